What follows belongs to an exercise in optimizing a design on an open flow for small area and few clock cycles; a production flow would make more cautious choices.
Function was checked by simulation only, so behaviour that the tests miss may differ from the original.
The runs stand in the order in which they began. Some may have run side by side, so a run need not build on the results above it, and the first need not be the original design.
Some runs may be left out. An edit can pass the tests and still lose a function that they never use.
No driver is modelled on the clock port, so clock power and skew are understated where the tree is cut down; a real chip needs a root buffer or a tree.

==> flow/design.v <==
module BRIDGE #(
    parameter ADDR_WIDTH = 32,
    parameter DATA_WIDTH = 32,
    parameter IDLE        = 3'b000,
    parameter READ        = 3'b001,
    parameter RENABLE     = 3'b010,
    parameter WWAIT       = 3'b011,
    parameter WRITE       = 3'b100,
    parameter WRITE_P     = 3'b101,
    parameter WENABLE     = 3'b110,
    parameter WENABLE_P   = 3'b111
)(
    input                        hclk,
    input                        hresetn,
    input                        hselapb,
    input                        hwrite,
    input       [1:0]            htrans,
    input       [ADDR_WIDTH-1:0] haddr,
    input       [DATA_WIDTH-1:0] hwdata,
    input       [DATA_WIDTH-1:0] prdata,
    output reg  [ADDR_WIDTH-1:0] paddr,
    output reg  [DATA_WIDTH-1:0] pwdata,
    output reg                   psel,
    output reg                   penable,
    output reg                   pwrite,
    output reg                   hresp,
    output reg                   hready,
    output reg  [DATA_WIDTH-1:0] hrdata
);
    reg [2:0] present_state, next_state;
    reg [ADDR_WIDTH-1:0] haddr_temp;
    reg [DATA_WIDTH-1:0] hwdata_temp;
    reg [ADDR_WIDTH-1:0] haddr_pend;
    reg hwrite_temp;
    reg valid;
    reg load_addr, load_pend, load_data, pend_to_addr;
    always @(*) begin
        valid = (hselapb == 1'b1) && (htrans == 2'b10 || htrans == 2'b11);
    end
    always @(posedge hclk or negedge hresetn) begin
        if (!hresetn)
            present_state <= IDLE;
        else
            present_state <= next_state;
    end
    always @(posedge hclk) begin
        if (load_addr)
            haddr_temp <= haddr;
        else if (pend_to_addr)
            haddr_temp <= haddr_pend;
        if (load_pend) begin
            haddr_pend  <= haddr;
            hwrite_temp <= hwrite;
        end
        if (load_data)
            hwdata_temp <= hwdata;
    end
    always @(*) begin
        next_state   = present_state;
        psel         = 1'b0;
        penable      = 1'b0;
        pwrite       = 1'b0;
        hready       = 1'b1;
        hresp        = 1'b0;
        paddr        = {ADDR_WIDTH{1'b0}};
        pwdata       = {DATA_WIDTH{1'b0}};
        hrdata       = {DATA_WIDTH{1'b0}};
        load_addr    = 1'b0;
        load_pend    = 1'b0;
        load_data    = 1'b0;
        pend_to_addr = 1'b0;
        case (present_state)
            IDLE: begin
                hready = 1'b1;
                if (valid) begin
                    load_addr = 1'b1;
                    if (!hwrite)
                        next_state = READ;
                    else
                        next_state = WWAIT;
                end
            end
            READ: begin
                psel   = 1'b1;
                paddr  = haddr_temp;
                pwrite = 1'b0;
                hready = 1'b0;
                next_state = RENABLE;
            end
            RENABLE: begin
                psel    = 1'b1;
                penable = 1'b1;
                paddr   = haddr_temp;
                hrdata  = prdata;
                hready  = 1'b1;
                if (valid) begin
                    load_addr = 1'b1;
                    if (!hwrite)
                        next_state = READ;
                    else
                        next_state = WWAIT;
                end else begin
                    next_state = IDLE;
                end
            end
            WWAIT: begin
                load_data = 1'b1;
                if (valid) begin
                    load_pend  = 1'b1;
                    next_state = WRITE_P;
                end else
                    next_state = WRITE;
            end
            WRITE: begin
                psel   = 1'b1;
                paddr  = haddr_temp;
                pwdata = hwdata_temp;
                pwrite = 1'b1;
                hready = 1'b0;
                next_state = WENABLE;
            end
            WRITE_P: begin
                psel   = 1'b1;
                paddr  = haddr_temp;
                pwdata = hwdata_temp;
                pwrite = 1'b1;
                hready = 1'b0;
                next_state = WENABLE_P;
            end
            WENABLE: begin
                psel    = 1'b1;
                penable = 1'b1;
                paddr   = haddr_temp;
                pwdata  = hwdata_temp;
                pwrite  = 1'b1;
                hready  = 1'b1;
                if (valid) begin
                    load_addr = 1'b1;
                    if (!hwrite)
                        next_state = READ;
                    else
                        next_state = WWAIT;
                end else begin
                    next_state = IDLE;
                end
            end
            WENABLE_P: begin
                psel         = 1'b1;
                penable      = 1'b1;
                paddr        = haddr_temp;
                pwdata       = hwdata_temp;
                pwrite       = 1'b1;
                pend_to_addr = 1'b1;
                if (hwrite_temp) begin
                    hready    = 1'b1;
                    load_data = 1'b1;
                    if (valid) begin
                        load_pend  = 1'b1;
                        next_state = WRITE_P;
                    end else
                        next_state = WRITE;
                end else begin
                    hready     = 1'b0;
                    next_state = READ;
                end
            end
            default: next_state = IDLE;
        endcase
    end
endmodule
==> flow/run.sh <==
#!/bin/bash
# synth_recipe.tcl (not shown) runs the flow's synth.tcl, then flattens the netlist and writes it again
# the make line also repeats each setting of config.mk as NAME=value (left out here)
make -C /OpenROAD-flow-scripts/flow DESIGN_CONFIG=/design/flow/config.mk WORK_HOME=/design/flow/orfs CLKGATE_MAP_FILE= SYNTH_SCRIPT=/design/flow/synth_recipe.tcl finish
==> flow/config.mk <==
export PLATFORM = sky130hd
export DESIGN_NAME = BRIDGE
export DESIGN_NICKNAME = BRIDGE
export VERILOG_FILES = /design/flow/design.v
export SDC_FILE = /design/flow/constraint.sdc
export NUM_CORES = 8
export LEC_CHECK = 0
export CAP_MARGIN = 20
export CORE_MARGIN = 2
export CORE_UTILIZATION = 40
export SLEW_MARGIN = 20
==> flow/constraint.sdc <==
create_clock -name core_clock -period 5.0 [get_ports {hclk}]
set_input_delay 1.0000 -clock core_clock [delete_from_list [all_inputs] [get_ports {hclk}]]
set_output_delay 1.0000 -clock core_clock [all_outputs]
set_load 0.01 [all_outputs]
==> impl_results.md, run 1 <==
* Status: finished clean
* Via count at 2840
* Worst hold path type: flip-flop to flip-flop
* Seq cells post-synth at 100
* Tcrit/Tclk final at 78.0%
* Hold Path End: haddr_temp[4]$_DFFE_PP_
* Area delta synth->final at 54.8%
* FFs w/ async S/R, synth at 3.00%
* M3 GR Usage at 5.70%
* First-pass GRT wire length at 14700 um
* Crit path time final at 3.90 ns
* Max-slew headroom at 34.5%
* GR Layer Usage met2 at 26.2%
* Worst skew pair latency at 0.36 ns
* Post-cts resize count at 0
* Sequential fraction of the synthesis area at 71.3%
* CP Capture Type: output pin
* Area leader, netlist: edfxtp_1
* Routed length per instance at 16.0 um
* Critical path arrival at 2.90 ns
* Row count at 37
* Clock Tree Root: clkbuf_8
* Gate Count Post-Synth at 272
* DR pass1 iterations at 4
* Reg-to-reg slack, setup at 2.30 ns
* FMAX at 0.256 GHz
* Worst Path Required at 4.00 ns
* Antenna Nets Post-Route at 0
* GRT Resource Usage Total at 16.9%
* HP Start: haddr_pend[4]$_DFFE_PP_
* Worst r2r dst: haddr_temp[24]$_DFFE_PP_
* Synth top area cells: edfxtp_1 69%, mux2_2 8.1%, and2_1 4.8%, and3_1 4.8%, nor2b_1 4.8%
* Ant. Diodes at 0
* CP Max Fanout at 41
* TNS Setup at 0 ns
* Die H at 106 um
* Routed WL at 9730 um
* Core area at 10200 um2
* Post-DP HPWL at 7070 um
* Most common cell in the netlist: edfxtp_1
* EDFF count, synth at 97
* Crit path from: present_state[1]$_DFFE_PN0P_
* Prevailing post-synth register cell: edfxtp_1
* DIE AREA at 11300 um2
* Reg2reg path depth at 4
* Worst hold stages at 1
* Setup violations, final at 0
* Top post-synthesis cells by count: 97 x edfxtp_1, 32 x and2_1, 32 x and3_1, 32 x nor2b_1, 30 x mux2_2
* Max Cap Viol at 0
* Nets at 569
* Routed vias/inst at 4.67
* Clk pin slew, worst setup/hold paths at 0.10 ns
* H-tree depth at 3
* M1 GR Usage at 22.1%
* Endpoints failing hold at 0
* Initial antenna violation count at 0
* Pins Over Slew Limit at 0
* Busiest layer in global routing: met2
* Synth warnings at 1
* Top-area cell type share of the netlist area at 69.5%
* Sink Count at 100
* Number of global-route vias before repair at 2750
* Startpoint Class: flip-flop
* Hold_buf cts at 0
* CTS tree: done
* PortBufs at 200
* Placer Congestion at 0.720
* Post-CTS Setup Inserts at 0
* Total grt overflow at 0
* Syn nets at 374
* RSZ-0062 raised after global routing: false
* Die X at 106 um
* Fraction of layout cells with a size suffix above 1 at 11.4%
* Iter 0 DRT Violations at 152
* Multi-input logic area at 1110 um2
* FF+latch area at 2990 um2
* Netlist cell types at 25
* Number of top-level pins at 203
* Largest net degree at the start of global routing at 42
* Mean Syn Cell Area at 15.4 um2
* Worst-margin pin slew at 0.980 ns
* Filler instances at 843
* Clock tree buffer depth at 2
* Kind of critical path: flip-flop to output pin
* DRC at 0
* Synthesized cell area at 4190 um2
* R2r startpoint: present_state[1]$_DFFE_PN0P_
* Initial Utilization at 41.0%
* Total CTS buffers at 9
* Worst clock skew at 0.00959 ns
[metal layers]
layer,routed length (um),up-vias
li1,-,1366
met1,4150,1352
met2,4560,110
met3,881,12
met4,145,0
met5,0,-
[worst max path at each step]
stage	endpoint	slack [ns]	cells past startpoint
3_5_place_dp	paddr[8]	1.47	4
2_1_floorplan	haddr_temp[0]$_DFFE_PP_	1.06	2
6_report	paddr[14]	1.10	4
3_3_place_gp	paddr[8]	1.44	4
4_1_cts	paddr[22]	1.06	4
5_1_grt	paddr[22]	0.82	4
[placed cells by master, fill, tap and decap left out, drive strengths merged]
master / count
clkbuf: 9
nor2b: 33
and3: 32
nor2: 4
nor3: 1
buf: 4
and2: 32
dfrtp: 3
o211ai: 1
conb: 1
clkinv: 5
nand2: 2
o32ai: 1
inv: 6
clkdlybuf4s50: 200
edfxtp: 97
a21oi: 2
a21boi: 1
o21ai: 3
nand3: 1
a211oi: 1
mux2: 32
xor2: 1
[per-stage QoR]
| step | setup WS (ns) | hold WS (ns) | std cells | cell area, um2 | utilization [%] |
|---|---|---|---|---|---|
| after floorplan | 1.06 | 0.501 | 272 | 4190 | - |
| after global placement | 1.44 | 0.509 | 592 | 6310 | 61.7 |
| after detailed placement | 1.47 | 0.517 | 592 | 6310 | 61.7 |
| after CTS | 1.06 | 0.541 | 608 | 6490 | 63.4 |
| after global routing | 0.818 | 0.562 | 608 | 6490 | 63.4 |
| final | 1.10 | 0.537 | 608 | 6490 | 63.4 |
[kinds of logic after synthesis]
| kind of cell | synth area share, % |
|---|---|
| flops | 71.3 |
| mux | 8.60 |
| simple gates | 15.6 |
| buf+inv | 2.90 |
| compound gates | 1.34 |
| xor+xnor | 0.209 |
| other cells | 0.0895 |
[sequential cells by signal, indices dropped and copies added, names as in the netlist]
| register | flops |
|---|---|
| hwdata_temp | 32 |
| hwrite_temp | 1 |
| haddr_pend | 32 |
| present_state | 3 |
| haddr_temp | 32 |
[final cells by class]
class | count | area share (%)
Timing Repair Buffer | 204 | 31.3
Sequential cell | 100 | 46.0
Multi-Input combinational cell | 148 | 17.1
Tap cell | 136 | 2.62
Inverter | 4 | 0.231
Clock inverter | 7 | 0.790
Clock buffer | 9 | 1.91
[worst max-delay path, cell delays in order, from the launching register on]
cell and delay [ns]:
dfrtp_1 0.98, xor2_1 0.22, nor2_4 0.67, nor2b_1 0.12, clkdlybuf4s50_1 0.54
Testbench counts, summed over its fixed seeds: cycles 10,769.
Power of run 1 is not shown: the default activity estimate is doubtful for this run.
==> run 2, diff against run 1 <==
==> flow/design.v (replaced) <==
module BRIDGE #(
    parameter ADDR_WIDTH = 32,
    parameter DATA_WIDTH = 32
)(
    input                        hclk,
    input                        hresetn,
    input                        hselapb,
    input                        hwrite,
    input       [1:0]            htrans,
    input       [ADDR_WIDTH-1:0] haddr,
    input       [DATA_WIDTH-1:0] hwdata,
    input       [DATA_WIDTH-1:0] prdata,
    output reg  [ADDR_WIDTH-1:0] paddr,
    output      [DATA_WIDTH-1:0] pwdata,
    output reg                   psel,
    output reg                   penable,
    output reg                   pwrite,
    output                       hresp,
    output                       hready,
    output      [DATA_WIDTH-1:0] hrdata
);
    wire valid = hselapb & htrans[1];
    assign hready = ~psel | penable;
    assign hresp  = 1'b0;
    assign pwdata = hwdata;
    assign hrdata = prdata;
    always @(posedge hclk or negedge hresetn) begin
        if (!hresetn) begin
            psel    <= 1'b0;
            penable <= 1'b0;
        end else begin
            psel    <= (hready & valid) | (psel & ~penable);
            penable <= psel & ~penable;
        end
    end
    always @(posedge hclk) begin
        if (hready) begin
            paddr  <= haddr;
            pwrite <= hwrite;
        end
    end
endmodule
==> run 2 against run 1 <==
Still clean on timing, DRC and antenna. Register-to-register slack better by 1.5 ns. Cell area shrank 70%. Critical path type unchanged. Global-route usage is 1.3 points higher. Maximum frequency grew 44%. Via count fell by 73%. Worst setup slack improved by 1.2 ns. Sequential cell count is 65 lower. Wire length decreased by 58%. Largest cell class unchanged. Critical path depth is 2 lower. First-iteration DRC count down 55%. Critical endpoint is now hready. Count of clock-buffer cells in the layout decreased by 3. Core utilization shrank 11 points.
==> impl_results.md, run 2 <==
* Initial antenna violation count at 0
* Synth top area cells: edfxtp_1 64%, buf_4 31%, dfrtp_1 3.2%, nand2b_4 0.88%, nand2_2 0.40%
* Sequential fraction of the synthesis area at 66.7%
* HP Start: psel$_DFF_PN0_
* Via count at 754
* DRC at 0
* Clock tree buffer depth at 2
* Worst hold stages at 2
* Largest net degree at the start of global routing at 37
* DIE AREA at 4420 um2
* R2r startpoint: psel$_DFF_PN0_
* Row count at 22
* EDFF count, synth at 33
* Reg-to-reg slack, setup at 3.84 ns
* Pins Over Slew Limit at 0
* Multi-input logic area at 27.5 um2
* Synthesized cell area at 1560 um2
* Top post-synthesis cells by count: 65 x buf_4, 33 x edfxtp_1, 2 x dfrtp_1
* Worst hold path type: flip-flop to flip-flop
* Worst skew pair latency at 0.28 ns
* FMAX at 0.369 GHz
* CTS tree: done
* Final Core Density at 52.2%
* Fraction of layout cells with a size suffix above 1 at 8.33%
* GRT Resource Usage Total at 18.3%
* Kind of critical path: flip-flop to output pin
* DR pass1 iterations at 4
* First-pass GRT wire length at 5110 um
* CP Max Fanout at 36
* Mean Syn Cell Area at 14.9 um2
* Placer Congestion at 0.814
* Worst clock skew at 0.00622 ns
* TNS Setup at 0 ns
* Post-cts resize count at 0
* RSZ-0062 raised after global routing: false
* Most common cell after layout, fill and taps aside: clkdlybuf4s50_1
* Critical path arrival at 1.71 ns
* Nets at 221
* Worst r2r dst: paddr[27]$_DFFE_PP_
* Area leader, netlist: edfxtp_1
* Sink Count at 35
* Total CTS buffers at 5
* Hold_buf cts at 0
* Synth warnings at 1
* Syn nets at 207
* Die H at 66.5 um
* Crit path time final at 2.71 ns
* Initial Utilization at 42.0%
* Max Cap Viol at 0
* Clock Tree Root: clkbuf_8
* Crit path from: psel$_DFF_PN0_
* Routed WL at 4080 um
* Status: finished clean
* Number of top-level pins at 203
* Filler instances at 314
* Biggest register: paddr
* Prevailing post-synth register cell: edfxtp_1
* Clk pin slew, worst setup/hold paths at 0.06 ns
* H-tree depth at 2
* Seq cells post-synth at 35
* Routed vias/inst at 4.49
* PortBufs at 72
* Max reg flops at 32
* Hold_ws at 0.817 ns
* Endpoints failing hold at 0
* Iter 0 DRT Violations at 69
* Antenna Nets Post-Route at 0
* Hold Path End: penable$_DFF_PN0_
* Ant. Diodes at 0
* Number of global-route vias before repair at 787
* Gate Count Post-Synth at 105
* Reg2reg path depth at 1
* Startpoint Class: flip-flop
* Worst Path Required at 4.00 ns
* FFs w/ async S/R, synth at 5.71%
* Routed length per instance at 24.3 um
* Most frequent cells in the layout: 72 x clkdlybuf4s50_1, 33 x edfxtp_1, 5 x clkbuf_8
* FF+latch area at 1040 um2
* Core area at 3720 um2
* Top-area cell type share of the netlist area at 63.5%
* Die X at 66.5 um
* Setup violations, final at 0
* Most common cell in the netlist: buf_4
* Post-CTS Setup Inserts at 0
* Total grt overflow at 0
* Netlist cell types at 8
* CP Capture Type: output pin
* Tcrit/Tclk final at 54.2%
* Area delta synth->final at 24.2%
==> run 2: per-stage QoR <==
step / std cells / area [um2] / worst slack (ns)
floorplan: 105 / 1560 / 2.88
global placement: 160 / 1850 / 2.60
detailed placement: 160 / 1850 / 2.58
CTS: 168 / 1940 / 2.27
global route: 168 / 1940 / 2.23
finish: 168 / 1940 / 2.29
==> run 2: kinds of logic (layout without fill, tap and decap cells) <==
group	Yosys count	after routing	share of synthesized area, %
buffers and inverters	66	81	31.5
DFF	35	35	66.7
other	1	1	0.240
and+or+nand+nor	3	3	1.52
==> run 2: per-layer routing <==
| layer | vias up | GRT usage [%] | part of all wire [%] |
|---|---|---|---|
| li1 | 308 | - | - |
| met1 | 325 | 9.23 | 19 |
| met2 | 96 | 36.0 | 59 |
| met3 | 25 | 12.0 | 16 |
| met4 | 0 | 15.8 | 6.6 |
| met5 | - | 0 | 0 |
==> run 2: worst max-delay path by stage <==
| stage | endpoint | slack [ns] | cells after the start |
|---|---|---|---|
| 3_3_place_gp | hready | 2.60 | 2 |
| 4_1_cts | hready | 2.27 | 2 |
| 3_5_place_dp | hready | 2.58 | 2 |
| 6_report | hready | 2.29 | 2 |
| 2_1_floorplan | hrdata[0] | 2.88 | 1 |
| 5_1_grt | hready | 2.23 | 2 |
==> run 2: final cells by class <==
class	count	share of cell area [%]
Clock buffer	6	3.74
Clock inverter	2	0.646
Inverter	1	0.194
Multi-Input combinational cell	4	1.42
Sequential cell	35	53.7
Tap cell	48	3.10
Timing Repair Buffer	72	37.2
==> run 2: critical path, cell delays in order, from the launching register on <==
cell,delay [ns]
dfrtp_1,0.41
nand2b_4,0.38
clkdlybuf4s50_1,0.63
Testbench counts for the RTL of run 2, summed over its fixed seeds: cycles 9,608.
Power of run 2 is not shown: the default activity estimate is doubtful for this run.
==> run 3, diff against run 2 <==
==> flow/flow/run.sh (new file) <==
#!/bin/bash
# Standard ORFS layout with the smallest buffer (buf_1) on the ports and a
# clock tree built from small clock buffers without dummy loads.
set -euo pipefail
bash standard.sh finish \
  BUFFER_PORTS_ARGS="-buffer_cell sky130_fd_sc_hd__buf_1" \
  CTS_ARGS="-sink_clustering_enable -repair_clock_nets -dont_use_dummy_load -buf_list sky130_fd_sc_hd__clkbuf_4 -root_buf sky130_fd_sc_hd__clkbuf_4" \
  > standard.log 2>&1
==> flow/standard.sh (new file) <==
#!/bin/bash
# synth_recipe.tcl (not shown) runs the flow's synth.tcl, then flattens the netlist and writes it again
# the make line also repeats each setting of config.mk as NAME=value (left out here)
make -C /OpenROAD-flow-scripts/flow DESIGN_CONFIG=/design/flow/config.mk WORK_HOME=/design/flow/orfs CLKGATE_MAP_FILE= SYNTH_SCRIPT=/design/flow/synth_recipe.tcl "${@:-finish}"
removed: flow/run.sh
==> run 3 against run 2 <==
Still clean. Area after synthesis unchanged. Synthesized cell count unchanged. Cell area decreased by 26%. Non-clock buffer count unchanged. Die area unchanged. Count of clock-buffer cells in the layout decreased by 1. Critical path type unchanged.
==> impl_results.md, run 3 <==
* Worst r2r dst: paddr[18]$_DFFE_PP_
* Max reg flops at 32
* Placer Congestion at 0.721
* Synth top area cells: edfxtp_1 64%, buf_4 31%, dfrtp_1 3.2%, nand2b_4 0.88%, nand2_2 0.40%
* Gate Count Post-Synth at 105
* Kind of critical path: flip-flop to output pin
* Status: finished clean
* Endpoints failing hold at 0
* Post-cts resize count at 0
* Total grt overflow at 0
* Seq cells post-synth at 35
* WP buf/inv at 1
* Top-area cell type share of the netlist area at 63.5%
* Core area at 3720 um2
* Largest net degree at the start of global routing at 37
* Routed WL at 3880 um
* Clock Tree Root: clkbuf_4
* Die X at 66.5 um
* Reg2reg path depth at 1
* Critical Path, Cell by Cell: nand2b_4, buf_1
* Worst clock skew at 0.0237 ns
* Pins Over Slew Limit at 0
* Critical path arrival at 1.32 ns
* Worst skew pair latency at 0.33 ns
* FMAX at 0.432 GHz
* Hold_buf cts at 0
* Slowest cell on the critical path: dfrtp_1
* PortBufs at 72
* Iter 0 DRT Violations at 47
* Row count at 22
* Post-CTS Setup Inserts at 0
* DRC at 0
* Netlist cell types at 8
* RSZ-0062 raised after global routing: false
* Ant. Diodes at 0
* Slowest cell delay on critical path at 0.41 ns
* Most common cell after layout, fill and taps aside: buf_1
* Nets at 221
* TNS Setup at 0 ns
* Sequential fraction of the synthesis area at 66.7%
* Crit-path leading delay family: flip-flops
* Reg-to-reg slack, setup at 3.84 ns
* Routed length per instance at 23.5 um
* Synth warnings at 1
* Area delta synth->final at -7.70%
* Initial Utilization at 42.0%
* Number of top-level pins at 203
* FFs w/ async S/R, synth at 5.71%
* Fraction of layout cells with a size suffix above 1 at 6.84%
* Top post-synthesis cells by count: 65 x buf_4, 33 x edfxtp_1, 2 x dfrtp_1
* Antenna Nets Post-Route at 0
* DR pass1 iterations at 4
* Area leader, netlist: edfxtp_1
* GRT Resource Usage Total at 17.4%
* Routed vias/inst at 4.52
* Synthesized cell area at 1560 um2
* R2r startpoint: psel$_DFF_PN0_
* Clk pin slew, worst setup/hold paths at 0.07 ns
* Sink Count at 35
* Die H at 66.5 um
* Filler instances at 375
* CP Capture Type: output pin
* Max Cap Viol at 0
* H-tree depth at 2
* Worst Path Required at 4.00 ns
* Mean Syn Cell Area at 14.9 um2
* Setup violations, final at 0
* Crit path time final at 2.32 ns
* EDFF count, synth at 33
* CTS tree: done
* CP Max Fanout at 36
* Initial antenna violation count at 0
* Tcrit/Tclk final at 46.3%
* Startpoint Class: flip-flop
* Most common cell in the netlist: buf_4
* Worst hold path type: primary input to asynchronous set/reset pin
* Via count at 746
* Biggest register: paddr
* DIE AREA at 4420 um2
* Total CTS buffers at 5
* Syn nets at 207
* Number of global-route vias before repair at 763
* Most frequent cells in the layout: 72 x buf_1, 33 x edfxtp_1, 5 x clkbuf_4
* Prevailing post-synth register cell: edfxtp_1
* Clock tree buffer depth at 2
* First-pass GRT wire length at 4880 um
[run 3: cell type report]
class / count / area (um2) / area share [%]
Sequential cell: 35 / 1040 / 72.3
Timing Repair Buffer: 72 / 270 / 18.8
Tap cell: 48 / 60.1 / 4.17
Clock buffer: 5 / 37.5 / 2.61
Multi-Input combinational cell: 4 / 27.5 / 1.91
Inverter: 1 / 3.75 / 0.261
[run 3: logic make-up after synthesis]
| group | after synthesis | share of synthesized area [%] |
|---|---|---|
| buffers and inverters | 66 | 31.5 |
| flip-flops | 35 | 66.7 |
| other | 1 | 0.240 |
| AND/OR/NAND/NOR | 3 | 1.52 |
[run 3: per-layer routing]
layer / GRT usage, % / wire length, um / vias to the layer above
met1: 9.59 / 747 / 323
met2: 33.9 / 2330 / 95
met3: 13.7 / 634 / 22
met5: 0 / 0 / -
met4: 11.0 / 174 / 0
li1: - / - / 306
[run 3: how the worst max path moves through the flow]
stage / endpoint / start / cells after the start / slack (ns)
2_1_floorplan: hrdata[0] / prdata[0] / 1 / 2.88
3_3_place_gp: pwdata[20] / hwdata[20] / 0 / 3.00
3_5_place_dp: pwdata[20] / hwdata[20] / 0 / 3.00
4_1_cts: hready / psel$_DFF_PN0_ / 2 / 2.66
5_1_grt: hready / psel$_DFF_PN0_ / 2 / 2.59
6_report: hready / psel$_DFF_PN0_ / 2 / 2.68
[run 3: per-stage QoR]
step	worst slack [ns]	std cells	utilization [%]	cell area [um2]	hold slack, ns
after floorplan	2.88	105	-	1560	0.704
after global placement	3.00	160	37.7	1400	0.785
after detailed placement	3.00	160	37.7	1400	0.790
after CTS	2.66	165	38.8	1440	0.446
after global routing	2.59	165	38.8	1440	0.443
final	2.68	165	38.8	1440	0.461
Power of run 3 is not shown: the default activity estimate is doubtful for this run.
==> run 4, diff against run 3 <==
==> flow/flow/run.sh (replaced) <==
#!/bin/bash
# Standard ORFS layout with the smallest buffer (buf_1) on the ports and a
# small clock tree without dummy loads.
set -euo pipefail
bash standard.sh finish \
  BUFFER_PORTS_ARGS="-buffer_cell sky130_fd_sc_hd__buf_1" \
  CTS_ARGS="-sink_clustering_enable -sink_clustering_size 50 -sink_clustering_max_diameter 500 -repair_clock_nets -dont_use_dummy_load -buf_list sky130_fd_sc_hd__clkbuf_8 -root_buf sky130_fd_sc_hd__clkbuf_8" \
  > standard.log 2>&1
==> run 4 against run 3 <==
Still clean on timing, DRC and antenna. Core utilization grew 0.84 points. Sequential share of layout area shrank 1.5 points. Via count shrank 0.13%. Die area is the same. Clock skew shrank 0.0094 ns. Hold slack gained 0.048 ns. Maximum frequency grew 2.2%. First-iteration DRC count grew 47%. Critical endpoint unchanged. Highest routed layer unchanged.
==> impl_results.md, run 4 <==
* Status: finished clean
* Number of global-route vias before repair at 775
* Iter 0 DRT Violations at 69
* Clk pin slew, worst setup/hold paths at 0.05 ns
* Crit-path leading delay family: flip-flops
* Biggest register: paddr
* Placer Congestion at 0.721
* H-tree depth at 2
* Die X at 66.5 um
* Sequential fraction of the synthesis area at 66.7%
* Tcrit/Tclk final at 45.4%
* Post-CTS Setup Inserts at 0
* DR pass1 iterations at 4
* Top-area cell type share of the netlist area at 63.5%
* Slowest cell on the critical path: dfrtp_1
* Critical path arrival at 1.27 ns
* EDFF count, synth at 33
* Netlist cell types at 8
* Sink Count at 35
* Worst Path Required at 4.00 ns
* Ant. Diodes at 0
* Row count at 22
* GRT Resource Usage Total at 17.3%
* CP Max Fanout at 36
* Most frequent cells in the layout: 72 x buf_1, 33 x edfxtp_1, 5 x clkbuf_8
* Pins Over Slew Limit at 0
* Core area at 3720 um2
* RSZ-0062 raised after global routing: false
* Critical Path, Cell by Cell: nand2b_4, buf_1
* Mean Syn Cell Area at 14.9 um2
* Syn nets at 207
* Max Cap Viol at 0
* Worst hold path type: primary input to asynchronous set/reset pin
* Worst skew pair latency at 0.28 ns
* Startpoint Class: flip-flop
* Most common cell after layout, fill and taps aside: buf_1
* Prevailing post-synth register cell: edfxtp_1
* Synth top area cells: edfxtp_1 64%, buf_4 31%, dfrtp_1 3.2%, nand2b_4 0.88%, nand2_2 0.40%
* Crit path time final at 2.27 ns
* Routed length per instance at 23.6 um
* Area leader, netlist: edfxtp_1
* Gate Count Post-Synth at 105
* Total grt overflow at 0
* Slowest cell delay on critical path at 0.40 ns
* FMAX at 0.441 GHz
* Via count at 745
* Endpoints failing hold at 0
* Synthesized cell area at 1560 um2
* DIE AREA at 4420 um2
* Worst clock skew at 0.0144 ns
* Initial Utilization at 42.0%
* Finished Layout Cells at 165
* Nets at 221
* Most common cell in the netlist: buf_4
* Die H at 66.5 um
* CP Capture Type: output pin
* PortBufs at 72
* First-pass GRT wire length at 4860 um
* Seq cells post-synth at 35
* Max reg flops at 32
* Number of top-level pins at 203
* Synth warnings at 1
* Routed vias/inst at 4.52
* Antenna Nets Post-Route at 0
* Total CTS buffers at 5
* Initial antenna violation count at 0
* Filler instances at 369
* TNS Setup at 0 ns
* Post-cts resize count at 0
* Kind of critical path: flip-flop to output pin
* Fraction of layout cells with a size suffix above 1 at 6.84%
* Placed Cells at 160
* Area delta synth->final at -5.69%
* Setup violations, final at 0
* Routed WL at 3900 um
* Clock Tree Root: clkbuf_8
* Top post-synthesis cells by count: 65 x buf_4, 33 x edfxtp_1, 2 x dfrtp_1
* Hold_buf cts at 0
* FFs w/ async S/R, synth at 5.71%
* Clock tree buffer depth at 2
* Largest net degree at the start of global routing at 37
* DRC at 0
* CTS tree: done
* WP buf/inv at 1
run 4: worst paths after layout:
path | start | endpoint | slack (ns) | cells after the start
worst min register to register | psel$_DFF_PN0_ | penable$_DFF_PN0_ | 0.81 | 2
worst max-delay path | psel$_DFF_PN0_ | hready | 2.73 | 2
max in group asynchronous | hresetn | penable$_DFF_PN0_ | 4.37 | 1
worst max register to register | psel$_DFF_PN0_ | paddr[18]$_DFFE_PP_ | 3.84 | 1
min in group core_clock | psel$_DFF_PN0_ | penable$_DFF_PN0_ | 0.81 | 2
worst min-delay path | hresetn | psel$_DFF_PN0_ | 0.51 | 1
run 4: cell type report:
type                    count  area [um2]  share of cell area [%]
inverters                   1        3.75                   0.255
multi-input cells           4        27.5                    1.87
clock buffers               5        68.8                    4.68
well taps                  48        60.1                    4.08
repair buffers             72         270                    18.4
flip-flops and latches     35        1040                    70.7
run 4: routing by layer:
layer	up-vias	wire length, um	global-route usage (%)
li1	304	-	-
met1	323	768	9.92
met2	94	2330	33.8
met3	24	618	11.7
met4	0	178	12.5
met5	-	0	0
run 4: logic make-up after synthesis:
| group | Yosys count | share of synthesized area, % |
|---|---|---|
| buf+inv | 66 | 31.5 |
| flops | 35 | 66.7 |
| simple gates | 3 | 1.52 |
| other cells | 1 | 0.240 |
run 4: through the flow:
stage | hold WS (ns) | cell area (um2) | util (%) | worst slack [ns]
2_1_floorplan | 0.704 | 1560 | - | 2.88
3_3_place_gp | 0.785 | 1400 | 37.7 | 3.00
3_5_place_dp | 0.790 | 1400 | 37.7 | 3.00
4_1_cts | 0.503 | 1470 | 39.6 | 2.72
5_1_grt | 0.508 | 1470 | 39.6 | 2.66
6_report | 0.509 | 1470 | 39.6 | 2.73
Power of run 4 is not shown: the default activity estimate is doubtful for this run.
==> run 5, diff against run 4 <==
==> flow/flow/run.sh (replaced) <==
#!/bin/bash
# Standard ORFS layout with the smallest buffer (buf_1) on the ports and a
# small clock tree without dummy loads.
set -euo pipefail
bash standard.sh finish \
  BUFFER_PORTS_ARGS="-buffer_cell sky130_fd_sc_hd__buf_1" \
  CTS_ARGS="-repair_clock_nets -dont_use_dummy_load -wire_unit 100 -buf_list sky130_fd_sc_hd__clkbuf_8 -root_buf sky130_fd_sc_hd__clkbuf_8" \
  > standard.log 2>&1
==> run 5 against run 4 <==
Via count fell by 0.54%. Worst setup slack improved by 0.0084 ns. Maximum frequency rose by 0.37%. Hold slack improved by 0.0071 ns. Sequential share of layout area did not move. Clock skew fell by 0.00091 ns. Critical path type unchanged. Area after synthesis did not move. Highest routed layer unchanged. Still clean on timing, DRC and antenna. Core utilization did not move.
==> impl_results.md, run 5 <==
* Pins Over Slew Limit at 0
* Routed length per instance at 23.5 um
* Syn nets at 207
* Most common cell in the netlist: buf_4
* Routed vias/inst at 4.49
* Dpl ws at 3.00 ns
* Top-area cell type share of the netlist area at 63.5%
* Most frequent cells in the layout: 72 x buf_1, 33 x edfxtp_1, 5 x clkbuf_8
* Die X at 66.5 um
* DIE AREA at 4420 um2
* Filler instances at 374
* Synth warnings at 1
* Endpoints failing hold at 0
* Clock Tree Root: clkbuf_8
* FFs w/ async S/R, synth at 5.71%
* Status: finished clean
* Area delta synth->final at -5.69%
* H-tree depth at 2
* Total CTS buffers at 5
* Number of global-route vias before repair at 761
* CP Capture Type: output pin
* Kind of critical path: flip-flop to output pin
* Core area at 3720 um2
* Via count at 741
* Post-CTS Setup Inserts at 0
* Nets at 221
* Clock tree buffer depth at 2
* Synthesized cell area at 1560 um2
* Startpoint Class: flip-flop
* CTS tree: done
* Finished Layout Cells at 165
* TNS Setup at 0 ns
* Crit path time final at 2.26 ns
* Tcrit/Tclk final at 45.2%
* Total grt overflow at 0
* Synth top area cells: edfxtp_1 64%, buf_4 31%, dfrtp_1 3.2%, nand2b_4 0.88%, nand2_2 0.40%
* Seq cells post-synth at 35
* Reg-to-reg slack, setup at 3.84 ns
* Max Cap Viol at 0
* Post-cts resize count at 0
* First-pass GRT wire length at 4820 um
* Number of top-level pins at 203
* Sink Count at 35
* Biggest register: paddr
* Row count at 22
* CP Max Fanout at 36
* Netlist cell types at 8
* GRT Resource Usage Total at 17.0%
* RSZ-0062 raised after global routing: false
* Crit path from: psel$_DFF_PN0_
* Antenna Nets Post-Route at 0
* DR pass1 iterations at 4
* Placer Congestion at 0.721
* Ant. Diodes at 0
* Mean Syn Cell Area at 14.9 um2
* Critical path arrival at 1.26 ns
* Gate Count Post-Synth at 105
* Initial antenna violation count at 0
* Worst setup margin at 2.74 ns
* PortBufs at 72
* FMAX at 0.443 GHz
* Initial Utilization at 42.0%
* Sequential fraction of the synthesis area at 66.7%
* Die H at 66.5 um
* Worst clock skew at 0.0135 ns
* Top post-synthesis cells by count: 65 x buf_4, 33 x edfxtp_1, 2 x dfrtp_1
* Prevailing post-synth register cell: edfxtp_1
* Multi-input logic area at 27.5 um2
* Clk pin slew, worst setup/hold paths at 0.05 ns
* R2r startpoint: psel$_DFF_PN0_
* Area leader, netlist: edfxtp_1
* Routed WL at 3870 um
* Worst Path Required at 4.00 ns
* Most common cell after layout, fill and taps aside: buf_1
* Placed Cells at 160
* EDFF count, synth at 33
* Hold_buf cts at 0
* Worst hold path type: primary input to asynchronous set/reset pin
* Setup violations, final at 0
* Fraction of layout cells with a size suffix above 1 at 6.84%
* DRC at 0
* Iter 0 DRT Violations at 46
* Largest net degree at the start of global routing at 37
* Max reg flops at 32
* FF+latch area at 1040 um2
* Worst skew pair latency at 0.27 ns
run 5: cell counts after synthesis:
Identical to the previous run, type by type.
run 5: cell type report:
cell class / instances / area share (%)
clock buffer: 5 / 4.68
tap: 48 / 4.08
multi-input combinational: 4 / 1.87
inverter: 1 / 0.255
sequential: 35 / 70.7
timing repair buffer: 72 / 18.4
run 5: worst max-delay path: stages (launching register included):
cell and delay (ns):
dfrtp_1 0.40, nand2b_4 0.38, buf_1 0.20
run 5: final timing paths:
| path | end | depth (start not counted) |
|---|---|---|
| worst max register to register | paddr[23]$_DFFE_PP_ | 1 |
| worst min register to register | penable$_DFF_PN0_ | 2 |
| worst max-delay path | hready | 2 |
| min in group core_clock | penable$_DFF_PN0_ | 2 |
| worst min-delay path | psel$_DFF_PN0_ | 1 |
| max in group asynchronous | penable$_DFF_PN0_ | 1 |
run 5: logic make-up after synthesis:
group,after synthesis,synth area share (%)
buffers and inverters,66,31.5
DFF,35,66.7
other,1,0.240
and+or+nand+nor,3,1.52
run 5: metrics by stage:
stage                     cell area (um2)  util (%)  hold slack, ns
final                                1470      39.6           0.516
after global routing                 1470      39.6           0.508
after CTS                            1470      39.6           0.511
after detailed placement             1400      37.7           0.790
after global placement               1400      37.7           0.785
after floorplan                      1560         -           0.704
run 5: layer usage:
| layer | global-route usage (%) | up-vias | wire length [um] |
|---|---|---|---|
| met5 | 0 | - | 0 |
| met4 | 10.2 | 0 | 164 |
| met3 | 12.2 | 21 | 617 |
| met2 | 34.1 | 91 | 2330 |
| met1 | 9.37 | 325 | 758 |
| li1 | - | 304 | - |
Power of run 5 is not shown: the default activity estimate is doubtful for this run.
==> run 6, diff against run 5 <==
==> flow/flow/run.sh (replaced) <==
#!/bin/bash
# Standard ORFS layout with the smallest buffer (buf_1) on the ports and a
# small clock tree without dummy loads.
set -euo pipefail
bash standard.sh finish \
  BUFFER_PORTS_ARGS="-buffer_cell sky130_fd_sc_hd__buf_1" \
  CTS_ARGS="-sink_clustering_enable -sink_clustering_size 50 -sink_clustering_max_diameter 500 -repair_clock_nets -dont_use_dummy_load -wire_unit 100 -buf_list sky130_fd_sc_hd__clkbuf_8 -root_buf sky130_fd_sc_hd__clkbuf_8" \
  > standard.log 2>&1
==> run 6 against run 5 <==
Global-route usage unchanged. Worst setup slack unchanged. Still clean on timing, DRC and antenna. Register-to-register slack about the same. First-iteration DRC count unchanged. Final cell count unchanged. Area after synthesis unchanged. Count of clock-buffer cells in the layout unchanged. Core utilization unchanged. Non-clock buffer count unchanged.
==> impl_results.md, run 6 <==
* Status: finished clean
* Top-area cell type share of the netlist area at 63.5%
* Worst skew pair latency at 0.27 ns
* Initial antenna violation count at 0
* Synthesized cell area at 1560 um2
* DIE AREA at 4420 um2
* Routed length per instance at 23.5 um
* Worst clock skew at 0.0135 ns
* Placer Congestion at 0.721
* Area delta synth->final at -5.69%
* FFs w/ async S/R, synth at 5.71%
* RSZ-0062 raised after global routing: false
* DR pass1 iterations at 4
* Startpoint Class: flip-flop
* Post-Synth Simple-Gate Area at 1.52%
* Most common cell in the netlist: buf_4
* Hold_buf cts at 0
* H-tree depth at 2
* Nets at 221
* Largest net degree at the start of global routing at 37
* FMAX at 0.443 GHz
* Clock Tree Root: clkbuf_8
* Max Cap Viol at 0
* Total grt overflow at 0
* Total CTS buffers at 5
* Critical path arrival at 1.26 ns
* Slowest cell on the critical path: dfrtp_1
* Die X at 66.5 um
* Most common cell after layout, fill and taps aside: buf_1
* Worst setup margin at 2.74 ns
* CTS tree: done
* Gate Count Post-Synth at 105
* Row count at 22
* Prevailing post-synth register cell: edfxtp_1
* Seq cells post-synth at 35
* Post-CTS Setup Inserts at 0
* Tcrit/Tclk final at 45.2%
* Netlist cell types at 8
* Kind of critical path: flip-flop to output pin
* Synth warnings at 1
* Endpoints failing hold at 0
* Mean Syn Cell Area at 14.9 um2
* Crit path time final at 2.26 ns
* Worst hold path type: primary input to asynchronous set/reset pin
* Via count at 741
* Sink Count at 35
* First-pass GRT wire length at 4820 um
* Area leader, netlist: edfxtp_1
* Routed WL at 3870 um
* Iter 0 DRT Violations at 46
* Worst Path Required at 4.00 ns
* Core area at 3720 um2
* Clk pin slew, worst setup/hold paths at 0.05 ns
* Max reg flops at 32
* EDFF count, synth at 33
* Number of global-route vias before repair at 761
* Adder-Cell Fraction of Synth Area at 0%
* Biggest register: paddr
* Number of top-level pins at 203
* Pins Over Slew Limit at 0
* Dpl ws at 3.00 ns
* TNS Setup at 0 ns
* Fraction of layout cells with a size suffix above 1 at 6.84%
* Clock tree buffer depth at 2
* DRC at 0
* Complex-gate fraction of the synthesized area at 0%
* Antenna Nets Post-Route at 0
* Die H at 66.5 um
* Initial Utilization at 42.0%
* CP Max Fanout at 36
* PortBufs at 72
* Xor/xnor share of the synthesized area at 0%
* Synth top area cells: edfxtp_1 64%, buf_4 31%, dfrtp_1 3.2%, nand2b_4 0.88%, nand2_2 0.40%
* CP Capture Type: output pin
* Most frequent cells in the layout: 72 x buf_1, 33 x edfxtp_1, 5 x clkbuf_8
* Syn nets at 207
* Slowest cell delay on critical path at 0.40 ns
* Routed vias/inst at 4.49
* Ant. Diodes at 0
* Top post-synthesis cells by count: 65 x buf_4, 33 x edfxtp_1, 2 x dfrtp_1
* Setup violations, final at 0
* Post-cts resize count at 0
* Critical Path, Cell by Cell: nand2b_4, buf_1
* Largest family of logic cells by synthesized area: buffers and inverters
* GRT Resource Usage Total at 17.0%
* Post-synthesis mux area share at 0%
* Sequential fraction of the synthesis area at 66.7%
## run 6: cell counts in the layout (fill, tap and decap cells not counted)
Identical to the previous run, type by type.
## run 6: final timing paths
path | startpoint | endpoint | slack (ns) | cells after the start
setup / recovery | psel$_DFF_PN0_ | hready | 2.74 | 2
hold / removal | hresetn | psel$_DFF_PN0_ | 0.52 | 1
setup reg to reg | psel$_DFF_PN0_ | paddr[23]$_DFFE_PP_ | 3.84 | 1
hold reg to reg | psel$_DFF_PN0_ | penable$_DFF_PN0_ | 0.81 | 2
max in group asynchronous | hresetn | penable$_DFF_PN0_ | 4.36 | 1
min in group core_clock | psel$_DFF_PN0_ | penable$_DFF_PN0_ | 0.81 | 2
## run 6: logic make-up (layout without fill, tap and decap cells)
kind of cell,count (synthesis),count (layout)
buffers and inverters,66,78
flip-flops,35,35
other,1,1
AND/OR/NAND/NOR,3,3
## run 6: per-layer routing
metal	global-route usage, %	wire (um)	vias to the layer above	part of all wire [%]
met5	0	0	-	0
met4	10.2	164	0	4.2
met3	12.2	617	21	16
met2	34.1	2330	91	60
met1	9.37	758	325	20
li1	-	-	304	-
## run 6: worst max-delay path: cells and delay by family (launching register included)
family	cells	cell delay, ns
buffers and inverters	1	0.20
DFF	1	0.40
and+or+nand+nor	1	0.38
## run 6: per-stage QoR
stage          util (%)  cells  instance area [um2]  hold WS [ns]
2_1_floorplan         -    105                 1560         0.704
3_3_place_gp       37.7    160                 1400         0.785
3_5_place_dp       37.7    160                 1400         0.790
4_1_cts            39.6    165                 1470         0.511
5_1_grt            39.6    165                 1470         0.508
6_report           39.6    165                 1470         0.516
## run 6: cell type report
type / instances / area [um2]
Clock buffer: 5 / 68.8
Fill cell: 374 / 2240
Inverter: 1 / 3.75
Multi-Input combinational cell: 4 / 27.5
Sequential cell: 35 / 1040
Tap cell: 48 / 60.1
Timing Repair Buffer: 72 / 270
Power of run 6 is not shown: the default activity estimate is doubtful for this run.
==> run 7, diff against run 6 <==
==> flow/flow/run.sh (replaced) <==
#!/bin/bash
# Standard ORFS layout with the smallest buffer (buf_1) on the ports and the
# clock driven from a single clock buffer (see post_cts.tcl).
set -euo pipefail
here=$(pwd)
export CLOCK_ROOT_CELL=${CLOCK_ROOT_CELL:-sky130_fd_sc_hd__clkbuf_16}
bash standard.sh finish \
  BUFFER_PORTS_ARGS="-buffer_cell sky130_fd_sc_hd__buf_1" \
  CTS_ARGS="-sink_clustering_enable -repair_clock_nets -dont_use_dummy_load -buf_list sky130_fd_sc_hd__clkbuf_8 -root_buf sky130_fd_sc_hd__clkbuf_8" \
  POST_CTS_TCL="$here/flow/post_cts.tcl" \
  > standard.log 2>&1
==> flow/flow/post_cts.tcl (new file) <==
# Collapse the clock tree that CTS built to its root buffer: every sink of a
# leaf buffer moves to the root buffer's output net, the leaf buffers are
# deleted and the root buffer is resized to drive all the flip-flops.
set root_cell $::env(CLOCK_ROOT_CELL)
set block [ord::get_db_block]
set root [$block findInst clkbuf_0_hclk]
set root_net [[$root findITerm X] getNet]
foreach it [$root_net getITerms] {
  set inst [$it getInst]
  if { $inst == $root } { continue }
  set master [[$inst getMaster] getName]
  if { [string match "sky130_fd_sc_hd__clkbuf_*" $master] } {
    set leaf_net [[$inst findITerm X] getNet]
    foreach lit [$leaf_net getITerms] {
      if { [$lit getInst] == $inst } { continue }
      $lit disconnect
      $lit connect $root_net
    }
    $it disconnect
    [$inst findITerm X] disconnect
    odb::dbInst_destroy $inst
    odb::dbNet_destroy $leaf_net
  }
}
replace_cell clkbuf_0_hclk $root_cell
detailed_placement
check_placement -verbose
estimate_parasitics -placement
report_clock_skew
--- a/flow/config.mk
+++ b/flow/config.mk
@@ -8,4 +8,4 @@
 export CAP_MARGIN = 20
 export CORE_MARGIN = 2
-export CORE_UTILIZATION = 40
+export CORE_UTILIZATION = 70
 export SLEW_MARGIN = 20
==> run 7 against run 6 <==
The run now fails in I/O pin placement (3_2_place_iop). Synthesized cell count unchanged. Area after synthesis stayed put.
==> impl_results.md, run 7 <==
* Status: stopped before the end
* Failed at: I/O pin placement (3_2_place_iop)
* Error msg: [ERROR PPL-0024] Number of IO pins (203) exceeds maximum number of available positions (176). Increase the die perimeter from 204.84um to 276.08um.
* Syn nets at 207
* Top post-synthesis cells by count: 65 x buf_4, 33 x edfxtp_1, 2 x dfrtp_1
* Die H at 51.2 um
* EDFF count, synth at 33
* Synth top area cells: edfxtp_1 64%, buf_4 31%, dfrtp_1 3.2%, nand2b_4 0.88%, nand2_2 0.40%
* Area leader, netlist: edfxtp_1
* Seq cells post-synth at 35
* Die X at 51.2 um
* Top-area cell type share of the netlist area at 63.5%
* Most common cell in the netlist: buf_4
* FFs w/ async S/R, synth at 5.71%
* Synth warnings at 1
* Mean Syn Cell Area at 14.9 um2
* Row count at 17
* Initial Utilization at 72.6%
* Sequential fraction of the synthesis area at 66.7%
* Gate Count Post-Synth at 105
* Synthesized cell area at 1560 um2
* Netlist cell types at 8
* Prevailing post-synth register cell: edfxtp_1
-- run 7: cell families after synthesis --
group         Yosys count  synth area share (%)
buf+inv                66                  31.5
other cells             1                 0.240
flops                  35                  66.7
simple gates            3                  1.52
==> run 8, diff against run 7 <==
--- a/flow/config.mk
+++ b/flow/config.mk
@@ -8,4 +8,4 @@
 export CAP_MARGIN = 20
 export CORE_MARGIN = 2
-export CORE_UTILIZATION = 70
+export CORE_UTILIZATION = 40
 export SLEW_MARGIN = 20
==> run 8 against run 7 <==
Now clean on timing, DRC and antenna. Synthesized cell count is the same. Area after synthesis is the same.
==> impl_results.md, run 8 <==
* Sequential fraction of the synthesis area at 66.7%
* Synth top area cells: edfxtp_1 64%, buf_4 31%, dfrtp_1 3.2%, nand2b_4 0.88%, nand2_2 0.40%
* Seq cells post-synth at 35
* Reg-to-reg slack, setup at 3.82 ns
* Slowest cell on the critical path: dfrtp_1
* Prevailing post-synth register cell: edfxtp_1
* Total grt overflow at 0
* Synth warnings at 1
* Worst skew pair latency at 0.18 ns
* Startpoint Class: flip-flop
* Antenna Nets Post-Route at 0
* Netlist cell types at 8
* DR pass1 iterations at 4
* Multi-input logic area at 27.5 um2
* Slowest cell delay on critical path at 0.42 ns
* Tcrit/Tclk final at 44.2%
* Ant. Diodes at 0
* Nets at 217
* Die H at 66.5 um
* Most common cell in the netlist: buf_4
* Routed WL at 3900 um
* EDFF count, synth at 33
* Top post-synthesis cells by count: 65 x buf_4, 33 x edfxtp_1, 2 x dfrtp_1
* Setup violations, final at 0
* DIE AREA at 4420 um2
* Worst clock skew at 0.00770 ns
* Syn nets at 207
* Gate Count Post-Synth at 105
* Top-area cell type share of the netlist area at 63.5%
* Routed vias/inst at 4.75
* Synthesized cell area at 1560 um2
* Biggest register: paddr
* PortBufs at 72
* Max Cap Viol at 0
* Crit path time final at 2.21 ns
* Number of top-level pins at 203
* WP buf/inv at 1
* Routed length per instance at 24.2 um
* TNS Setup at 0 ns
* Status: finished clean
* Clk pin slew, worst setup/hold paths at 0.12 ns
* Sink Count at 35
* Reg2reg path depth at 1
* Filler instances at 376
* First-pass GRT wire length at 4750 um
* Worst hold path type: primary input to asynchronous set/reset pin
* Kind of critical path: flip-flop to output pin
* Worst setup margin at 2.79 ns
* Core area at 3720 um2
* Placer Congestion at 0.721
* CP Max Fanout at 36
* Fraction of layout cells with a size suffix above 1 at 3.54%
* Placed Cells at 160
* GRT Resource Usage Total at 18.6%
* Most common cell after layout, fill and taps aside: buf_1
* Row count at 22
* Most frequent cells in the layout: 72 x buf_1, 33 x edfxtp_1, 2 x dfrtp_1
* R2r startpoint: psel$_DFF_PN0_
* Die X at 66.5 um
* Initial antenna violation count at 0
* Mean Syn Cell Area at 14.9 um2
* Critical path arrival at 1.21 ns
* Iter 0 DRT Violations at 127
* FFs w/ async S/R, synth at 5.71%
* Largest net degree at the start of global routing at 37
* Via count at 764
* DRC at 0
* FMAX at 0.453 GHz
* Crit-path leading delay family: flip-flops
* Finished Layout Cells at 161
* Number of global-route vias before repair at 731
* Area leader, netlist: edfxtp_1
* FF+latch area at 1040 um2
* Worst r2r dst: paddr[17]$_DFFE_PP_
* Endpoints failing hold at 0
* CP Capture Type: output pin
* Area delta synth->final at -8.50%
* Initial Utilization at 42.0%
* Dpl ws at 3.00 ns
* RSZ-0062 raised after global routing: false
* Worst Path Required at 4.00 ns
* Pins Over Slew Limit at 0
* Max reg flops at 32
* Critical Path, Cell by Cell: nand2b_4, buf_1
## run 8: how the worst max path moves through the flow
| stage | start | to | slack, ns | depth (start not counted) |
|---|---|---|---|---|
| after floorplan | prdata[0] | hrdata[0] | 2.88 | 1 |
| after global placement | hwdata[20] | pwdata[20] | 3.00 | 0 |
| after detailed placement | hwdata[20] | pwdata[20] | 3.00 | 0 |
| after global routing | psel$_DFF_PN0_ | hready | 2.72 | 2 |
| final | psel$_DFF_PN0_ | hready | 2.79 | 2 |
## run 8: area by class of cell
type	instances	share of cell area, %
Sequential cell	35	72.9
Tap cell	48	4.21
Multi-Input combinational cell	4	1.93
Timing Repair Buffer	72	18.9
Inverter	1	0.263
Clock buffer	1	1.75
## run 8: through the flow
stage          area [um2]  utilization (%)  hold WS, ns
2_1_floorplan        1560                -        0.704
3_3_place_gp         1400             37.7        0.785
3_5_place_dp         1400             37.7        0.790
5_1_grt              1430             38.4        0.575
6_report             1430             38.4        0.579
## run 8: routing by layer
| layer | global-route usage [%] | part of all wire, % |
|---|---|---|
| met2 | 39.0 | 60 |
| met1 | 12.9 | 21 |
| met4 | 7.14 | 4.3 |
| met5 | 0 | 0 |
| met3 | 9.63 | 15 |
## run 8: logic make-up (layout without fill, tap and decap cells)
| group | after synthesis | in the layout | share of synthesized area (%) |
|---|---|---|---|
| buf+inv | 66 | 74 | 31.5 |
| flops | 35 | 35 | 66.7 |
| other cells | 1 | 1 | 0.240 |
| simple gates | 3 | 3 | 1.52 |
Power of run 8 is not shown: the default activity estimate is doubtful for this run.
==> run 9, diff against run 8 <==
--- a/flow/design.v
+++ b/flow/design.v
@@ -13,13 +13,13 @@
     output reg  [ADDR_WIDTH-1:0] paddr,
     output      [DATA_WIDTH-1:0] pwdata,
-    output reg                   psel,
+    output                       psel,
     output reg                   penable,
     output reg                   pwrite,
     output                       hresp,
-    output                       hready,
+    output reg                   hready,
     output      [DATA_WIDTH-1:0] hrdata
 );
     wire valid = hselapb & htrans[1];
-    assign hready = ~psel | penable;
+    assign psel   = ~hready | penable;
     assign hresp  = 1'b0;
     assign pwdata = hwdata;
@@ -27,9 +27,9 @@
     always @(posedge hclk or negedge hresetn) begin
         if (!hresetn) begin
-            psel    <= 1'b0;
+            hready  <= 1'b1;
             penable <= 1'b0;
         end else begin
-            psel    <= (hready & valid) | (psel & ~penable);
-            penable <= psel & ~penable;
+            hready  <= ~(hready & valid);
+            penable <= ~hready;
         end
     end
==> run 9 against run 8 <==
Still clean on timing, DRC and antenna. Maximum frequency down 13%. Non-clock buffer count unchanged. Final cell count down 0.62%. Count of clock-buffer cells in the layout unchanged. First-iteration DRC count down 31%. Sequential share of layout area up 0.67 points. Sequential cell count unchanged. Wire length down 12%. Hold slack better by 0.0028 ns.
==> impl_results.md, run 9 <==
* Status: finished clean
* Max reg flops at 32
* FFs w/ async S/R, synth at 5.71%
* Kind of critical path: flip-flop to output pin
* Cell Area, Placed at 1390 um2
* Area delta synth->final at -8.56%
* Synth warnings at 1
* R2r startpoint: hready$_DFF_PN1_
* Sequential fraction of the synthesis area at 67.3%
* Critical path arrival at 1.53 ns
* Most common cell in the netlist: buf_4
* Via count at 744
* Die X at 66.2 um
* FMAX at 0.395 GHz
* Crit path time final at 2.53 ns
* Endpoints failing hold at 0
* Worst Path Required at 4.00 ns
* Fraction of layout cells with a size suffix above 1 at 1.79%
* Setup violations, final at 0
* RSZ-0062 raised after global routing: false
* EDFF count, synth at 33
* Most common cell after layout, fill and taps aside: buf_1
* Placer Congestion at 0.673
* TNS Setup at 0 ns
* Biggest register: paddr
* First-pass GRT wire length at 4280 um
* Filler instances at 368
* DIE AREA at 4390 um2
* Routed length per instance at 21.4 um
* Core area at 3690 um2
* Number of top-level pins at 203
* Syn nets at 206
* Pins Over Slew Limit at 0
* Tcrit/Tclk final at 50.6%
* Initial antenna violation count at 0
* Routed WL at 3430 um
* Most frequent cells in the layout: 72 x buf_1, 33 x edfxtp_1
* Nets at 216
* Worst skew pair latency at 0.17 ns
* Area leader, netlist: edfxtp_1
* Worst r2r dst: paddr[21]$_DFFE_PP_
* Die H at 66.2 um
* Seq cells post-synth at 35
* Synthesized cell area at 1550 um2
* CP Max Fanout at 37
* DR pass1 iterations at 5
* Prevailing post-synth register cell: edfxtp_1
* Initial Utilization at 42.0%
* Antenna Nets Post-Route at 0
* Number of global-route vias before repair at 758
* Worst hold path type: primary input to asynchronous set/reset pin
* Synth top area cells: edfxtp_1 64%, buf_4 32%, dfstp_2 1.7%, dfrtp_1 1.6%, nand2b_1 0.40%
* Clk pin slew, worst setup/hold paths at 0.12 ns
* Cell area after layout at 1420 um2
* Gate Count Post-Synth at 104
* Largest net degree at the start of global routing at 38
* CP Capture Type: output pin
* Sink Count at 35
* Top post-synthesis cells by count: 65 x buf_4, 33 x edfxtp_1
* Hold_ws at 0.582 ns
* PortBufs at 72
* Max Cap Viol at 0
* Critical Path, Cell by Cell: nand2b_1, buf_1
* Slowest cell delay on critical path at 1.06 ns
* Reg-to-reg slack, setup at 3.57 ns
* Mean Syn Cell Area at 14.9 um2
* Worst-margin pin slew at 0.773 ns
* Final Core Density at 38.4%
* Top-area cell type share of the netlist area at 64.0%
* GRT Resource Usage Total at 16.2%
* Row count at 22
* Netlist cell types at 8
* Ant. Diodes at 0
* Routed vias/inst at 4.65
* Max-slew headroom at 48.5%
* Total grt overflow at 0
* Startpoint Class: flip-flop
* Iter 0 DRT Violations at 88
* Slowest cell on the critical path: dfstp_2
* Worst clock skew at 0.00412 ns
* Reg2reg path depth at 0
* DRC at 0
-- run 9: cell count changes in the layout (fill, tap and decap cells not counted) --
cell,change
nand2_1,-1
inv_1,+1
nand2b_4,-1
nand2_2,-1
dfrtp_1,-1
nand3_1,+1
nand2b_1,+1
inv_2,-1
dfstp_2,+1
-- run 9: worst max-delay path by stage --
stage                           from  endpoint  slack [ns]  depth (start not counted)
detailed placement  hready$_DFF_PN1_      psel        2.66                          2
global route        hready$_DFF_PN1_      psel        2.37                          2
finish              hready$_DFF_PN1_      psel        2.47                          2
floorplan           hready$_DFF_PN1_      psel        2.88                          1
global placement    hready$_DFF_PN1_      psel        2.72                          2
-- run 9: area by class of cell --
class / instances / area, um2 / share of cell area (%)
tap: 48 / 60.1 / 4.24
clock buffer: 1 / 25.0 / 1.77
multi-input combinational: 3 / 15.0 / 1.06
sequential: 35 / 1040 / 73.6
inverter: 1 / 3.75 / 0.265
timing repair buffer: 72 / 270 / 19.1
-- run 9: critical path, delay by kind of cell, from the launching register on --
family | cells | cell delay (ns)
buffers and inverters | 1 | 0.16
flip-flops | 1 | 1.06
AND/OR/NAND/NOR | 1 | 0.13
-- run 9: through the flow --
step                      std cells  setup WS, ns
after global routing            160          2.37
final                           160          2.47
after floorplan                 104          2.88
after detailed placement        159          2.66
after global placement          159          2.72
-- run 9: cells by family after synthesis --
kind of cell / Yosys count / share of synthesized area (%)
buffers and inverters: 66 / 31.7
DFF: 35 / 67.3
other: 1 / 0.242
and+or+nand+nor: 2 / 0.727
-- run 9: per-layer routing --
| metal | vias to the layer above | wire (um) | GRT usage, % | part of all wire, % |
|---|---|---|---|---|
| met3 | 36 | 626 | 8.86 | 18 |
| met2 | 106 | 1720 | 27.5 | 50 |
| met1 | 307 | 745 | 12.9 | 22 |
| met5 | - | 0 | 0 | 0 |
| met4 | 0 | 338 | 14.5 | 9.9 |
| li1 | 295 | - | - | - |
Testbench counts for the RTL of run 9, summed over its fixed seeds: cycles 9,608.
Power of run 9 is not shown: the default activity estimate is doubtful for this run.
==> run 10, diff against run 9 <==
--- a/flow/flow/run.sh
+++ b/flow/flow/run.sh
@@ -4,5 +4,5 @@
 set -euo pipefail
 here=$(pwd)
-export CLOCK_ROOT_CELL=${CLOCK_ROOT_CELL:-sky130_fd_sc_hd__clkbuf_16}
+export CLOCK_ROOT_CELL=${CLOCK_ROOT_CELL:-sky130_fd_sc_hd__buf_12}
 bash standard.sh finish \
   BUFFER_PORTS_ARGS="-buffer_cell sky130_fd_sc_hd__buf_1" \
==> run 10 against run 9 <==
Register-to-register slack about the same. Critical path depth unchanged. Sequential share of layout area up 0.26 points. Hold slack better by 0.027 ns. Largest cell class unchanged.
==> impl_results.md, run 10 <==
* Area delta synth->final at -8.89%
* FFs w/ async S/R, synth at 5.71%
* Worst-margin pin slew at 0.777 ns
* Max reg flops at 32
* Cell Area, Placed at 1390 um2
* Die X at 66.2 um
* Mean Syn Cell Area at 14.9 um2
* Ant. Diodes at 0
* Worst Path Required at 4.00 ns
* Filler instances at 369
* Placer Congestion at 0.673
* Sequential fraction of the synthesis area at 67.3%
* First-pass GRT wire length at 4280 um
* Routed length per instance at 21.4 um
* Biggest register: paddr
* Synth warnings at 1
* Routed WL at 3420 um
* Via count at 750
* Total grt overflow at 0
* Clk pin slew, worst setup/hold paths at 0.12 ns
* Row count at 22
* Crit path time final at 2.50 ns
* RSZ-0062 raised after global routing: false
* Worst hold path type: primary input to asynchronous set/reset pin
* Top post-synthesis cells by count: 65 x buf_4, 33 x edfxtp_1
* Cell area after layout at 1410 um2
* Pins Over Slew Limit at 0
* Die H at 66.2 um
* Core area at 3690 um2
* Status: finished clean
* Worst clock skew at 0.00342 ns
* Synthesized cell area at 1550 um2
* Kind of critical path: flip-flop to output pin
* Worst skew pair latency at 0.15 ns
* DRC at 0
* Critical path capture point: psel
* TNS Setup at 0 ns
* Antenna Nets Post-Route at 0
* Worst setup margin at 2.50 ns
* CP Max Fanout at 37
* DR pass1 iterations at 4
* Max-slew headroom at 48.2%
* Number of global-route vias before repair at 758
* Max Cap Viol at 0
* Routed vias/inst at 4.69
* PortBufs at 72
* Startpoint Class: flip-flop
* FMAX at 0.399 GHz
* Placed Cells at 159
* Area leader, netlist: edfxtp_1
* Most common cell after layout, fill and taps aside: buf_1
* Top-area cell type share of the netlist area at 64.0%
* Most frequent cells in the layout: 72 x buf_1, 33 x edfxtp_1
* Critical path arrival at 1.50 ns
* Seq cells post-synth at 35
* Largest net degree at the start of global routing at 38
* Iter 0 DRT Violations at 90
* Synth top area cells: edfxtp_1 64%, buf_4 32%, dfstp_2 1.7%, dfrtp_1 1.6%, nand2b_1 0.40%
* Worst r2r dst: paddr[18]$_DFFE_PP_
* Most common cell in the netlist: buf_4
* Prevailing post-synth register cell: edfxtp_1
* Reg2reg path depth at 0
* R2r startpoint: hready$_DFF_PN1_
* DIE AREA at 4390 um2
* Multi-input logic area at 15.0 um2
* EDFF count, synth at 33
* Number of top-level pins at 203
* Fraction of layout cells with a size suffix above 1 at 1.79%
* Crit path from: hready$_DFF_PN1_
* CP Capture Type: output pin
* Reg-to-reg slack, setup at 3.56 ns
* GRT Resource Usage Total at 16.2%
* Nets at 216
* Netlist cell types at 8
* Finished Layout Cells at 160
* Syn nets at 206
* Setup violations, final at 0
* Gate Count Post-Synth at 104
* Sink Count at 35
* Tcrit/Tclk final at 50.1%
* Dpl ws at 2.66 ns
* Initial antenna violation count at 0
* Initial Utilization at 42.0%
* Endpoints failing hold at 0
* FF+latch area at 1040 um2
## run 10: cell types whose count changed in the layout (fill, tap and decap cells not counted)
cell | previous run | this run
buf_12 | 0 | 1
clkbuf_16 | 1 | 0
## run 10: routing by layer
layer  part of all wire [%]  GRT usage (%)
met5                      0              0
met4                    9.9           14.5
met3                     17           8.86
met2                     51           27.5
met1                     22           12.9
## run 10: how the worst min path moves through the flow
stage | start | end | depth (start not counted)
2_1_floorplan | hready$_DFF_PN1_ | penable$_DFF_PN0_ | 1
5_1_grt | hresetn | penable$_DFF_PN0_ | 1
3_3_place_gp | hready$_DFF_PN1_ | penable$_DFF_PN0_ | 1
6_report | hresetn | penable$_DFF_PN0_ | 1
3_5_place_dp | hready$_DFF_PN1_ | penable$_DFF_PN0_ | 1
## run 10: kinds of logic (layout without fill, tap and decap cells)
logic type | count (synthesis) | in the layout | synth area share (%)
buffers and inverters | 66 | 74 | 31.7
DFF | 35 | 35 | 67.3
other | 1 | 1 | 0.242
and+or+nand+nor | 2 | 2 | 0.727
## run 10: area by class of cell
cell class / instances / share of cell area, %
clock buffers: 1 / 1.42
inverters: 1 / 0.266
multi-input cells: 3 / 1.06
flip-flops and latches: 35 / 73.8
well taps: 48 / 4.26
repair buffers: 72 / 19.1
## run 10: worst max-delay path, cell delays in order (launching register included)
cell,delay (ns)
dfstp_2,1.06
nand2b_1,0.12
buf_1,0.16
## run 10: metrics by stage
stage | hold WS, ns | util [%]
global route | 0.596 | 38.3
global placement | 0.743 | 37.7
detailed placement | 0.771 | 37.7
finish | 0.609 | 38.3
floorplan | 0.691 | -
Power of run 10 is not shown: the default activity estimate is doubtful for this run.
==> run 11, diff against run 10 <==
--- a/flow/design.v
+++ b/flow/design.v
@@ -14,5 +14,5 @@
     output      [DATA_WIDTH-1:0] pwdata,
     output                       psel,
-    output reg                   penable,
+    output                      penable,
     output reg                   pwrite,
     output                       hresp,
@@ -21,5 +21,7 @@
 );
     wire valid = hselapb & htrans[1];
-    assign psel   = ~hready | penable;
+    reg access_n;
+    assign psel    = ~(hready & access_n);
+    assign penable = ~access_n;
     assign hresp  = 1'b0;
     assign pwdata = hwdata;
@@ -27,9 +29,9 @@
     always @(posedge hclk or negedge hresetn) begin
         if (!hresetn) begin
-            hready  <= 1'b1;
-            penable <= 1'b0;
+            hready   <= 1'b1;
+            access_n <= 1'b1;
         end else begin
-            hready  <= ~(hready & valid);
-            penable <= ~hready;
+            hready   <= ~(hready & valid);
+            access_n <= hready;
         end
     end
--- a/flow/flow/run.sh
+++ b/flow/flow/run.sh
@@ -4,5 +4,5 @@
 set -euo pipefail
 here=$(pwd)
-export CLOCK_ROOT_CELL=${CLOCK_ROOT_CELL:-sky130_fd_sc_hd__buf_12}
+export CLOCK_ROOT_CELL=${CLOCK_ROOT_CELL:-sky130_fd_sc_hd__clkbuf_16}
 bash standard.sh finish \
   BUFFER_PORTS_ARGS="-buffer_cell sky130_fd_sc_hd__buf_1" \
--- a/flow/flow/post_cts.tcl
+++ b/flow/flow/post_cts.tcl
@@ -24,4 +24,17 @@
 }
 replace_cell clkbuf_0_hclk $root_cell
+# Put the root buffer at the centre of its flip-flops
+set n 0
+set sx 0
+set sy 0
+foreach it [$root_net getITerms] {
+  set inst [$it getInst]
+  if { $inst == $root } { continue }
+  set loc [$inst getLocation]
+  set sx [expr { $sx + [lindex $loc 0] }]
+  set sy [expr { $sy + [lindex $loc 1] }]
+  incr n
+}
+$root setLocation [expr { $sx / $n }] [expr { $sy / $n }]
 detailed_placement
 check_placement -verbose
==> run 11 against run 10 <==
Clock skew fell by 0.00090 ns. First-iteration DRC count grew 50%. Sequential cell count unchanged. Worst setup slack lost 0.014 ns. Sequential share of layout area is 0.11 points lower. Largest cell class unchanged. Highest routed layer unchanged. Die area hardly changed. Count of clock-buffer cells in the layout unchanged.
==> impl_results.md, run 11 <==
* Status: finished clean
* Tcrit/Tclk final at 50.4%
* Prevailing post-synth register cell: edfxtp_1
* Worst hold path type: flip-flop to flip-flop
* Worst clock skew at 0.00252 ns
* WP buf/inv at 1
* Gate Count Post-Synth at 104
* FFs w/ async S/R, synth at 5.71%
* Routed vias/inst at 4.49
* Met2 wire len at 2000 um
* Nets at 216
* Area delta synth->final at -8.57%
* Netlist cell types at 7
* Critical Path, Cell by Cell: nand2_1, buf_1
* Via count at 719
* EDFF count, synth at 33
* DR top layer: met4
* Routed length per instance at 24.2 um
* Ant. Diodes at 0
* Kind of critical path: flip-flop to output pin
* Most common cell after layout, fill and taps aside: buf_1
* Max reg flops at 32
* Endpoints failing hold at 0
* Row count at 22
* Synthesized cell area at 1550 um2
* Crit path time final at 2.52 ns
* Syn nets at 206
* Biggest register: paddr
* Core area at 3690 um2
* RSZ-0062 raised after global routing: false
* TNS Setup at 0 ns
* FF+latch area at 1040 um2
* Startpoint Class: flip-flop
* Worst Path Required at 4.00 ns
* Sink Count at 35
* DIE AREA at 4380 um2
* Top post-synthesis cells by count: 65 x buf_4, 33 x edfxtp_1, 2 x dfstp_2
* Crit-path leading delay family: flip-flops
* Initial antenna violation count at 0
* Final Core Density at 38.4%
* First-pass GRT wire length at 4810 um
* Top-area cell type share of the netlist area at 64.0%
* Antenna Nets Post-Route at 0
* Total grt overflow at 0
* DRC at 0
* FMAX at 0.397 GHz
* Most common cell in the netlist: buf_4
* Finished Layout Cells at 160
* CP Max Fanout at 37
* Mean Syn Cell Area at 14.9 um2
* PortBufs at 72
* Iter 0 DRT Violations at 135
* Max-slew headroom at 46.7%
* Area leader, netlist: edfxtp_1
* Pins Over Slew Limit at 0
* Fraction of layout cells with a size suffix above 1 at 2.68%
* Die H at 66.2 um
* Largest net degree at the start of global routing at 38
* Max Cap Viol at 0
* Worst skew pair latency at 0.18 ns
* Routed WL at 3880 um
* Met1 Wirelength at 788 um
* Placed Cells at 159
* Sequential fraction of the synthesis area at 67.4%
* Met3 WL at 977 um
* Number of top-level pins at 203
* Multi-input logic area at 12.5 um2
* Filler instances at 371
* CP Capture Type: output pin
* Critical path arrival at 1.52 ns
* GRT Resource Usage Total at 19.2%
* Number of global-route vias before repair at 727
* Die X at 66.2 um
* Slowest cell delay on critical path at 1.08 ns
* Most frequent cells in the layout: 72 x buf_1, 33 x edfxtp_1, 2 x dfstp_2
* Clk pin slew, worst setup/hold paths at 0.12 ns
* Slowest cell on the critical path: dfstp_2
* Synth top area cells: edfxtp_1 64%, buf_4 32%, dfstp_2 3.4%, nand3_1 0.32%, conb_1 0.24%
* Seq cells post-synth at 35
* Worst-margin pin slew at 0.800 ns
* Setup violations, final at 0
* Initial Utilization at 42.0%
* DR pass1 iterations at 6
* Synth warnings at 1
* Placer Congestion at 0.701
## run 11: worst paths after layout
kind,startpoint,endpoint,slack (ns),depth (start not counted)
max,hready$_DFF_PN1_,psel,2.48,2
min,hready$_DFF_PN1_,access_n$_DFF_PN1_,0.73,0
max reg2reg,hready$_DFF_PN1_,paddr[12]$_DFFE_PP_,3.55,0
min reg2reg,hready$_DFF_PN1_,access_n$_DFF_PN1_,0.73,0
max in group asynchronous,hresetn,access_n$_DFF_PN1_,4.22,1
min in group asynchronous,hresetn,hready$_DFF_PN1_,0.76,1
## run 11: logic make-up after synthesis
family	count (synthesis)	synth area share (%)
buffers and inverters	66	31.8
DFF	35	67.4
other	1	0.242
and+or+nand+nor	2	0.565
## run 11: area by class of cell
| type | instances | area share [%] |
|---|---|---|
| clock buffer | 1 | 1.77 |
| inverter | 1 | 0.265 |
| multi-input combinational | 3 | 0.884 |
| sequential | 35 | 73.7 |
| tap | 48 | 4.24 |
| timing repair buffer | 72 | 19.1 |
## run 11: per-layer routing
metal | vias up | global-route usage [%]
met4 | 0 | 7.40
li1 | 294 | -
met1 | 317 | 13.3
met3 | 14 | 16.9
met2 | 94 | 35.3
met5 | - | 0
## run 11: stage by stage
step / setup WS, ns / hold WS [ns] / instance area [um2]
2_1_floorplan: 2.88 / 0.629 / 1550
3_3_place_gp: 2.73 / 0.691 / 1390
3_5_place_dp: 2.68 / 0.725 / 1390
5_1_grt: 2.37 / 0.776 / 1420
6_report: 2.48 / 0.727 / 1420
Testbench counts for the RTL of run 11, summed over its fixed seeds: cycles 9,608.
Power of run 11 is not shown: the default activity estimate is doubtful for this run.
==> run 12, diff against run 11 <==
--- a/flow/flow/run.sh
+++ b/flow/flow/run.sh
@@ -4,5 +4,5 @@
 set -euo pipefail
 here=$(pwd)
-export CLOCK_ROOT_CELL=${CLOCK_ROOT_CELL:-sky130_fd_sc_hd__clkbuf_16}
+export CLOCK_ROOT_CELL=${CLOCK_ROOT_CELL:-sky130_fd_sc_hd__buf_12}
 bash standard.sh finish \
   BUFFER_PORTS_ARGS="-buffer_cell sky130_fd_sc_hd__buf_1" \
--- a/flow/config.mk
+++ b/flow/config.mk
@@ -9,3 +9,4 @@
 export CORE_MARGIN = 2
 export CORE_UTILIZATION = 40
+export PLACE_DENSITY = 0.9
 export SLEW_MARGIN = 20
==> run 12 against run 11 <==
Die area unchanged. Final cell count unchanged. Count of clock-buffer cells in the layout unchanged. Hold slack worse by 0.0079 ns. First-iteration DRC count up 11%. Via count up 5.1%. Maximum frequency up 1.8%. Critical path depth unchanged. Register-to-register slack better by 0.02 ns. Synthesized cell count unchanged. Still clean. Non-clock buffer count unchanged. Global-route usage down 0.56 points.
==> impl_results.md, run 12 <==
* FF+latch area at 1040 um2
* Routed vias/inst at 4.73
* Initial antenna violation count at 0
* Reg-to-reg slack, setup at 3.57 ns
* Synthesized cell area at 1550 um2
* Sink Count at 35
* Most common cell after layout, fill and taps aside: buf_1
* RSZ-0062 raised after global routing: false
* Worst Path Required at 4.00 ns
* Seq cells post-synth at 35
* Pins Over Slew Limit at 0
* FMAX at 0.404 GHz
* Top post-synthesis cells by count: 65 x buf_4, 33 x edfxtp_1, 2 x dfstp_2
* Gate Count Post-Synth at 104
* CP Max Fanout at 37
* First-pass GRT wire length at 4750 um
* Crit path time final at 2.47 ns
* DR pass1 iterations at 5
* Synth warnings at 1
* Startpoint Class: flip-flop
* Top-area cell type share of the netlist area at 64.0%
* Worst hold stages at 0
* EDFF count, synth at 33
* Cell area after layout at 1410 um2
* GRT Resource Usage Total at 18.7%
* FFs w/ async S/R, synth at 5.71%
* Total grt overflow at 0
* Area leader, netlist: edfxtp_1
* Mean Syn Cell Area at 14.9 um2
* Prevailing post-synth register cell: edfxtp_1
* Status: finished clean
* Syn nets at 206
* Worst hold path type: flip-flop to flip-flop
* Critical path arrival at 1.47 ns
* Routed WL at 3990 um
* Worst r2r dst: paddr[16]$_DFFE_PP_
* Slowest cell on the critical path: dfstp_2
* HP Start: hready$_DFF_PN1_
* Die H at 66.2 um
* Nets at 216
* Most frequent cells in the layout: 72 x buf_1, 33 x edfxtp_1, 2 x dfstp_2
* R2r startpoint: hready$_DFF_PN1_
* Multi-input logic area at 12.5 um2
* Reg2reg path depth at 0
* Die X at 66.2 um
* Max-slew headroom at 47.7%
* Sequential fraction of the synthesis area at 67.4%
* Setup violations, final at 0
* Tcrit/Tclk final at 49.5%
* Max reg flops at 32
* Routed length per instance at 24.9 um
* Kind of critical path: flip-flop to output pin
* Initial Utilization at 42.0%
* Placer Congestion at 0.693
* Post-DP HPWL at 3450 um
* Endpoints failing hold at 0
* Filler instances at 378
* TNS Setup at 0 ns
* WP buf/inv at 1
* Netlist cell types at 7
* Row count at 22
* Max Cap Viol at 0
* Area delta synth->final at -8.89%
* Number of global-route vias before repair at 724
* Core area at 3690 um2
* Cell Area, Placed at 1390 um2
* PortBufs at 72
* Worst-margin pin slew at 0.784 ns
* Critical Path, Cell by Cell: nand2_1, buf_1
* Worst skew pair latency at 0.15 ns
* Number of top-level pins at 203
* Worst clock skew at 0.00369 ns
* Most common cell in the netlist: buf_4
* CP Capture Type: output pin
* Hold Path End: access_n$_DFF_PN1_
* Crit-path leading delay family: flip-flops
* Antenna Nets Post-Route at 0
* Biggest register: paddr
* Iter 0 DRT Violations at 150
* Largest net degree at the start of global routing at 38
* Via count at 756
* DRC at 0
* Slowest cell delay on critical path at 1.07 ns
* Ant. Diodes at 0
* DIE AREA at 4380 um2
* Fraction of layout cells with a size suffix above 1 at 2.68%
* Synth top area cells: edfxtp_1 64%, buf_4 32%, dfstp_2 3.4%, nand3_1 0.32%, conb_1 0.24%
* Clk pin slew, worst setup/hold paths at 0.12 ns
## run 12: changes by cell type in the layout (fill, tap and decap cells not counted)
cell | previous run | this run
clkbuf_16 | 1 | 0
buf_12 | 0 | 1
## run 12: metal layers
layer	track usage (%)	vias to the layer above	routed length, um
met4	8.93	0	240
met3	15.3	18	917
li1	-	294	-
met2	32.5	110	2080
met1	14.4	334	750
met5	0	-	0
## run 12: per-stage QoR
step                hold slack [ns]  setup slack [ns]  utilization (%)  instances
finish                        0.719              2.53             38.2        160
global route                  0.763              2.38             38.2        160
detailed placement            0.707              2.70             37.7        159
global placement              0.687              2.75             37.7        159
floorplan                     0.629              2.88                -        104
## run 12: worst max path at each step
stage / endpoint / cells after the start / startpoint / slack, ns
2_1_floorplan: psel / 1 / hready$_DFF_PN1_ / 2.88
3_3_place_gp: psel / 2 / hready$_DFF_PN1_ / 2.75
3_5_place_dp: psel / 2 / hready$_DFF_PN1_ / 2.70
5_1_grt: psel / 2 / hready$_DFF_PN1_ / 2.38
6_report: psel / 2 / hready$_DFF_PN1_ / 2.53
## run 12: layout make-up
type                            count  share of cell area [%]
Timing Repair Buffer               72                    19.2
Tap cell                           48                    4.26
Inverter                            1                   0.266
Sequential cell                    35                    74.0
Clock buffer                        1                    1.42
Multi-Input combinational cell      3                   0.887
## run 12: kinds of logic after synthesis
family                 Yosys count  share of synthesized area [%]
DFF                             35                           67.4
other                            1                          0.242
buffers and inverters           66                           31.8
and+or+nand+nor                  2                          0.565
Power of run 12 is not shown: the default activity estimate is doubtful for this run.
==> run 13, diff against run 12 <==
--- a/flow/config.mk
+++ b/flow/config.mk
@@ -9,4 +9,4 @@
 export CORE_MARGIN = 2
 export CORE_UTILIZATION = 40
-export PLACE_DENSITY = 0.9
+export PLACE_DENSITY = 0.7
 export SLEW_MARGIN = 20
==> run 13 against run 12 <==
Non-clock buffer count did not move. Wire length increased by 5.8%. Clock skew barely moved. Sequential share of layout area did not move. Final cell count stayed put. Sequential cell count stayed put. Core utilization did not move. Die area stayed put. Cell area stayed put. Critical path type unchanged. Highest routed layer unchanged.
==> impl_results.md, run 13 <==
* Synth top area cells: edfxtp_1 64%, buf_4 32%, dfstp_2 3.4%, nand3_1 0.32%, conb_1 0.24%
* Top-area cell type share of the netlist area at 64.0%
* CP Max Fanout at 37
* Routed vias/inst at 4.64
* Largest family of logic cells by synthesized area: buffers and inverters
* Fraction of layout cells with a size suffix above 1 at 2.68%
* Routed WL at 4220 um
* Critical path arrival at 1.49 ns
* FMAX at 0.402 GHz
* Crit path time final at 2.49 ns
* Initial antenna violation count at 0
* Top post-synthesis cells by count: 65 x buf_4, 33 x edfxtp_1, 2 x dfstp_2
* Prevailing post-synth register cell: edfxtp_1
* Largest net degree at the start of global routing at 38
* DRC at 0
* EDFF count, synth at 33
* Netlist cell types at 7
* Row count at 22
* Sequential fraction of the synthesis area at 67.4%
* GRT Resource Usage Total at 20.1%
* Area delta synth->final at -8.89%
* Startpoint Class: flip-flop
* Clk pin slew, worst setup/hold paths at 0.12 ns
* Total grt overflow at 0
* Ant. Diodes at 0
* Multi-input logic area at 12.5 um2
* Adder-Cell Fraction of Synth Area at 0%
* Xor/xnor share of the synthesized area at 0%
* Die X at 66.2 um
* PortBufs at 72
* Area leader, netlist: edfxtp_1
* Kind of critical path: flip-flop to output pin
* Tcrit/Tclk final at 49.8%
* Max Cap Viol at 0
* Cell Area, Placed at 1390 um2
* Sink Count at 35
* Complex-gate fraction of the synthesized area at 0%
* Post-synthesis mux area share at 0%
* Max-slew headroom at 48.5%
* Via count at 742
* Routed length per instance at 26.4 um
* DIE AREA at 4380 um2
* Biggest register: paddr
* DR pass1 iterations at 4
* Nets at 216
* Synth warnings at 1
* Worst hold path type: flip-flop to flip-flop
* Syn nets at 206
* Worst clock skew at 0.00375 ns
* FF+latch area at 1040 um2
* Mean Syn Cell Area at 14.9 um2
* Most common cell after layout, fill and taps aside: buf_1
* Pins Over Slew Limit at 0
* CP Capture Type: output pin
* Reg-to-reg slack, setup at 3.57 ns
* Seq cells post-synth at 35
* Number of top-level pins at 203
* Placer Congestion at 0.680
* Worst skew pair latency at 0.15 ns
* Endpoints failing hold at 0
* Number of global-route vias before repair at 711
* Setup violations, final at 0
* Worst Path Required at 4.00 ns
* TNS Setup at 0 ns
* Die H at 66.2 um
* RSZ-0062 raised after global routing: false
* Post-Synth Simple-Gate Area at 0.566%
* Initial Utilization at 42.0%
* Most frequent cells in the layout: 72 x buf_1, 33 x edfxtp_1, 2 x dfstp_2
* Gate Count Post-Synth at 104
* Status: finished clean
* FFs w/ async S/R, synth at 5.71%
* Synthesized cell area at 1550 um2
* First-pass GRT wire length at 5010 um
* Max reg flops at 32
* Filler instances at 366
* Iter 0 DRT Violations at 91
* Worst-margin pin slew at 0.773 ns
* Most common cell in the netlist: buf_4
* Cell area after layout at 1410 um2
* Antenna Nets Post-Route at 0
* Core area at 3690 um2
## run 13: cell counts after synthesis
No cell type changed its count.
## run 13: critical path, stage by stage, from the launching register on
cell and delay, ns:
dfstp_2 1.06, nand2_1 0.11, buf_1 0.17
## run 13: per-layer routing
metal  share of wire [%]  GRT usage [%]
met4                 6.5           13.0
met1                  16           11.6
met5                   0              0
met3                  31           25.2
met2                  47           31.3
## run 13: final timing paths
path / start / endpoint / cells after the start
worst min-delay path: hready$_DFF_PN1_ / access_n$_DFF_PN1_ / 0
worst max-delay path: hready$_DFF_PN1_ / psel / 2
worst min register to register: hready$_DFF_PN1_ / access_n$_DFF_PN1_ / 0
max in group asynchronous: hresetn / hready$_DFF_PN1_ / 1
worst max register to register: hready$_DFF_PN1_ / paddr[8]$_DFFE_PP_ / 0
min in group asynchronous: hresetn / access_n$_DFF_PN1_ / 1
## run 13: final cells by class
type                    count  area share, %
flip-flops and latches     35           74.0
repair buffers             72           19.2
well taps                  48           4.26
clock buffers               1           1.42
multi-input cells           3          0.887
inverters                   1          0.266
## run 13: cells by family (layout without fill, tap and decap cells)
logic type             Yosys count  count (layout)
buffers and inverters           66              74
other                            1               1
flip-flops                      35              35
AND/OR/NAND/NOR                  2               2
## run 13: metrics by stage
stage	hold WS (ns)	worst slack [ns]	util (%)	instances
6_report	0.711	2.51	38.2	160
5_1_grt	0.764	2.40	38.2	160
3_5_place_dp	0.711	2.67	37.7	159
3_3_place_gp	0.684	2.72	37.7	159
2_1_floorplan	0.629	2.88	-	104
Power of run 13 is not shown: the default activity estimate is doubtful for this run.

==> what the ideal ports hide <==
The flow's constraints put no driver on any port. The routed layouts listed below were extracted and timed again, unchanged, in two steps. Step 1 sets driving cells, clkbuf_16 on the clock port and buf_2 on the other inputs (assumed; they add their load-dependent delay and slew). Step 2, shift: input delay + t, output delay - t, t = (earliest + latest rising clock arrival at the registers) / 2. This alone moves slack from input paths to output paths. Slacks: ideal / step 1 / step 2; pairs: ideal / step 1.
run	t, ns	slack for setup (ns)	hold WS [ns]	clock arrival spread, ns	slew at the worst register clock pin (ns)
run 1	0.386	1.099 / 1.068 / 1.454	0.537 / 0.537 / 0.537	0.011 / 0.011	0.10 / 0.10
run 2	0.300	2.290 / 2.264 / 2.565	0.817 / 0.817 / 0.817	0.008 / 0.007	0.07 / 0.07
run 3	0.339	2.683 / 2.662 / 2.918	0.461 / 0.464 / 0.803	0.024 / 0.024	0.10 / 0.10
run 4	0.295	2.732 / 2.708 / 2.924	0.509 / 0.509 / 0.804	0.014 / 0.014	0.07 / 0.07
run 5	0.287	2.741 / 2.717 / 2.922	0.516 / 0.516 / 0.803	0.013 / 0.014	0.07 / 0.07
run 6	0.287	2.741 / 2.717 / 2.922	0.516 / 0.516 / 0.803	0.013 / 0.014	0.07 / 0.07
run 8	0.200	2.790 / 2.762 / 2.924	0.579 / 0.575 / 0.775	0.008 / 0.008	0.12 / 0.12
run 9	0.202	2.469 / 2.440 / 2.641	0.582 / 0.579 / 0.780	0.005 / 0.005	0.12 / 0.12
run 10	0.177	2.495 / 2.464 / 2.641	0.609 / 0.603 / 0.780	0.004 / 0.004	0.12 / 0.12
run 11	0.205	2.481 / 2.453 / 2.658	0.727 / 0.727 / 0.727	0.004 / 0.004	0.12 / 0.12
run 12	0.175	2.526 / 2.496 / 2.672	0.719 / 0.719 / 0.719	0.006 / 0.005	0.12 / 0.12
run 13	0.174	2.512 / 2.481 / 2.655	0.711 / 0.711 / 0.711	0.004 / 0.004	0.12 / 0.12
After both steps every run listed still meets setup and hold.
